Source: an optimization exercise on an open RTL-to-GDS flow (aim: small area). Production flows keep margins and buffers that such runs may drop.
At most, simulation tests tie the RTL to the original design; equivalence was not proved.
The runs stand in the order in which they began. Some may have run side by side, so a run need not build on the results above it, and the first need not be the original design.
The series may have gaps, and a smaller design here may also do less where the tests do not look.
The RTL of run 1 was laid out without a check of its function.
Power figures rest on the tool's default switching activity, not on a simulated workload.

==> flow/run.sh <==
#!/bin/bash
# synth_recipe.tcl (not shown) runs the flow's synth.tcl, then flattens the netlist and writes it again
# the make line also repeats each setting of config.mk as NAME=value (left out here)
make -C /OpenROAD-flow-scripts/flow DESIGN_CONFIG=/design/flow/config.mk WORK_HOME=/design/flow/orfs CLKGATE_MAP_FILE= SYNTH_SCRIPT=/design/flow/synth_recipe.tcl finish
==> flow/config.mk <==
export PLATFORM = sky130hd
export DESIGN_NAME = mips_core
export DESIGN_NICKNAME = mips_core
export VERILOG_FILES = /design/flow/design.v
export SDC_FILE = /design/flow/constraint.sdc
export NUM_CORES = 4
export LEC_CHECK = 0
export CAP_MARGIN = 20
export CORE_MARGIN = 2
export CORE_UTILIZATION = 40
export SLEW_MARGIN = 20
==> flow/constraint.sdc <==
create_clock -name core_clock -period 12.0 [get_ports {clk}]
set_input_delay 2.4000 -clock core_clock [delete_from_list [all_inputs] [get_ports {clk}]]
set_output_delay 2.4000 -clock core_clock [all_outputs]
set_load 0.01 [all_outputs]
==> flow/design.v <==
module MUX2TO1
	(
		input[31:0] a, b, 
		input sel,
		output [31:0] res
	);
assign res = sel ? a : b ;
endmodule
module MUX3TO1
	(
		input[31:0] a, b,c , 
		input [1:0]sel,
		output [31:0] res
	);
	assign res = (sel== 2'b00) ? a : (sel == 2'b01) ? b : (sel == 2'b10) ? c  : 32'b0 ;
endmodule
module MUX5
(
	input[4:0] a, b, 
	input sel,
	output [4:0] res);
assign res = sel ? a : b ;
endmodule
module Sign_Extend
	(
		input [15:0] in,
		output [31:0] out
	);
	assign out = {in[7], in[7], in[7], in[7], in[7], in[7], in[7], in[7], in[7], in[7], in[7], in[7], in[7], in[7], in[7], in[7], in[15:0]};
endmodule
module ALU 
  (
    input [31:0] in1,
    input [31:0] in2,
    input [3:0] cmd,
    output [31:0] result
  );
  reg [31:0] Y;
  always @(in1 or in2 or cmd)begin
    case (cmd)
      4'b0000:  Y = in1 + in2;
      4'b0010:  Y = in1 - in2;
      4'b0110:  Y = ~ (in1 | in2);
      4'b0100:  Y = in1 & in2;
      4'b0101:  Y = in1 | in2;
      4'b0111:  Y = in1 ^ in2;
      4'b1000:  Y = in1 << in2;
      4'b1010:  Y = in1 >> in2;
      4'b1001:  Y = $signed(in1) >>> in2;
      default:  Y = 32'b0;
    endcase       
  end
  assign result = Y;
endmodule
module Condition_Check
	(
		input [1:0] Br_type,
		input [31:0] Val1,
		input [31:0] Src2_Val,
		output Branch_Taken
	);
	assign Branch_Taken = ((Br_type == 2'b01) && (Val1 == 32'b0))? 1 :
						((Br_type == 2'b10) && (Val1 != Src2_Val))? 1 :
						(Br_type == 2'b11)? 1 :
						(Br_type == 2'b00)? 0 : 0;
endmodule
module Control_Unit
	(
		input [5:0] opcode, 
		output reg [3:0] alu_command,
		output reg mem_read, 
		output reg mem_write, 
		output reg wb_enable, 
		output reg is_immediate,
		output reg [1:0] branch,
		output reg is_single_source
	);
	always@(*)
	begin
		mem_read = 1'b0;
		mem_write = 1'b0;
		wb_enable = 1'b0;
		is_immediate = 1'b0;
		branch = 2'b0;
		alu_command = 4'b0;
		is_single_source = 1'b0;
	case(opcode)
		6'd0 :
			begin
			mem_read = 1'b0;
			mem_write = 1'b0;
			wb_enable = 1'b0;
			is_immediate = 1'b0;
			branch = 2'b0;
			alu_command = 4'b0;
			is_single_source = 1'b0;
			end
		6'd1 :
			begin
			mem_read = 1'b0;
			mem_write = 1'b0;
			wb_enable = 1'b1;
			is_immediate = 1'b0;
			branch = 2'b0;
			alu_command = 4'b0;
			is_single_source = 1'b0;
			end
		6'd3 :
			begin
			mem_read = 1'b0;
			mem_write = 1'b0;
			wb_enable = 1'b1;
			is_immediate = 1'b0;
			branch = 2'b0;
			alu_command = 4'b0010;
			is_single_source = 1'b0;
			end
		6'd5 :
			begin
			mem_read = 1'b0;
			mem_write = 1'b0;
			wb_enable = 1'b1;
			is_immediate = 1'b0;
			branch = 2'b0;
			alu_command = 4'b0100;
			is_single_source = 1'b0;
			end
		6'd6 :
			begin
			mem_read = 1'b0;
			mem_write = 1'b0;
			wb_enable = 1'b1;
			is_immediate = 1'b0;
			branch = 2'b0;
			alu_command = 4'b0101;
			is_single_source = 1'b0;
			end
		6'd7 :
			begin
			mem_read = 1'b0;
			mem_write = 1'b0;
			wb_enable = 1'b1;
			is_immediate = 1'b0;
			branch = 2'b0;
			alu_command = 4'b0110;
			is_single_source = 1'b0;
			end
		6'd8 :
			begin
			mem_read = 1'b0;
			mem_write = 1'b0;
			wb_enable = 1'b1;
			is_immediate = 1'b0;
			branch = 2'b0;
			alu_command = 4'b0111;
			is_single_source = 1'b0;
			end
		6'd9 :
			begin
			mem_read = 1'b0;
			mem_write = 1'b0;
			wb_enable = 1'b1;
			is_immediate = 1'b0;
			branch = 2'b0;
			alu_command = 4'b1000;
			end
		6'd10 :
			begin
			mem_read = 1'b0;
			mem_write = 1'b0;
			wb_enable = 1'b1;
			is_immediate = 1'b0;
			branch = 2'b0;
			alu_command = 4'b1000;
			is_single_source = 1'b0;
			end
		6'd11 :
			begin
			mem_read = 1'b0;
			mem_write = 1'b0;
			wb_enable = 1'b1;
			is_immediate = 1'b0;
			branch = 2'b0;
			alu_command = 4'b1001;
			is_single_source = 1'b0;
			end
		6'd12 :
			begin
			mem_read = 1'b0;
			mem_write = 1'b0;
			wb_enable = 1'b1;
			is_immediate = 1'b0;
			branch = 2'b0;
			alu_command = 4'b1010;
			is_single_source = 1'b0;
			end
		6'd32 :
			begin
			mem_read = 1'b0;
			mem_write = 1'b0;
			wb_enable = 1'b1;
			is_immediate = 1'b1;
			branch = 2'b0;
			alu_command = 4'b0;
			is_single_source = 1'b1;
			end
		6'd33 :
			begin
			mem_read = 1'b0;
			mem_write = 1'b0;
			wb_enable = 1'b1;
			is_immediate = 1'b1;
			branch = 2'b0;
			alu_command = 4'b0010;
			is_single_source = 1'b1;
			end
		6'd36 :
			begin
			mem_read = 1'b1;
			mem_write = 1'b0;
			wb_enable = 1'b1;
			is_immediate = 1'b1;
			branch = 2'b0;
			alu_command = 4'b0000;
			is_single_source = 1'b1;
			end
		6'd37 :
			begin
			mem_read = 1'b0;
			mem_write = 1'b1;
			wb_enable = 1'b0;
			is_immediate = 1'b1;
			branch = 2'b0;
			alu_command = 4'b0000;
			is_single_source = 1'b0;
			end
		6'd40 :
			begin
			mem_read = 1'b0;
			mem_write = 1'b0;
			wb_enable = 1'b0;
			is_immediate = 1'b1;
			branch = 2'b01;
			alu_command = 4'b0;
			is_single_source = 1'b1;
			end
		6'd41 :
			begin
			mem_read = 1'b0;
			mem_write = 1'b0;
			wb_enable = 1'b0;
			is_immediate = 1'b1;
			branch = 2'b10;
			alu_command = 4'b0;
			is_single_source = 1'b0;
			end
		6'd42 :
			begin
			mem_read = 1'b0;
			mem_write = 1'b0;
			wb_enable = 1'b0;
			is_immediate = 1'b1;
			branch = 2'b11;
			alu_command = 4'b0;
			is_single_source = 1'b1;
			end
	endcase
end
endmodule
module Registers_File
    (
        input clk,
        input rst,
        input [4:0] src1,
        input [4:0] src2,
        input [4:0] dest,
        input [31:0] Write_Val,
        input Write_EN,
        output [31:0] reg1,
        output [31:0] reg2
    );
    reg [31:0] Reg [0:31];
    integer i;
    always @(negedge clk or posedge rst) begin
        if (rst) begin
            for (i = 0; i < 32; i = i + 1)
                Reg[i] <= 32'b0;
        end
        else if ((Write_EN) && (dest != 5'b0)) begin
            Reg[dest] <= Write_Val;
        end
    end
    assign reg1 = Reg[src1];
    assign reg2 = Reg[src2];
endmodule
module Hazard_Detection_Unit (
  	input is_forward ,
	input single_source,
	input [4:0] src1,
	input [4:0] src2,
	input [4:0] Exe_Dest,
	input Exe_WB_EN,
	input [4:0] Mem_Dest,
	input Mem_WB_EN,
	input Exe_RD_EN,
	output Hazard_Detected
);
 	wire Hazard_Detected_nf, Hazard_Detected_f;
	assign Hazard_Detected_nf = (single_source && Exe_Dest == src1 && Exe_WB_EN) ? 1 :
		 (single_source && src1 == Mem_Dest && Mem_WB_EN) ? 1 :
		 (!single_source && (Exe_Dest == src1 || Exe_Dest == src2) && Exe_WB_EN) ? 1 :
		 (!single_source && (src1 == Mem_Dest || src2 == Mem_Dest) && Mem_WB_EN) ? 1 : 0;
	assign Hazard_Detected_f = 
		((Exe_Dest == src1 || (Exe_Dest == src2 && !single_source)) && Exe_Dest != 5'b0 && Exe_RD_EN)? 1 : 0;
	assign  Hazard_Detected = is_forward ? Hazard_Detected_f : Hazard_Detected_nf;
endmodule
module Forwarding_Unit
  (
    input [4:0] ID_reg_out_dest,
    input [4:0] ID_reg_out_src1,
    input [4:0] ID_reg_out_src2,
    input EXE_reg_out_WBEN ,
    input [4:0] EXE_reg_out_DEST ,
    input [4:0] MEM_reg_out_DEST ,
    input MEM_reg_out_WBEN,
    input ID_reg_out_MEM_W, 
    output  [1:0]forward_a_select,
    output  [1:0]forward_b_select,
    output  [1:0]st_val_select
    );
  assign forward_a_select = ((ID_reg_out_src1 == EXE_reg_out_DEST) && EXE_reg_out_WBEN == 1'b1 && EXE_reg_out_DEST != 5'b0) ? 2'b01 :
      ((ID_reg_out_src1 == MEM_reg_out_DEST) && MEM_reg_out_WBEN == 1'b1 && MEM_reg_out_DEST != 5'b0) ? 2'b10 : 2'b00;
  assign forward_b_select = (!ID_reg_out_MEM_W && (ID_reg_out_src2 == EXE_reg_out_DEST) && EXE_reg_out_WBEN == 1'b1 && EXE_reg_out_DEST != 5'b0) ? 2'b01 :
      (!ID_reg_out_MEM_W && (ID_reg_out_src2 == MEM_reg_out_DEST) && MEM_reg_out_WBEN == 1'b1 && MEM_reg_out_DEST != 5'b0) ? 2'b10 : 2'b00;
  assign st_val_select = (MEM_reg_out_WBEN && (MEM_reg_out_DEST == ID_reg_out_dest) &&  MEM_reg_out_DEST != 5'b0)? 2'b10 : 
      (EXE_reg_out_WBEN && (EXE_reg_out_DEST == ID_reg_out_src2) &&  EXE_reg_out_DEST != 5'b0)? 2'b01 : 2'b00;
endmodule
module IF_Stage
	(
		input clk, 
		input rst,
		input Br_taken,
		input hazard_freeze,
		input [31:0] Br_Addr,
		input freeze,
		output reg[31:0] PC,
		output [31:0] Inst_Addr
	);
wire [31:0] PC_in;
	always @(posedge clk or posedge rst)
	begin
		if(rst)
			PC <= 32'b0;
		else if(freeze || hazard_freeze)
			PC <= PC_in;
		else
			PC <= PC_in + 32'd4;
	end
	MUX2TO1 pc_mux (
		.a				(Br_Addr),
		.b 				(PC),
		.sel 			(Br_taken),
		.res 			(PC_in)
	);
	assign Inst_Addr = PC_in;
endmodule
module IF_Stage_reg
	(
		input clk, 
		input rst,
		input flush,
		input hazard_freeze,
		input [31:0] PC_in, 
		input [31:0] Instruction_in,
		input freeze,
		output reg [31:0] PC, 
		output reg [31:0] Instruction
	);
	always@(posedge clk or posedge rst)
	begin
		if(rst)
		begin
			PC <= 32'b0;
			Instruction <= 32'b0;
		end
		else if (flush)
		  begin
		    Instruction <=32'b0 ;
		    end
		else if(!hazard_freeze && !freeze) 
		begin
			Instruction <= Instruction_in;
			PC <= PC_in;
		end
	end
endmodule
module ID_Stage
	(
		input clk, 
		input rst,
		input [31:0] Instruction,
		input [31:0] WB_Data,
		input [4:0] WB_Dest,
		input WB_Write_Enable,
		input [4:0] EXE_Dest,
		input Exe_WB_EN,
		input [4:0] MEM_Dest,
		input MEM_WB_EN,
		input is_forward,
		input MEM_R_EN_regout,
		output [31:0]Val1, Val2, Reg2, 
		output [4:0] Dest, 
		output [1:0] Branch_Type,
		output Br_Taken,  
		output  [3:0] EXE_CMD,
		output  MEM_R_EN,
		output  MEM_W_EN,
		output  WB_EN,
		output Hazard_Detected_Signal,
		output [4:0] src1,
		output [4:0] src2  
	);
	wire [31:0] signed_out;
	wire MEM_R_EN_ctrl, MEM_W_EN_ctrl, WB_EN_ctrl, is_Imm_ctrl;
	wire [3:0] EXE_CMD_ctrl;
	wire [1:0] Branch_Type_ctrl;
	wire is_Imm, single_src;
	Registers_File registers_file (
		.clk 				(clk),
		.rst 				(rst),
		.src1				(Instruction[25:21]),
		.src2 				(Instruction[20:16]),
		.dest 				(WB_Dest), 
		.Write_Val 			(WB_Data), 
		.Write_EN 			(WB_Write_Enable), 
		.reg1 				(Val1), 
		.reg2 				(Reg2)
	);
	Sign_Extend sign_extend (
		.in 				(Instruction[15:0]), 
		.out 				(signed_out)
	);
	MUX2TO1 mux_reg2 (
		.a 					(signed_out), 
		.b 					(Reg2), 
		.sel 				(is_Imm), 
		.res 				(Val2)
	);
	MUX5 mux_dest (
		.a 					(Instruction[20:16]), 
		.b 					(Instruction[15:11]), 
		.sel 				(is_Imm), 
		.res 				(Dest)
	);
	Hazard_Detection_Unit hazard_detection (
		.is_forward 		(is_forward),
		.single_source 		(single_src),
		.src1 				(Instruction[25:21]),
		.src2 				(Instruction[20:16]),
	 	.Exe_Dest			(EXE_Dest),
		.Exe_WB_EN 			(Exe_WB_EN),
		.Mem_Dest			(MEM_Dest),
		.Mem_WB_EN 			(MEM_WB_EN),
		.Exe_RD_EN 			(MEM_R_EN_regout),
		.Hazard_Detected 	(Hazard_Detected_Signal)
	);
	MUX5 hazard_mux1 (
		.a 					(5'b0),
		.b 					({MEM_R_EN_ctrl, MEM_W_EN_ctrl, WB_EN_ctrl, Branch_Type_ctrl}),
		.sel 				(Hazard_Detected_Signal),
		.res 				({MEM_R_EN, MEM_W_EN, WB_EN, Branch_Type})
	);
	MUX5 hazard_mux2 (
		.a 					(5'b0),
		.b 					({EXE_CMD_ctrl, is_Imm_ctrl}),
		.sel 				(Hazard_Detected_Signal),
		.res 				({EXE_CMD, is_Imm})
	);
	Control_Unit controller (
		.opcode 			(Instruction[31:26]), 
		.alu_command 		(EXE_CMD_ctrl), 
		.mem_read 			(MEM_R_EN_ctrl), 
		.mem_write 			(MEM_W_EN_ctrl), 
		.wb_enable 			(WB_EN_ctrl), 
		.is_immediate 		(is_Imm_ctrl), 
		.branch 			(Branch_Type_ctrl),
		.is_single_source	(single_src)
	);
	assign Br_Taken = (Instruction[31:29] == 3'b101)? 1'b1 : 1'b0;
	assign src1 = Instruction[25:21];
  	assign src2 = Instruction[20:16];
endmodule
module ID_Stage_reg
	(
		input clk,
		input rst,
		input flush,
		input [4:0] src1_in ,
		input [4:0] src2_in ,
		input [4:0] Dest_in,
		input [31:0] Reg2_in,
		input [31:0] Val2_in,
		input [31:0] Val1_in,
		input [31:0] PC_in,
		input [1:0] Br_type_in,
		input [3:0] EXE_CMD_in,
		input MEM_R_EN_in,
		input MEM_W_EN_in,
		input WB_EN_in,
		input freeze,
		output reg [4:0] Dest,
		output reg [31:0] Reg2,
		output reg [31:0] Val2,
		output reg [31:0] Val1,
		output reg [31:0] PC_out,
		output reg [1:0] Br_type,
		output reg [3:0] EXE_CMD,
		output reg MEM_R_EN,
		output reg MEM_W_EN,
		output reg WB_EN ,
		output reg [4:0] src1_out ,
		output reg [4:0] src2_out 
	);
	always@(posedge clk or posedge rst)
	begin
		if(rst )
		begin
			EXE_CMD <= 0;
			MEM_R_EN <= 0;
			MEM_W_EN <= 0;
			WB_EN <= 0; 
			PC_out <= 0;
			Br_type <= 0;
			Dest <= 0;
			Val1 <= 0;
			Val2 <= 0;
			Reg2 <= 0;
			src1_out <= 5'b0 ;
			src2_out <= 5'b0 ;
		end 
		else if (flush) begin
		  EXE_CMD <= 0;
			MEM_R_EN <= 0;
			MEM_W_EN <= 0;
			WB_EN <= 0; 
			PC_out <= 0;
			Br_type <= 0;
			Dest <= 0;
			Val1 <= 0;
			Val2 <= 0;
			Reg2 <= 0;
			src1_out <= 5'b0 ;
			src2_out <= 5'b0 ;
		  end
		else if(!freeze) begin
			EXE_CMD <= EXE_CMD_in;
			MEM_R_EN <= MEM_R_EN_in;
			MEM_W_EN <= MEM_W_EN_in;
			WB_EN <= WB_EN_in; 
			PC_out <= PC_in;
			Br_type <= Br_type_in;
			Dest <= Dest_in;
			Val1 <= Val1_in;
			Val2 <= Val2_in;
			Reg2 <= Reg2_in;
			src1_out <= src1_in ;
			src2_out <= src2_in ;
		end
	end
endmodule
module EXE_Stage
	(
		input clk,		
		input [3:0] EXE_CMD,
		input [31:0] val1,
		input [31:0] val2,
		input [31:0] PC,
		input [1:0] Br_type,
		input [1:0] sel_A, sel_B, sel_ST,
		input [31:0] reg_2,
		input [31:0] MEM_ALU_result, 
		input [31:0] WB_ALU_result,
		output [31:0] ALU_result,
		output reg [31:0] Br_Addr,
		output Br_taken,
		output [31:0] Src2_Val
	);
	wire [31:0] in_A , in_B ;
	always @(PC or val2) begin
		Br_Addr <= PC + {val2[29:0], 2'd0};
	end
	Condition_Check condition_check (
		.Br_type 			(Br_type), 
		.Val1 				(in_A), 
		.Src2_Val 			(Src2_Val), 
		.Branch_Taken 		(Br_taken)
	);
	MUX3TO1 MUXA (
		.a 					(val1),
		.b 					(MEM_ALU_result),
		.c 					(WB_ALU_result), 
		.sel 				(sel_A),
    	.res 				(in_A)
	);
	MUX3TO1 MUXB (
    	.a 					(val2),
    	.b 					(MEM_ALU_result),
    	.c 					(WB_ALU_result), 
		.sel 				(sel_B),
		.res 				(in_B)
	);
	MUX3TO1 MUXST (
		.a 					(reg_2),
		.b 					(MEM_ALU_result),
		.c 					(WB_ALU_result), 
		.sel 				(sel_ST),
		.res 				(Src2_Val)
	);
	ALU alu (
		.in1 				(in_A), 
		.in2 				(in_B), 
		.cmd 				(EXE_CMD), 
		.result 			(ALU_result)
	);
endmodule
module EXE_Stage_reg
	(
		input clk,
		input rst,
		input WB_en_in,
		input MEM_R_EN_in,
		input MEM_W_EN_in,
		input [31:0] ALU_result_in,
		input [31:0] ST_val_in,
		input [4:0] Dest_in,
		input freeze,
		output reg WB_en,
		output reg MEM_R_EN,
		output reg MEM_W_EN,
		output reg [31:0] ALU_result,
		output reg [31:0] ST_Val,
		output reg [4:0] Dest
	);
	always@(posedge clk or posedge rst)
	begin
		if(rst)
		begin
			WB_en <= 0;
			MEM_R_EN <= 0;
			MEM_W_EN <= 0;
			ALU_result <= 0;
			ST_Val <= 0;
			Dest <= 0;
		end
		else if(!freeze) begin
			WB_en <= WB_en_in;
			MEM_R_EN <= MEM_R_EN_in;
			MEM_W_EN <= MEM_W_EN_in;
			ALU_result <= ALU_result_in;
			ST_Val <= ST_val_in;
			Dest <= Dest_in;
		end
	end
endmodule
module SRAM_Controller
  (
    input clk,
    input rst,
    input wr_en,
    input rd_en,
    input [31:0] address,
    input [31:0] writeData,
    output [31:0] readData,
    output ready,
    input [15:0] SRAM_DQ_in,
    output [15:0] SRAM_DQ_out,
    output reg [17:0] SRAM_ADDR,
    output reg SRAM_WE_N
  );
  reg[2:0] count;
  wire[2:0] count_nx = count + 3'd1;
  reg[15:0] Data1, Data2;
  reg[15:0] wr_data;
  always@(posedge clk)
  begin
    if(rst)
    begin
      count <= 0;
      SRAM_WE_N <= 1; 
      SRAM_ADDR <= 18'd0;
    end
    else 
    begin
      if(wr_en)
      begin
        count <= count_nx;
        case(count_nx)
          3'd1:
            begin
               SRAM_ADDR <= {address[17:2], 2'd0};
               wr_data <= writeData[15:0];
               SRAM_WE_N <= 0;
            end
          3'd2:
            begin
              SRAM_ADDR <= {address[17:2], 2'd1};
              wr_data <= writeData[31:16];
              SRAM_WE_N <= 0;
            end
          3'd3:
            begin
              SRAM_WE_N <= 1;
            end
          3'd4:
            begin
            end
          3'd5:
            begin
            end
          3'd6: 
            begin 
              count <= 3'd0;
            end
        endcase
      end 
      else if(rd_en) 
      begin
      SRAM_WE_N <= 1;
        count <= count_nx;
        case(count_nx)
          3'd1:
            begin
              SRAM_ADDR <= {address[17:2], 2'd0};
            end
          3'd2:
            begin
              SRAM_ADDR <= {address[17:2], 2'd1};
              Data1 <= SRAM_DQ_in;
            end
          3'd3:
            begin
              Data2 <= SRAM_DQ_in;
            end
          3'd4:
            begin
            end
          3'd5:
            begin
            end
          3'd6: 
            begin
              count <= 0;
            end
       endcase
      end
    end
  end
  assign ready = (!(rd_en || wr_en) || (count == 5))? 1 : 0;
  assign SRAM_DQ_out = wr_data;
  assign readData = {Data2, Data1};
endmodule
module MEM_Stage
	(
		input clk,
		input rst ,
		input MEM_R_EN_in,
		input MEM_W_EN_in,
		input [31:0] ALU_result_in,
		input [31:0] ST_val,
    	input wb_en_mem_in ,
		output [31:0] MEM_read_value,
		output MEM_WB_EN_MUX,  
		input [15:0] SRAM_DQ_in,	 
		output [15:0] SRAM_DQ_out,	 
		output [17:0] SRAM_ADDR,	 
		output SRAM_WE_N,			 
		output freeze
	);
	wire [31:0] Address;
	wire ready;
	SRAM_Controller SRAM_Controller (
		.clk 					(clk),
		.rst  					(rst),
		.wr_en 					(MEM_W_EN_in),
		.rd_en 					(MEM_R_EN_in), 
		.address 				(ALU_result_in),
		.writeData 				(ST_val),
   		.readData 				(MEM_read_value),
		.ready 					(ready),
		.SRAM_DQ_in				(SRAM_DQ_in),
		.SRAM_DQ_out			(SRAM_DQ_out),
		.SRAM_ADDR 				(SRAM_ADDR),
		.SRAM_WE_N 				(SRAM_WE_N)
	);
	assign MEM_WB_EN_MUX = ready? wb_en_mem_in : 0;
	assign freeze = ~ready;
endmodule
module MEM_Stage_reg
	(
		input clk,
		input rst,
		input WB_en_in,
		input MEM_R_EN_in,
		input [31:0] ALU_result_in,
		input [31:0] Mem_read_value_in,
		input [4:0] Dest_in,
		input freeze,
		output reg WB_en,
		output reg MEM_R_EN,
		output reg [31:0] ALU_result,
		output reg [31:0] Mem_read_value,
		output reg [4:0] Dest
	);
	always@(posedge clk or posedge rst)
	begin
		if(rst)
		begin
			WB_en <= 0;
			MEM_R_EN <= 0;
			ALU_result <= 0;
			Mem_read_value <= 0;
			Dest <= 0;
		end
		else if (!freeze) begin
			WB_en <= WB_en_in;
			MEM_R_EN <= MEM_R_EN_in;
			ALU_result <= ALU_result_in;
			Mem_read_value <= Mem_read_value_in;
			Dest <= Dest_in;
		end
	end
endmodule
module WB_Stage
	(
		input clk,
		input WB_en_in,
		input MEM_R_EN,
		input [31:0] ALU_result,
		input [31:0] Mem_read_value,
		input [4:0] Dest_in,
		output WB_en,
		output [31:0] Write_value,
		output [4:0] Dest
	);
	assign WB_en = WB_en_in;
	assign Dest = Dest_in;
	MUX2TO1 wb_mux (
		.a 				(Mem_read_value),
		.b 				(ALU_result),
		.sel 			(MEM_R_EN),
		.res 			(Write_value)
	);
endmodule
module mips_core
	(
		input			clk,
		input			rst,			 
		input			is_forward,		 
		output	[31:0]	inst_addr,
		input	[31:0]	inst_data,
		output	[17:0]	sram_addr,
		output			sram_we_n,
		output	[15:0]	sram_dq_out,
		input	[15:0]	sram_dq_in,
		output			wb_en,
		output	[4:0]	wb_dest,
		output	[31:0]	wb_data
	);
wire [31:0] PC, BrAddress, instruction, PCf, instruction_out, Result_WB_Value, val1_ID, val2_ID, Reg2_ID, Reg2, val1, val2, PC_ID_OUT;
wire [31:0] ALU_res_MEM, ALU_result_toReg, BrAddress_EXE, ST_Val, Data, ALU_Result_WBin, memreadval;
wire MEM_W_EN_EXE, MEM_R_EN_EXE, WB_EN_EXE, WB_EN_MEM, MEM_R_EN_MEM, MEM_W_EN_MEM, MEM_R_EN_WB;
wire Br_taken_IF, WB_EN, WB_en_output, WB_EN_input, Br_taken, MEM_R_EN_ID, MEM_W_EN_ID, WB_EN_ID;
wire [4:0] Dest_WB, Dest_ID, Dest_MEM, Dest_out, WBdestAddress;
wire [1:0] Br_type_ID, Br_type;
wire [3:0 ] EXE_CMD_Sig, EXECMD;
wire hazard_freeze, freeze , wb_out;
wire [1:0] frwA , frwB , stSelect ;
wire [4:0] src1 , src2 ;
wire [31:0] st_val_out ,st_val_in ;
wire isFrw;
assign isFrw = is_forward;
IF_Stage if_stage (
	.clk 					(clk),
	.rst 					(rst),
	.PC 					(PC),
	.hazard_freeze			(hazard_freeze),
	.freeze 				(freeze),
	.Br_taken 				(Br_taken_IF),
	.Br_Addr 				(BrAddress_EXE),
	.Inst_Addr 				(inst_addr)
);
assign instruction = inst_data;
IF_Stage_reg if_stage_reg (
	.clk 					(clk),
	.rst 					(rst),
	.PC_in 					(PC),
	.hazard_freeze			(hazard_freeze),
	.freeze 				(freeze),
	.Instruction_in 		(instruction),
	.flush 					(Br_taken_IF),
	.PC 					(PCf),
	.Instruction 			(instruction_out)
);
wire [4:0] source1, source2;
ID_Stage id_stage (
	.is_forward 			(isFrw),
	.clk 					(clk),
	.rst 					(rst),
	.Instruction 			(instruction_out),
	.WB_Data 				(Result_WB_Value),
	.WB_Dest 				(Dest_WB),
	.WB_Write_Enable 		(WB_en_output),
  	.MEM_R_EN_regout 		(MEM_R_EN_EXE),
	.EXE_Dest				(Dest_MEM),
	.Exe_WB_EN				(WB_EN_EXE),
	.MEM_Dest				(Dest_out),
	.MEM_WB_EN				(WB_EN_MEM),
	.Val1 					(val1_ID), 
	.Val2 					(val2_ID),
	.Reg2 					(Reg2_ID), 
	.Dest 					(Dest_ID), 
	.Branch_Type 			(Br_type_ID),  
	.Br_Taken 				(Br_taken), 
	.EXE_CMD 				(EXE_CMD_Sig),
	.MEM_R_EN 				(MEM_R_EN_ID),
	.MEM_W_EN 				(MEM_W_EN_ID),
	.WB_EN 					(WB_EN_ID),
	.Hazard_Detected_Signal	(hazard_freeze),
	.src1 					(source1),
	.src2 					(source2)
);
ID_Stage_reg id_stage_reg	(
	.clk 					(clk),
	.rst 					(rst),
	.freeze 				(freeze),
	.flush 					(Br_taken_IF),
	.src1_in  				(source1),
	.src2_in  				(source2),
	.Dest_in 				(Dest_ID),
	.Reg2_in 				(Reg2_ID),
	.Val2_in 				(val2_ID),
	.Val1_in				(val1_ID),
	.PC_in 					(PCf),
	.Br_type_in				(Br_type_ID),
	.EXE_CMD_in 			(EXE_CMD_Sig),
	.MEM_R_EN_in 			(MEM_R_EN_ID),
	.MEM_W_EN_in 			(MEM_W_EN_ID),
    .WB_EN_in 				(WB_EN_ID),
    .Dest 					(Dest_MEM),
	.Reg2 					(Reg2),
	.Val2 					(val2),
	.Val1 					(val1),
	.PC_out 				(PC_ID_OUT),
	.Br_type 				(Br_type),
	.EXE_CMD 				(EXECMD),
	.MEM_R_EN 				(MEM_R_EN_EXE),
	.MEM_W_EN 				(MEM_W_EN_EXE),
	.WB_EN 					(WB_EN_EXE),
	.src1_out  				(src1),
	.src2_out  				(src2)
);
Forwarding_Unit forwardingUnit(
    .ID_reg_out_dest 		(Dest_MEM),
    .ID_reg_out_src1 		(src1),
    .ID_reg_out_src2 		(src2),
    .EXE_reg_out_WBEN 		(WB_EN_MEM),
    .EXE_reg_out_DEST 		(Dest_out),
    .MEM_reg_out_DEST 		(WBdestAddress),
    .MEM_reg_out_WBEN  		(WB_EN_input),
  	.ID_reg_out_MEM_W  		(MEM_W_EN_EXE),
    .forward_a_select 		(frwA),
    .forward_b_select  		(frwB),
    .st_val_select 			(stSelect)
);
EXE_Stage exe_stage (
    .clk 					(clk),
    .sel_A   				(frwA),
    .sel_B   				(frwB),
    .sel_ST 				(stSelect),
    .reg_2  				(Reg2),
	.EXE_CMD 				(EXECMD),
	.val1 					(val1),
	.val2 					(val2),
	.PC 					(PC_ID_OUT),
	.Br_type 				(Br_type),
	.MEM_ALU_result		 	(ALU_res_MEM),
	.WB_ALU_result 			(Result_WB_Value),
	.ALU_result 			(ALU_result_toReg),
	.Br_Addr 				(BrAddress_EXE),
	.Br_taken 				(Br_taken_IF),
	.Src2_Val 				(st_val_in)	
);
EXE_Stage_reg exe_stage_reg (
	.clk 					(clk),
	.rst 					(rst),
	.freeze 				(freeze),
	.WB_en_in 				(WB_EN_EXE),
	.MEM_R_EN_in 			(MEM_R_EN_EXE),
	.MEM_W_EN_in 			(MEM_W_EN_EXE),
	.ALU_result_in 			(ALU_result_toReg),
	.ST_val_in 				(st_val_in),
	.Dest_in 				(Dest_MEM),
	.WB_en 					(WB_EN_MEM),
	.MEM_R_EN 				(MEM_R_EN_MEM),
	.MEM_W_EN 				(MEM_W_EN_MEM),
	.ALU_result 			(ALU_res_MEM),
	.ST_Val 				(st_val_out),
	.Dest 					(Dest_out)
);	
MEM_Stage mem_stage (
	.clk 					(clk),
	.rst 					(rst),
	.MEM_R_EN_in 			(MEM_R_EN_MEM),
	.MEM_W_EN_in 			(MEM_W_EN_MEM),
	.ALU_result_in 			(ALU_res_MEM),
	.ST_val 				(st_val_out),
	.MEM_read_value 		(Data),
	.SRAM_DQ_in				(sram_dq_in),
	.SRAM_DQ_out			(sram_dq_out),
	.SRAM_ADDR				(sram_addr),
	.SRAM_WE_N 				(sram_we_n),
	.wb_en_mem_in			(WB_EN_MEM),
	.MEM_WB_EN_MUX  		(wb_out),
	.freeze 				(freeze)
);
MEM_Stage_reg mem_stage_reg (
	.clk 					(clk),
	.rst 					(rst),
	.freeze 				(freeze),
	.WB_en_in 				(wb_out),
	.MEM_R_EN_in 			(MEM_R_EN_MEM),
	.ALU_result_in 			(ALU_res_MEM),
	.Mem_read_value_in 		(Data),
	.Dest_in 				(Dest_out),
	.WB_en 					(WB_EN_input),
	.MEM_R_EN 				(MEM_R_EN_WB),
	.ALU_result 			(ALU_Result_WBin),
	.Mem_read_value 		(memreadval),
	.Dest 					(WBdestAddress)
);
WB_Stage wb_stage (
	.clk 					(clk),
	.WB_en_in 				(WB_EN_input),
	.MEM_R_EN 				(MEM_R_EN_WB),
	.ALU_result 			(ALU_Result_WBin),
	.Mem_read_value 		(memreadval),
	.Dest_in 				(WBdestAddress),
	.WB_en 					(WB_en_output),
    .Write_value			(Result_WB_Value),
    .Dest 					(Dest_WB)
);
assign wb_en   = WB_en_output;
assign wb_dest = Dest_WB;
assign wb_data = Result_WB_Value;
endmodule
==> summary.md, run 1 <==
Count of cell types in the netlist: 110. The worst slew margin relative to its limit is 8.81%. The mean number of vias per cell works out to 6.97.

After the last flow step, the layout net total stands at 9,104. The tools report the maximum frequency from static timing analysis as 99.7 MHz. Leakage power figure: 39.0 nW.

TritonCTS built the clock tree. The tools report the final count of hold timing violations as 0. The synthesized netlist occupies a cell area of 81,000 um2. Slew of the pin with the lowest slew margin: 1360 ps.

For the number of max-slew violations in the final report, the log shows 0. Initial antenna violation count: 26. Entering global routing, the biggest net connects 148 pins. The startpoint identified for the worst hold timing path is id_stage.registers_file.Reg[0][4]. The remaining antenna violation count is 0, and the detail-routed net length per standard cell is 36.3 um. In this run the worst setup path begins at mem_stage_reg.MEM_R_EN. For the half-perimeter wire length of the detailed placement result, the log shows 264,000 um.

The later pin in the worst-skew pair is clocked with a latency of 870 ps. For the area enclosed by the die boundary, the log shows 206,000 um2. The critical path class is register to output port.

After clock tree synthesis, the repair step resized 0 gates. For this design, the sink count on the clock tree is 1,484. The number of buffers inserted by port buffering was 154; the utilization after layout was 45.7%. The most used flip-flop cell after synthesis is sky130_fd_sc_hd__dfrtn_1.

After clock tree synthesis, the flow added hold-fix buffers numbering 0. The H-tree was split into 4 levels. The startpoint of the lowest-slack register-to-register path was mem_stage_reg.Dest[1]. The tools report the total routing resource utilization after global routing as 40.4%. Portion of the post-synthesis area used by sequential elements: 46.0%. The clock period minus final worst setup slack came out at 10,030 ps. The first global-routing pass estimated 591,000 um of wire. The routed design has 426,000 um of wire. Synthesis produced a netlist whose cell count is 9,169. The min-delay analysis places its worst path in the category register to register. Max-cap violations in this run came to 0. The launching element type of the critical path is a register.

In this run, synthesis inferred 48 flip-flops with an integrated enable. In this run the worst path has a maximum fanout of 39. Timing analysis after detailed placement gives a worst setup slack of 1810 ps. The run gives 125 ps as the clock skew after layout. Power per cell area: 306 nW/um2.

The arrival time of the worst setup path came out at 7630 ps. The die outline width is 454 um. The critical path data required time is 9600 ps. Setup repair after global routing left no endpoint under its margin.

The first-iteration detailed-routing DRC count was 13,400; the number of iterations in the first detailed-routing pass was 11. The effective utilization at floorplan is 40.2%. The core area is 202,000 um2. The floorplan has 165 rows. The number of global-route vias before repair was 76,100.

Power comes to 28.2 mW. The endpoint type of the worst setup path is an output port. The run gives 11 as the count of synthesis-stage warnings from yosys. A synthesized cell averages 8.84 um2. The share of synthesized flip-flops with an asynchronous set or reset is 95.4%, and the number of vias in the routed layout is 81,800.

The clock slew seen by the registers of the worst setup and hold paths is 60 ps. The tree is rooted in a sky130_fd_sc_hd__clkbuf_16. For the number of buffers on the longest clock path, the log shows 3.

The run finished with no timing, DRC or antenna violations. Setup total negative slack on the finished layout was measured at 0 ps. The cell area after placement was 86,100 um2; the finished layout cell area was 92,200 um2.

The die outline height is 454 um. Maximum ir drop on the vdd rail: 251 uV. The congestion estimate from routability-driven global placement came to 1.02. For this run the aggregate overflow at the end of global routing stands at 0. The number of top-level design ports was 156; the number of setup violations in the final report was 0. The worst-case register-to-register setup slack is 2420 ps, and the number of flip-flops and latches in the synthesized netlist is 1,484. The post-CTS setup buffer count is 0, and the final critical-path share of the clock period is 83.6%.

In the post-route analysis, the smallest setup slack over all paths is 1970 ps. The fraction of layout cells with a size suffix above 1 came out at 9.98%. After detailed routing, the number of remaining DRC violations is 0.

Clock tree synthesis inserted a total of 165 buffers. The synthesis-to-finish area growth was 13.8%.
==> flip-flops by register name, summed over array words and instances (netlist names), 5 cells and up <==
| name | cells |
|---|---|
| id_stage_reg.Val2 | 32 |
| id_stage_reg.Dest | 5 |
| mem_stage_reg.ALU_result | 32 |
| mem_stage.SRAM_Controller.SRAM_ADDR | 17 |
| id_stage.registers_file.Reg | 1024 |
| mem_stage.SRAM_Controller.wr_data | 16 |
| exe_stage_reg.ST_Val | 32 |
| if_stage.PC | 32 |
| id_stage_reg.Val1 | 32 |
| if_stage_reg.Instruction | 32 |
| mem_stage.SRAM_Controller.Data2 | 16 |
| id_stage_reg.src2_out | 5 |
| exe_stage_reg.ALU_result | 32 |
| mem_stage_reg.Dest | 5 |
| exe_stage_reg.Dest | 5 |
| id_stage_reg.src1_out | 5 |
| mem_stage.SRAM_Controller.Data1 | 16 |
| if_stage_reg.PC | 32 |
| mem_stage_reg.Mem_read_value | 32 |
| id_stage_reg.PC_out | 32 |
| id_stage_reg.Reg2 | 32 |
==> placed cells by master, fill, tap and decap left out, types with 130 or more instances in the layout <==
cell,count
sky130_fd_sc_hd__nor3_1,163
sky130_fd_sc_hd__nand2_1,1268
sky130_fd_sc_hd__o21ai_0,581
sky130_fd_sc_hd__clkdlybuf4s50_1,154
sky130_fd_sc_hd__a221oi_1,431
sky130_fd_sc_hd__dfrtn_1,1024
sky130_fd_sc_hd__a22o_1,386
sky130_fd_sc_hd__ha_1,136
sky130_fd_sc_hd__a21oi_1,1050
sky130_fd_sc_hd__buf_4,261
sky130_fd_sc_hd__nand3_1,155
sky130_fd_sc_hd__dfrtp_1,388
sky130_fd_sc_hd__a22oi_1,179
sky130_fd_sc_hd__xnor2_1,147
sky130_fd_sc_hd__mux2i_1,154
sky130_fd_sc_hd__nand4_1,167
sky130_fd_sc_hd__inv_1,130
sky130_fd_sc_hd__clkbuf_16,167
sky130_fd_sc_hd__nor2_1,876
==> through the flow <==
stage	std cells	hold WS (ps)
final	11700	352
after global placement	11400	348
after detailed placement	11400	352
after CTS	11700	353
after floorplan	9169	412
after global routing	11700	361
==> power by group <==
part / switching (mW) / internal (mW) / total, mW / leakage, nW
clock network: 2.29 / 3.21 / 5.50 / 2.87
registers: 2.12 / 6.96 / 9.08 / 19.4
logic: 9.47 / 4.17 / 13.6 / 16.8
total: 13.9 / 14.3 / 28.2 / 39.0
==> final cells by class <==
type | count | area [um2]
fill | 19300 | 110000
multi-input combinational | 6679 | 41000
sequential | 1484 | 37300
clock buffer | 229 | 4770
timing repair buffer | 446 | 4130
tap | 2672 | 3340
clock inverter | 73 | 1040
inverter | 139 | 531
antenna | 27 | 67.6
==> per-layer routing <==
metal / GRT usage (%) / wire length (um) / vias up
met5: 0.863 / 402 / -
met3: 16.8 / 61900 / 2300
met2: 56.3 / 171000 / 6908
met4: 31.3 / 42500 / 30
li1: - / - / 32900
met1: 48.9 / 151000 / 39700
==> worst max-delay path: stages (launching register included) <==
cell and delay (ps):
sky130_fd_sc_hd__dfrtp_4 980, sky130_fd_sc_hd__buf_4 580, sky130_fd_sc_hd__mux2i_4 980, sky130_fd_sc_hd__inv_1 580
sky130_fd_sc_hd__nor3_1 300, sky130_fd_sc_hd__o31a_1 360, sky130_fd_sc_hd__inv_1 330, sky130_fd_sc_hd__xnor2_1 240
sky130_fd_sc_hd__nand4_1 130, sky130_fd_sc_hd__nor4_2 80, sky130_fd_sc_hd__a31oi_4 530, sky130_fd_sc_hd__buf_4 660
sky130_fd_sc_hd__mux2_2 420, sky130_fd_sc_hd__clkdlybuf4s50_1 520
==> cells by family (layout without fill, tap and decap cells) <==
logic type               count (synthesis)  count (layout)  share of synthesized area (%)
adder cells (fa/ha/maj)                138             138                           2.15
buffers and inverters                 1006             887                           4.92
flip-flops                            1484            1484                           46.0
AO/OA/AOI/OAI                         3161            3161                           26.0
XOR/XNOR                               184             184                           1.99
AND/OR/NAND/NOR                       2911            2911                           15.3
multiplexers                           284             284                           3.69
other                                    1              28                        0.00463
==> Yosys cell counts, types with 28 or more instances <==
cell | number | area (um2)
sky130_fd_sc_hd__ha_1 | 136 | 1700
sky130_fd_sc_hd__buf_1 | 46 | 173
sky130_fd_sc_hd__dfrtp_1 | 391 | 9780
sky130_fd_sc_hd__a21oi_1 | 1053 | 5270
sky130_fd_sc_hd__nor2_1 | 954 | 3580
sky130_fd_sc_hd__nand3_1 | 156 | 781
sky130_fd_sc_hd__a211oi_1 | 88 | 661
sky130_fd_sc_hd__mux2_2 | 96 | 1080
sky130_fd_sc_hd__inv_1 | 132 | 495
sky130_fd_sc_hd__a31oi_1 | 56 | 350
sky130_fd_sc_hd__dfrtn_1 | 1024 | 25600
sky130_fd_sc_hd__clkbuf_1 | 713 | 2680
sky130_fd_sc_hd__a22oi_1 | 179 | 1340
sky130_fd_sc_hd__buf_2 | 88 | 440
sky130_fd_sc_hd__o32a_1 | 32 | 320
sky130_fd_sc_hd__o211ai_1 | 39 | 293
sky130_fd_sc_hd__nand4_1 | 167 | 1040
sky130_fd_sc_hd__a221oi_1 | 431 | 3770
sky130_fd_sc_hd__mux2i_1 | 186 | 1860
sky130_fd_sc_hd__o21ai_0 | 582 | 2910
sky130_fd_sc_hd__o22ai_1 | 29 | 181
sky130_fd_sc_hd__o221ai_1 | 42 | 368
sky130_fd_sc_hd__a22o_1 | 386 | 3380
sky130_fd_sc_hd__nor4_1 | 28 | 175
sky130_fd_sc_hd__nor3_1 | 168 | 841
sky130_fd_sc_hd__a21o_1 | 31 | 233
sky130_fd_sc_hd__xnor2_1 | 147 | 1290
sky130_fd_sc_hd__edfxtp_1 | 48 | 1440
sky130_fd_sc_hd__xor2_1 | 37 | 324
sky130_fd_sc_hd__nand2_1 | 1280 | 4800
==> final timing paths <==
path                                                        to  cells past startpoint
min in group asynchronous                id_stage_reg.Val1[30]                      4
max                                               inst_addr[1]                     13
min                          id_stage.registers_file.Reg[0][4]                      0
max reg2reg                id_stage.registers_file.Reg[13][28]                      5
min reg2reg                  id_stage.registers_file.Reg[0][4]                      0
max in group asynchronous  id_stage.registers_file.Reg[10][20]                      4
==> inputs of run 2 (changes only) <==
==> flow/design.v (replaced) <==
module mips_core
	(
		input			clk,
		input			rst,			 
		input			is_forward,		 
		output	[31:0]	inst_addr,
		input	[31:0]	inst_data,
		output	[17:0]	sram_addr,
		output			sram_we_n,
		output	[15:0]	sram_dq_out,
		input	[15:0]	sram_dq_in,
		output			wb_en,
		output	[4:0]	wb_dest,
		output	[31:0]	wb_data
	);
	integer kr, ks, kt, kw, kv;
	reg  [31:2] pc;                  
	reg  [5:0]  id_op;               
	reg  [4:0]  id_s1, id_s2;
	reg  [15:0] id_imm;
	reg  [3:0]  ex_cmd;              
	reg         ex_rd, ex_wr, ex_wb;
	reg  [1:0]  ex_br;
	reg         ex_isimm;
	reg  [4:0]  ex_s1, ex_s2;
	reg  [15:0] ex_imm;
	reg         mem_wb, mem_rd, mem_wr;    
	reg  [31:0] mem_alu;
	reg  [31:0] mem_st;              
	reg  [4:0]  mem_dest;
	reg  [2:0]  count;               
	reg         we_n_r;
	reg  [17:0] sram_addr_r;
	reg         wb_en_r;             
	reg  [4:0]  wb_dest_r;
	reg  [31:0] wb_val;
	reg  [32*32-1:32] rf;             
	reg  [31:1] rf_valid;
	reg  [3:0] c_cmd;
	reg        c_rd, c_wr, c_wb, c_imm, c_ss;
	reg  [1:0] c_br;
	always @(*) begin
		c_cmd = 4'b0000; c_rd = 1'b0; c_wr = 1'b0; c_wb = 1'b0;
		c_imm = 1'b0; c_br = 2'b00; c_ss = 1'b0;
		case (id_op)
			6'd1:  begin c_wb = 1'b1; end
			6'd3:  begin c_wb = 1'b1; c_cmd = 4'b0010; end
			6'd5:  begin c_wb = 1'b1; c_cmd = 4'b0100; end
			6'd6:  begin c_wb = 1'b1; c_cmd = 4'b0101; end
			6'd7:  begin c_wb = 1'b1; c_cmd = 4'b0110; end
			6'd8:  begin c_wb = 1'b1; c_cmd = 4'b0111; end
			6'd9:  begin c_wb = 1'b1; c_cmd = 4'b1000; end
			6'd10: begin c_wb = 1'b1; c_cmd = 4'b1000; end
			6'd11: begin c_wb = 1'b1; c_cmd = 4'b1001; end
			6'd12: begin c_wb = 1'b1; c_cmd = 4'b1010; end
			6'd32: begin c_wb = 1'b1; c_imm = 1'b1; c_ss = 1'b1; end
			6'd33: begin c_wb = 1'b1; c_imm = 1'b1; c_ss = 1'b1; c_cmd = 4'b0010; end
			6'd36: begin c_rd = 1'b1; c_wb = 1'b1; c_imm = 1'b1; c_ss = 1'b1; end
			6'd37: begin c_wr = 1'b1; c_imm = 1'b1; end
			6'd40: begin c_imm = 1'b1; c_br = 2'b01; c_ss = 1'b1; end
			6'd41: begin c_imm = 1'b1; c_br = 2'b10; end
			6'd42: begin c_imm = 1'b1; c_br = 2'b11; c_ss = 1'b1; end
			default: ;
		endcase
	end
	wire [4:0] ex_dest = ex_isimm ? ex_s2 : ex_imm[15:11];
	wire e1 = (ex_dest == id_s1);
	wire e2 = (ex_dest == id_s2);
	wire m1 = (mem_dest == id_s1);
	wire m2 = (mem_dest == id_s2);
	wire haz_nf = c_ss ? ((e1 && ex_wb) || (m1 && mem_wb))
	                   : (((e1 || e2) && ex_wb) || ((m1 || m2) && mem_wb));
	wire haz_f  = (e1 || (e2 && !c_ss)) && (ex_dest != 5'd0) && ex_rd;
	wire hazard = is_forward ? haz_f : haz_nf;
	reg  [31:0] rf_a, rf_b;
	always @(*) begin
		rf_a = 32'b0;
		rf_b = 32'b0;
		for (kr = 1; kr < 32; kr = kr + 1) begin
			rf_a = rf_a | (rf[kr*32 +: 32] & {32{(ex_s1 == kr) && rf_valid[kr]}});
			rf_b = rf_b | (rf[kr*32 +: 32] & {32{(ex_s2 == kr) && rf_valid[kr]}});
		end
	end
	wire mem_fw = mem_wb && (mem_dest != 5'd0);
	wire wb_fw  = wb_en_r && (wb_dest_r != 5'd0);
	wire mem_h1 = mem_fw && (mem_dest == ex_s1);
	wire mem_h2 = mem_fw && (mem_dest == ex_s2);
	wire wb_h1  = wb_fw && (wb_dest_r == ex_s1);
	wire wb_h2  = wb_fw && (wb_dest_r == ex_s2);
	wire [31:0] sext = {{16{ex_imm[7]}}, ex_imm};
	wire [31:0] in_a = mem_h1 ? mem_alu : wb_h1 ? wb_val : rf_a;
	wire [31:0] in_b = (!ex_wr && mem_h2) ? mem_alu :
	                   (!ex_wr && wb_h2)  ? wb_val  :
	                   ex_isimm ? sext : rf_b;
	wire [31:0] src2_val = wb_h2 ? wb_val : mem_h2 ? mem_alu : rf_b;
	wire        sub   = ex_cmd[1];
	wire [31:0] sum   = in_a + (in_b ^ {32{sub}}) + {31'b0, sub};
	reg  [31:0] logic_r;
	always @(*) begin
		case (ex_cmd[1:0])
			2'b00: logic_r = in_a & in_b;
			2'b01: logic_r = in_a | in_b;
			2'b10: logic_r = ~(in_a | in_b);
			default: logic_r = in_a ^ in_b;
		endcase
	end
	wire        sh_left = ~ex_cmd[1] & ~ex_cmd[0];
	wire        sh_fill = ex_cmd[0] & in_a[31];
	reg  [31:0] sh_in, sh_rev;
	always @(*) begin
		for (ks = 0; ks < 32; ks = ks + 1) sh_in[ks] = sh_left ? in_a[31-ks] : in_a[ks];
	end
	wire [63:0] sh_ext = {{32{sh_fill}}, sh_in} >> in_b[4:0];
	wire [31:0] sh_out = (|in_b[31:5]) ? {32{sh_fill}} : sh_ext[31:0];
	always @(*) begin
		for (kt = 0; kt < 32; kt = kt + 1) sh_rev[kt] = sh_left ? sh_out[31-kt] : sh_out[kt];
	end
	wire [31:0] alu_out = ex_cmd[3] ? sh_rev : ex_cmd[2] ? logic_r : sum;
	wire br_taken = ((ex_br == 2'b01) && (in_a == 32'b0)) ||
	                ((ex_br == 2'b10) && (in_a != src2_val)) ||
	                (ex_br == 2'b11);
	wire [31:2] br_addr = pc + {{14{ex_imm[7]}}, ex_imm} - 30'd2;
	wire ready  = !(mem_rd || mem_wr) || (count == 3'd5);
	wire freeze = !ready;
	wire [2:0] count_nx = count + 3'd1;
	always @(posedge clk) begin
		if (rst) begin
			count <= 3'd0;
			we_n_r <= 1'b1;
			sram_addr_r <= 18'd0;
		end else if (mem_wr) begin
			count <= (count_nx == 3'd6) ? 3'd0 : count_nx;
			case (count_nx)
				3'd1: begin sram_addr_r <= {mem_alu[17:2], 2'd0}; we_n_r <= 1'b0; end
				3'd2: begin sram_addr_r <= {mem_alu[17:2], 2'd1}; we_n_r <= 1'b0; end
				3'd3: we_n_r <= 1'b1;
				default: ;
			endcase
		end else if (mem_rd) begin
			we_n_r <= 1'b1;
			count <= (count_nx == 3'd6) ? 3'd0 : count_nx;
			case (count_nx)
				3'd1: sram_addr_r <= {mem_alu[17:2], 2'd0};
				3'd2: sram_addr_r <= {mem_alu[17:2], 2'd1};
				default: ;
			endcase
		end
	end
	assign sram_addr   = sram_addr_r;
	assign sram_we_n   = we_n_r;
	assign sram_dq_out = count[1] ? mem_st[31:16] : mem_st[15:0];
	wire [31:2] pc_in = br_taken ? br_addr : pc;
	assign inst_addr = {pc_in, 2'b00};
	always @(posedge clk or posedge rst) begin
		if (rst)
			pc <= 30'd0;
		else if (freeze || hazard)
			pc <= pc_in;
		else
			pc <= pc_in + 30'd1;
	end
	always @(posedge clk or posedge rst) begin
		if (rst) begin
			id_op <= 6'd0;
			id_s1 <= 5'd0;
			id_s2 <= 5'd0;
		end else if (br_taken) begin
			id_op <= 6'd0;
			id_s1 <= 5'd0;
			id_s2 <= 5'd0;
		end else if (!hazard && !freeze) begin
			id_op <= inst_data[31:26];
			id_s1 <= inst_data[25:21];
			id_s2 <= inst_data[20:16];
		end
	end
	always @(posedge clk) begin
		if (!hazard && !freeze)
			id_imm <= inst_data[15:0];
	end
	always @(posedge clk or posedge rst) begin
		if (rst) begin
			ex_cmd <= 4'd0; ex_rd <= 1'b0; ex_wr <= 1'b0; ex_wb <= 1'b0; ex_br <= 2'd0;
		end else if (br_taken || (!freeze && hazard)) begin
			ex_cmd <= 4'd0; ex_rd <= 1'b0; ex_wr <= 1'b0; ex_wb <= 1'b0; ex_br <= 2'd0;
		end else if (!freeze) begin
			ex_cmd <= c_cmd; ex_rd <= c_rd; ex_wr <= c_wr; ex_wb <= c_wb; ex_br <= c_br;
		end
	end
	always @(posedge clk) begin
		if (!freeze) begin
			ex_isimm <= c_imm;
			ex_s1 <= id_s1;
			ex_s2 <= id_s2;
			ex_imm <= id_imm;
		end
	end
	always @(posedge clk or posedge rst) begin
		if (rst) begin
			mem_wb <= 1'b0; mem_rd <= 1'b0; mem_wr <= 1'b0;
		end else if (!freeze) begin
			mem_wb <= ex_wb; mem_rd <= ex_rd; mem_wr <= ex_wr;
		end
	end
	always @(posedge clk) begin
		if (!freeze) begin
			mem_alu <= alu_out;
			mem_dest <= ex_dest;
			mem_st <= src2_val;
		end else if (mem_rd && !mem_wr) begin
			if (count == 3'd1) mem_st[15:0]  <= sram_dq_in;
			if (count == 3'd2) mem_st[31:16] <= sram_dq_in;
		end
	end
	always @(posedge clk or posedge rst) begin
		if (rst)
			wb_en_r <= 1'b0;
		else if (ready)
			wb_en_r <= mem_wb;
	end
	always @(posedge clk) begin
		if (ready) begin
			wb_dest_r <= mem_dest;
			wb_val <= mem_rd ? mem_st : mem_alu;
		end
	end
	assign wb_en   = wb_en_r;
	assign wb_dest = wb_dest_r;
	assign wb_data = wb_val;
	always @(posedge clk) begin
		for (kw = 1; kw < 32; kw = kw + 1)
			if (wb_fw && (wb_dest_r == kw))
				rf[kw*32 +: 32] <= wb_val;
	end
	always @(posedge clk or posedge rst) begin
		if (rst)
			rf_valid <= 31'd0;
		else
			for (kv = 1; kv < 32; kv = kv + 1)
				if (wb_fw && (wb_dest_r == kv))
					rf_valid[kv] <= 1'b1;
	end
endmodule
==> run 2 against run 1 <==
Still clean. Final area down 13%. Via count shrank 14%. Area after synthesis shrank 13%. Sequential power is 24% lower. Sequential cell count shrank 232. Final cell count down 22%. Clock power fell by 13%. Worst hold slack better by 59 ps. Synthesized cell count shrank 27%. Highest routed layer unchanged.
==> summary.md, run 2 <==
Counting I/O delays and the setup requirement, the final critical path takes 11,200 ps. The tools report the finished layout cell area as 80,500 um2. The area of combinational cells with multiple inputs was 30,700 um2; the highest net fanout along the worst path was 69. The area enclosed by the die boundary was 179,000 um2; the maximum ir drop on the vdd rail was 182 uV. The most common cell after layout, fill and taps aside is sky130_fd_sc_hd__edfxtp_1.

Yosys attributes the largest share of cell area to sky130_fd_sc_hd__edfxtp_1, sky130_fd_sc_hd__nand4_1, sky130_fd_sc_hd__nand3_1. For the wire length after detailed routing, the log shows 416,000 um. The run finished with no timing, DRC or antenna violations. In this run the cell area of the synthesized design comes to 70,300 um2. Sorting the synthesized cells by how often they occur yields sky130_fd_sc_hd__edfxtp_1, sky130_fd_sc_hd__nand3_1, sky130_fd_sc_hd__nand4_1, sky130_fd_sc_hd__nand2_1, sky130_fd_sc_hd__nor2_1. The number of placed instances with taps included is 8,907, and the average footprint of a synthesized cell is 10.5 um2. Setup total negative slack on the finished layout was measured at 0 ps.

The final count of hold timing violations came out at 0. Share of total power in combinational logic: 57.3%. The global-route wire length before repair is 552,000 um.

For this run, the post-layout net count is 6,891. The detailed router finished its first iteration with 17,000 violations. The min-delay analysis places its worst path in the category register to register. The cell area after placement was 75,300 um2; the initial antenna violation count was 41. Once the floorplan was initialized, standard cells occupied 40.3% of the core.

The adder-cell share of the synthesized area was 2.07%; the total routing resource utilization after global routing was 44.9%. Number of iterations in the first detailed-routing pass: 17. In this run the core area contains 153 standard-cell rows. Between clock sinks in the finished design, the worst skew comes to 56.6 ps. Leaving out fill and tap cells, the most frequent cells in the layout are sky130_fd_sc_hd__edfxtp_1, sky130_fd_sc_hd__nand3_1, sky130_fd_sc_hd__nand4_1.

In this run the remaining antenna-violating nets after routing total 0. After Yosys synthesis, and, or, nand and nor cells account for 20.4% of the synthesized area. The number of maximum-capacitance constraint violations is 0. The number of clock buffers added by TritonCTS is 145.

The count of cell types in the netlist is 122. The run gives 70,300 as the number of vias in the routed layout. Of the total power, the clock network draws 17.4%. The tools report the number of hold buffers added after CTS as 0. The power after layout was 27.4 mW.

STA puts the critical path data required time at 9600 ps. The region available for standard cell placement spans 174,000 um2. Headroom to the max-slew limit came out at 5.49%. At the end of the flow the core is filled with cells to 46.2%. For this design the static power due to leakage is 28.5 nW. The post-CTS setup buffer count was 0; the slew of the pin with the lowest slew margin was 1410 ps. Most prevalent standard cell on the critical path: sky130_fd_sc_hd__buf_4. The most used standard cell by instance count after synthesis is sky130_fd_sc_hd__edfxtp_1. The synthesis-to-finish area growth was 14.6%. Overflow left after global routing: 0.

Counting every instance in the synthesized netlist gives 6,661. Gates resized during post-CTS repair numbered 0. The number of global-route vias before repair came out at 63,300. Portion of the post-synthesis area used by sequential elements: 52.6%. The root buffer cell chosen for the clock tree is sky130_fd_sc_hd__clkbuf_16. The power per cell area is 340 nW/um2, and the number of flip-flops and latches in the synthesized netlist is 1,252. The net load switching power is 14.1 mW. The number of buffers inserted by port buffering was 152.

In this run the register-to-register setup slack is 3100 ps. The clock drives 1,252 sinks. The share of synthesized flip-flops with an asynchronous set or reset works out to 7.19%.

TritonCTS built the clock tree. The number of standard cells in the final layout excluding fillers was 9,204; the complex-gate fraction of the synthesized area was 14.0%. The logs give 36,900 um2 for the storage element area and 13.2 mW for the internal power component. The die is 423 um tall.

After synthesis, the largest family of logic cells by area is simple AND/OR/NAND/NOR gates. In this run the count of I/O pins placed on the die edge is 156. The final critical-path share of the clock period is 93.4%.

The number of buffers and inverters on the critical path is 6. The top-area cell type share of the netlist area works out to 48.8%. The portion of synthesized area spent on multiplexers is 3.64%. The tools report the number of setup violations in the final report as 0.

The weighted congestion at the end of routability-driven global placement came out at 1.09. Walking the worst path, the cells encountered are buf_4 -> and3b_1 -> and2_1 -> buf_4 -> a22oi_1 -> nand4_1 -> nor2_1 -> a31oi_2 -> nor3_1 -> nand4_1 -> nor4b_1 -> a31oi_1 -> a31oi_4 -> buf_4 -> buf_4 -> nor2_1 -> a21oi_1 -> inv_1 -> clkdlybuf4s50_1. The total of fill cells in the finished design came out at 16,100. Setup repair after global routing left no endpoint under its margin. In this design, the stage delay of the slowest critical-path cell is 820 ps. The number of remaining DRC errors was 0; the switching power share of the total was 51.6%.

Timing would allow up to 89.3 MHz. The number of buffers on the longest clock path was 3; the die outline width was 423 um. STA classifies the critical path endpoint as an output port. The fraction of layout cells with a size suffix above 1 was 12.4%. By startpoint and endpoint, the worst setup path is classified as register to output port.

The clock slew seen by the registers of the worst setup and hold paths is 60 ps, and the maximum number of pins on one net before global-route repair is 70. Data arrives at the worst endpoint at 8800 ps. Of the total synthesized cell area, the portion taken by XOR and XNOR cells is 2.64%. Grouping stages by cell kind, the critical path spends the most delay in simple AND/OR/NAND/NOR gates. The count of synthesis-stage warnings from yosys is 1. After detailed routing, the average wire length per cell comes to 45.2 um. Number of levels the H-tree was split into: 4. Counting flops with a built-in enable in the synthesized netlist gives 1,141. The most used flip-flop cell after synthesis is sky130_fd_sc_hd__edfxtp_1.

The register with the most flip-flops in the layout has 992 of them. On the critical path, the stage with the largest delay is an instance of sky130_fd_sc_hd__nor2_1. The clock latency of the later-clocked register in the worst-skew pair is 860 ps.

The most flop-heavy register is rf. STA classifies the critical path startpoint as a register. Using the TritonRoute via totals, the vias-per-cell ratio works out to 7.64.

The post-synthesis cell type with the largest combined area is sky130_fd_sc_hd__edfxtp_1. Once detailed placement completed, the half-perimeter wirelength came to 269,000 um. Number of max-slew violations in the final report: 0. The sequential cell fraction of total power was 25.2%.
-- run 2: changes by cell type after synthesis, moves of 352 or more --
cell	delta
sky130_fd_sc_hd__clkbuf_1	-389
sky130_fd_sc_hd__a21oi_1	-847
sky130_fd_sc_hd__nand3_1	+404
sky130_fd_sc_hd__a22o_1	-375
sky130_fd_sc_hd__dfrtn_1	-1024
sky130_fd_sc_hd__o21ai_0	-404
sky130_fd_sc_hd__nand4_1	+352
sky130_fd_sc_hd__nor2_1	-566
sky130_fd_sc_hd__edfxtp_1	+1093
sky130_fd_sc_hd__nand2_1	-774
sky130_fd_sc_hd__a221oi_1	-424
-- run 2: worst paths after layout --
path | from | to | cells past startpoint
setup / recovery | ex_s1[0] | inst_addr[7] | 19
hold / removal | id_imm[0] | ex_imm[0] | 0
setup reg to reg | ex_s2[2] | mem_alu[31] | 18
hold reg to reg | id_imm[0] | ex_imm[0] | 0
max in group asynchronous | rst | ex_cmd[0] | 3
min in group asynchronous | rst | rf_valid[18] | 2
-- run 2: power by group through the flow --
| stage | logic (mW) | clock network [mW] | registers [mW] |
|---|---|---|---|
| after floorplan | 8.24 | 0 | 6.78 |
| after global placement | 14.6 | 0 | 6.93 |
| after detailed placement | 14.6 | 0 | 6.93 |
| after CTS | 14.7 | 4.74 | 6.85 |
| after global routing | 16.0 | 4.90 | 6.91 |
| final | 15.7 | 4.77 | 6.91 |
-- run 2: layout make-up --
type / instances / area share [%]
antenna: 26 / 0.0808
multi-input combinational: 4635 / 38.1
sequential: 1252 / 45.9
timing repair buffer: 492 / 5.16
clock buffer: 168 / 4.73
clock inverter: 99 / 1.45
tap: 2325 / 3.61
inverter: 207 / 0.975
-- run 2: cell families after synthesis --
logic type / count (synthesis)
compound gates: 1345
xor+xnor: 209
fa+ha+maj: 118
buf+inv: 776
flops: 1252
mux: 245
other cells: 1
simple gates: 2715
-- run 2: metal layers --
layer / wire (um) / vias up / part of all wire [%] / GRT usage [%]
li1: - / 26100 / - / -
met1: 148000 / 34000 / 36 / 56.9
met2: 155000 / 7921 / 37 / 58.2
met3: 74800 / 2301 / 18 / 23.5
met4: 38500 / 24 / 9.2 / 30.4
met5: 267 / - / 0.064 / 0.538
-- run 2: metrics by stage --
step	hold slack (ps)	worst slack (ps)
after floorplan	400	5020
after global placement	402	2150
after detailed placement	405	2050
after CTS	415	1170
after global routing	425	720
final	412	796
==> inputs of run 3 (changes only) <==
--- a/flow/design.v
+++ b/flow/design.v
@@ -72,13 +72,25 @@
 	                   : (((e1 || e2) && ex_wb) || ((m1 || m2) && mem_wb));
 	wire haz_f  = (e1 || (e2 && !c_ss)) && (ex_dest != 5'd0) && ex_rd;
 	wire hazard = is_forward ? haz_f : haz_nf;
+	reg  [31:1] sel_a, sel_b;
+	reg  [32*11-1:0] grp_a, grp_b;
 	reg  [31:0] rf_a, rf_b;
 	always @(*) begin
+		for (kr = 1; kr < 32; kr = kr + 1) begin
+			sel_a[kr] = (ex_s1 == kr) && rf_valid[kr];
+			sel_b[kr] = (ex_s2 == kr) && rf_valid[kr];
+		end
+		grp_a = {32*11{1'b0}};
+		grp_b = {32*11{1'b0}};
+		for (kr = 1; kr < 32; kr = kr + 1) begin
+			grp_a[(kr/3)*32 +: 32] = grp_a[(kr/3)*32 +: 32] | (rf[kr*32 +: 32] & {32{sel_a[kr]}});
+			grp_b[(kr/3)*32 +: 32] = grp_b[(kr/3)*32 +: 32] | (rf[kr*32 +: 32] & {32{sel_b[kr]}});
+		end
 		rf_a = 32'b0;
 		rf_b = 32'b0;
-		for (kr = 1; kr < 32; kr = kr + 1) begin
-			rf_a = rf_a | (rf[kr*32 +: 32] & {32{(ex_s1 == kr) && rf_valid[kr]}});
-			rf_b = rf_b | (rf[kr*32 +: 32] & {32{(ex_s2 == kr) && rf_valid[kr]}});
+		for (kr = 0; kr < 11; kr = kr + 1) begin
+			rf_a = rf_a | grp_a[kr*32 +: 32];
+			rf_b = rf_b | grp_b[kr*32 +: 32];
 		end
 	end
 	wire mem_fw = mem_wb && (mem_dest != 5'd0);
==> flow/flow/run.sh (new file) <==
#!/bin/bash
# Own layout flow: the standard ORFS flow, with only ABC's combinational
# mapping script replaced by an area-oriented one (flow/abc_area_map.script).
# Registers are mapped by Yosys before ABC runs, so they are the standard
# synthesis's registers.
set -euo pipefail
here="$PWD"
rm -rf "$here/scripts_abc"
cp -r "$FLOW_HOME/scripts" "$here/scripts_abc"
cp "$here/flow/abc_area_map.script" "$here/scripts_abc/abc_speed.script"
bash standard.sh SCRIPTS_DIR="$here/scripts_abc" synth > "$here/synth.log" 2>&1
bash standard.sh SCRIPTS_DIR="$here/scripts_abc" finish > "$here/layout.log" 2>&1
==> flow/flow/abc_area_map.script (new file) <==
&get -n
&st
&dch
&nf -R 1000
&put
buffer -c
topo
stime -c
upsize -c
dnsize -c
==> flow/standard.sh (new file) <==
#!/bin/bash
# synth_recipe.tcl (not shown) runs the flow's synth.tcl, then flattens the netlist and writes it again
# the make line also repeats each setting of config.mk as NAME=value (left out here)
make -C /OpenROAD-flow-scripts/flow DESIGN_CONFIG=/design/flow/config.mk WORK_HOME=/design/flow/orfs CLKGATE_MAP_FILE= SYNTH_SCRIPT=/design/flow/synth_recipe.tcl "${@:-finish}"
removed: flow/run.sh
==> run 3 against run 2 <==
Power down 32%. Combinational power decreased by 48%. Fmax increased by 7.3%. Synthesized cell count shrank 25%. Still clean. Die area fell by 12%. Clock power down about 10%. Worst hold slack gained 2.2 ps. Critical path type unchanged. Critical path depth fell by 1. Final area shrank 12%. First-iteration DRC count shrank 35%. Area after synthesis down 12%. Sequential cell count is the same.
==> summary.md, run 3 <==
The run finished with no timing, DRC or antenna violations. For the pin with the worst max-slew slack, the measured transition is 1270 ps. The routed layout has 49,100 vias. The run gives 0 as the overflow left after global routing. The worst path needs 10,440 ps of the cycle, external delays included. Number of levels the H-tree was split into: 4. TritonCTS built the clock tree.

The global-route wire length before repair was 336,000 um. Global routing consumed, over all layers together, 29.3% of the routing resources. The leakage power figure is 24.2 nW, and the number of buffers on the longest clock path is 3. The root buffer cell was sky130_fd_sc_hd__clkbuf_16.

The synthesized instance count is 4,996. Internal power comes to 10.8 mW. The finished layout cell area was 71,100 um2; the number of standard cells in the final layout excluding fillers was 7,280. The die is 397 um tall. In the layout the commonest cells are sky130_fd_sc_hd__edfxtp_1, sky130_fd_sc_hd__a222oi_1, sky130_fd_sc_hd__nand2_1. Once routing completed, OpenROAD measured the worst setup slack at 1560 ps.

The clock network is responsible for 23.1% of the overall power. In the routed layout, each cell is associated on average with a via count of 6.74. The tools report the number of maximum-capacitance constraint violations as 0.

The cell area after placement was 66,500 um2; the switching power share of the total was 42.0%. The critical path is of the register to output port type. Leaving out fill and tap cells, the most frequent cell in the layout is sky130_fd_sc_hd__edfxtp_1. The number of global-route vias before repair was 46,600. The tightest min-delay check is of the register to register type. The count of cell types in the netlist is 87. The number of sinks driven by the clock tree was 1,252; the die outline width was 397 um. The share of synthesized flip-flops with an asynchronous set or reset works out to 7.19%. The number of flip-flops and latches in the synthesized netlist was 1,252.

Counting both buffers and inverters, the worst setup path holds a total of 4. For the clock skew after layout, the log shows 59.9 ps. The final critical-path share of the clock period is 87.0%, and the maximum frequency from static timing analysis is 95.8 MHz. The arrival time of the worst setup path was 8040 ps. The initial antenna violation count is 12. The highest net fanout along the worst path was 53. The tools report the post-synthesis instance area as 61,800 um2.

The count of synthesis-stage warnings from yosys is 1, and the portion of the post-synthesis area used by sequential elements is 59.8%. Clock-pin slew was measured on the worst setup and hold paths at 60 ps. Setup violations remaining at the end of the flow were counted as 0. Power spread over the standard cell area amounts to 262 nW/um2. Relative to the synthesized area, the layout overhead comes to 15.0%. Most used standard cell by instance count after synthesis: sky130_fd_sc_hd__edfxtp_1.

Longest individual stage delay on the worst path: 770 ps. Across the VDD grid, the largest voltage drop is 137 uV. The average footprint of a synthesized cell works out to 12.4 um2. Input and output buffers added on the ports amount to 152. Registers take 36,900 um2. At the worst endpoint, the required time is 9600 ps. The filler cells instantiated in the layout total 13,700. The top-area cell type share of the netlist area is 55.4%. Ranked by total cell area, the synthesized netlist is headed by sky130_fd_sc_hd__edfxtp_1, sky130_fd_sc_hd__a222oi_1, sky130_fd_sc_hd__dfrtp_1. The final hold slack was 414 ps.

By count the netlist is led by sky130_fd_sc_hd__edfxtp_1, sky130_fd_sc_hd__a222oi_1, sky130_fd_sc_hd__nand2_1, sky130_fd_sc_hd__nor2_1, sky130_fd_sc_hd__clkbuf_1. First-iteration detailed-routing DRC count: 11,000. Of the total power, combinational logic draws 43.9%. Including well taps, the total number of placed cells is 7,029. The tools report the wire length after detailed routing as 237,000 um. The largest individual stage delay along the critical path comes from the cell sky130_fd_sc_hd__a31oi_1. The worst slew margin relative to its limit was 14.3%; the number of top-level design ports was 156. The register with the most flip-flops in the layout has 992 of them. The initial utilization of the core area, before any placement, comes to 40.2%. For the count of standard-cell rows, the log shows 144. The signal on the critical path passes through nand2b_1 -> nor4b_2 -> buf_4 -> a222oi_1 -> and3_1 -> nand4_1 -> and4b_1 -> nand3_1 -> nand2_1 -> a31oi_1 -> xnor2_1 -> nor3_1 -> nand4_1 -> o21ai_4 -> buf_4 -> mux2i_1 -> inv_1 -> clkdlybuf4s50_1. Setup repair after global routing left no endpoint under its margin.

The worst setup path is launched from a register. Area enclosed by the die boundary: 158,000 um2. At the end of routability-driven placement, the weighted congestion stood at 1.01. The total area inside the core boundary comes to 154,000 um2. The tools report the final count of hold timing violations as 0.

sky130_fd_sc_hd__edfxtp_1 takes more of the synthesized area than any other cell. The most flop-heavy register is rf. Of the cells placed in the final design, the portion with a size suffix greater than 1 is 12.4%.

The tools report the number of hold buffers added after CTS as 0. In this run the power spent charging and discharging nets is 7.81 mW. In this run the remaining antenna-violating nets after routing total 0. Among cell families on the critical path, the largest total delay comes from simple AND/OR/NAND/NOR gates. The number of clock buffers added by TritonCTS is 137. Counting flops with a built-in enable in the synthesized netlist gives 1,141.

After clock tree synthesis, the setup repair step added 0 buffers. Area of combinational cells with multiple inputs: 23,100 um2. The tools report the endpoint type of the worst setup path as an output port.

After clock tree synthesis, the repair step resized 0 gates. The clock latency of the later-clocked register in the worst-skew pair is 800 ps, and the setup TNS after final layout is 0 ps. The net count of the finished layout is 5,341.

Timing analysis after detailed placement gives a worst setup slack of 2470 ps. Entering global routing, the biggest net connects 67 pins. Among all flip-flop cells after synthesis, the most frequent one is sky130_fd_sc_hd__edfxtp_1.

The number of max-slew violations in the final report is 0. In the final routed layout, each cell accounts on average for 32.6 um. The number of remaining DRC errors is 0, and the number of iterations in the first detailed-routing pass is 14. The HPWL after detailed placement is 158,000 um. For the sequential cell fraction of total power, the log shows 33.1%.
-- run 3: layer usage --
| metal | wire length [um] | vias up | share of wire (%) | global-route usage, % |
|---|---|---|---|---|
| met2 | 104000 | 3697 | 44 | 43.8 |
| li1 | - | 20500 | - | - |
| met3 | 30200 | 560 | 13 | 7.61 |
| met5 | 82 | - | 0.035 | 0 |
| met4 | 12800 | 12 | 5.4 | 14.2 |
| met1 | 90500 | 24300 | 38 | 39.5 |
-- run 3: layout make-up --
cell class              instances  share of cell area [%]
multi-input cells            3147                    32.4
flip-flops and latches       1252                    51.9
repair buffers                371                    4.48
well taps                    2044                    3.60
clock buffers                 171                    5.13
clock inverters                76                    1.27
diodes                          3                  0.0106
inverters                     216                    1.15
-- run 3: cell families after synthesis --
logic type / after synthesis / synth area share, %
simple gates: 1256 / 9.96
mux: 157 / 2.66
flops: 1252 / 59.8
fa+ha+maj: 165 / 3.36
other cells: 1 / 0.00607
compound gates: 1380 / 17.7
buf+inv: 599 / 3.90
xor+xnor: 186 / 2.64
-- run 3: worst register-to-register path: cells and delay by family (launching register included) --
| family | cells | cell delay (ps) |
|---|---|---|
| and+or+nand+nor | 10 | 1990 |
| xor gates and xnor gates | 2 | 400 |
| adders and majority gates | 1 | 460 |
| buffers and inverters | 3 | 760 |
| DFF | 1 | 620 |
| AOI/OAI and AO/OA | 18 | 4660 |
-- run 3: metrics by stage --
| stage | util (%) | total power, mW |
|---|---|---|
| 2_1_floorplan | - | 10.9 |
| 3_3_place_gp | 43.3 | 14.1 |
| 3_5_place_dp | 43.3 | 14.1 |
| 4_1_cts | 46.2 | 18.4 |
| 5_1_grt | 46.3 | 19.4 |
| 6_report | 46.3 | 18.6 |
-- run 3: path summary, 6_finish.rpt --
path | startpoint | endpoint | slack, ps | cells after the start
max reg2reg | ex_s2[2] | mem_alu[30] | 2790 | 34
min | id_imm[15] | ex_imm[15] | 410 | 0
min reg2reg | id_imm[15] | ex_imm[15] | 410 | 0
min in group asynchronous | rst | mem_rd | 2280 | 2
max | ex_s2[2] | inst_addr[12] | 1560 | 18
max in group asynchronous | rst | ex_cmd[1] | 8370 | 3
-- run 3: power groups by stage --
stage                     registers [mW]  clock network (mW)  logic (mW)
after floorplan                     6.10                   0        4.77
after global placement              6.22                   0        7.90
after detailed placement            6.22                   0        7.89
after CTS                           6.13                4.33        7.94
after global routing                6.18                4.51        8.69
final                               6.16                4.29        8.17
==> inputs of run 4 (changes only) <==
--- a/flow/design.v
+++ b/flow/design.v
@@ -13,7 +13,7 @@
 		output	[4:0]	wb_dest,
 		output	[31:0]	wb_data
 	);
-	integer kr, ks, kt, kw, kv;
+	integer kr, ks, kt, kw, kv, ka, la, kb, lb, kc;
 	reg  [31:2] pc;                  
 	reg  [5:0]  id_op;               
 	reg  [4:0]  id_s1, id_s2;
@@ -44,7 +44,7 @@
 		c_imm = 1'b0; c_br = 2'b00; c_ss = 1'b0;
 		case (id_op)
 			6'd1:  begin c_wb = 1'b1; end
-			6'd3:  begin c_wb = 1'b1; c_cmd = 4'b0010; end
+			6'd3:  begin c_wb = 1'b1; c_cmd = 4'b0001; end
 			6'd5:  begin c_wb = 1'b1; c_cmd = 4'b0100; end
 			6'd6:  begin c_wb = 1'b1; c_cmd = 4'b0101; end
 			6'd7:  begin c_wb = 1'b1; c_cmd = 4'b0110; end
@@ -54,7 +54,7 @@
 			6'd11: begin c_wb = 1'b1; c_cmd = 4'b1001; end
 			6'd12: begin c_wb = 1'b1; c_cmd = 4'b1010; end
 			6'd32: begin c_wb = 1'b1; c_imm = 1'b1; c_ss = 1'b1; end
-			6'd33: begin c_wb = 1'b1; c_imm = 1'b1; c_ss = 1'b1; c_cmd = 4'b0010; end
+			6'd33: begin c_wb = 1'b1; c_imm = 1'b1; c_ss = 1'b1; c_cmd = 4'b0001; end
 			6'd36: begin c_rd = 1'b1; c_wb = 1'b1; c_imm = 1'b1; c_ss = 1'b1; end
 			6'd37: begin c_wr = 1'b1; c_imm = 1'b1; end
 			6'd40: begin c_imm = 1'b1; c_br = 2'b01; c_ss = 1'b1; end
@@ -72,48 +72,73 @@
 	                   : (((e1 || e2) && ex_wb) || ((m1 || m2) && mem_wb));
 	wire haz_f  = (e1 || (e2 && !c_ss)) && (ex_dest != 5'd0) && ex_rd;
 	wire hazard = is_forward ? haz_f : haz_nf;
-	reg  [31:1] sel_a, sel_b;
-	reg  [32*11-1:0] grp_a, grp_b;
-	reg  [31:0] rf_a, rf_b;
-	always @(*) begin
-		for (kr = 1; kr < 32; kr = kr + 1) begin
-			sel_a[kr] = (ex_s1 == kr) && rf_valid[kr];
-			sel_b[kr] = (ex_s2 == kr) && rf_valid[kr];
-		end
-		grp_a = {32*11{1'b0}};
-		grp_b = {32*11{1'b0}};
-		for (kr = 1; kr < 32; kr = kr + 1) begin
-			grp_a[(kr/3)*32 +: 32] = grp_a[(kr/3)*32 +: 32] | (rf[kr*32 +: 32] & {32{sel_a[kr]}});
-			grp_b[(kr/3)*32 +: 32] = grp_b[(kr/3)*32 +: 32] | (rf[kr*32 +: 32] & {32{sel_b[kr]}});
-		end
-		rf_a = 32'b0;
-		rf_b = 32'b0;
-		for (kr = 0; kr < 11; kr = kr + 1) begin
-			rf_a = rf_a | grp_a[kr*32 +: 32];
-			rf_b = rf_b | grp_b[kr*32 +: 32];
-		end
-	end
 	wire mem_fw = mem_wb && (mem_dest != 5'd0);
 	wire wb_fw  = wb_en_r && (wb_dest_r != 5'd0);
 	wire mem_h1 = mem_fw && (mem_dest == ex_s1);
 	wire mem_h2 = mem_fw && (mem_dest == ex_s2);
 	wire wb_h1  = wb_fw && (wb_dest_r == ex_s1);
 	wire wb_h2  = wb_fw && (wb_dest_r == ex_s2);
+	wire older  = ex_wr || (ex_br == 2'b10);
+	reg  [32:0] sel_a, sel_b;
+	reg  [32*11-1:0] grp_a, grp_b;
+	reg  [31:0] in_a, fwd_b;
+	always @(*) begin
+		sel_a[0] = 1'b0;
+		sel_b[0] = 1'b0;
+		for (kr = 1; kr < 32; kr = kr + 1) begin
+			sel_a[kr] = (ex_s1 == kr) && rf_valid[kr] && !mem_h1 && !wb_h1;
+			sel_b[kr] = (ex_s2 == kr) && rf_valid[kr] && !mem_h2 && !wb_h2;
+		end
+		sel_a[32] = wb_h1 && !mem_h1;
+		sel_b[32] = wb_h2 && !(mem_h2 && !older);
+		grp_a = {32*11{1'b0}};
+		grp_b = {32*11{1'b0}};
+		for (kr = 1; kr < 32; kr = kr + 1) begin
+			grp_a[(kr/3)*32 +: 32] = grp_a[(kr/3)*32 +: 32] | (rf[kr*32 +: 32] & {32{sel_a[kr]}});
+			grp_b[(kr/3)*32 +: 32] = grp_b[(kr/3)*32 +: 32] | (rf[kr*32 +: 32] & {32{sel_b[kr]}});
+		end
+		grp_a[10*32 +: 32] = grp_a[10*32 +: 32] | (wb_val & {32{sel_a[32]}})
+		                                        | (mem_alu & {32{mem_h1}});
+		grp_b[10*32 +: 32] = grp_b[10*32 +: 32] | (wb_val & {32{sel_b[32]}})
+		                                        | (mem_alu & {32{mem_h2 && !(wb_h2 && older)}});
+		in_a  = 32'b0;
+		fwd_b = 32'b0;
+		for (kr = 0; kr < 11; kr = kr + 1) begin
+			in_a  = in_a  | grp_a[kr*32 +: 32];
+			fwd_b = fwd_b | grp_b[kr*32 +: 32];
+		end
+	end
 	wire [31:0] sext = {{16{ex_imm[7]}}, ex_imm};
-	wire [31:0] in_a = mem_h1 ? mem_alu : wb_h1 ? wb_val : rf_a;
-	wire [31:0] in_b = (!ex_wr && mem_h2) ? mem_alu :
-	                   (!ex_wr && wb_h2)  ? wb_val  :
-	                   ex_isimm ? sext : rf_b;
-	wire [31:0] src2_val = wb_h2 ? wb_val : mem_h2 ? mem_alu : rf_b;
-	wire        sub   = ex_cmd[1];
-	wire [31:0] sum   = in_a + (in_b ^ {32{sub}}) + {31'b0, sub};
+	wire [31:0] in_b = (ex_wr || (ex_isimm && !mem_h2 && !wb_h2)) ? sext : fwd_b;
+	wire [31:0] src2_val = fwd_b;
+	wire        sub   = ~ex_cmd[3] & ~ex_cmd[2] & ex_cmd[0];
+	wire [31:0] add_b = in_b ^ {32{sub}};
+	wire [31:0] bit_g = in_a & add_b;      
+	wire [31:0] bit_p = in_a ^ add_b;      
+	reg  [31:0] add_g, add_p, sum;
+	always @(*) begin
+		add_g = bit_g;
+		add_p = bit_p;
+		add_g[0] = add_g[0] | (add_p[0] & sub);
+		for (la = 1; la < 32; la = la * 2)
+			for (ka = 2*la - 1; ka < 32; ka = ka + 2*la) begin
+				add_g[ka] = add_g[ka] | (add_p[ka] & add_g[ka-la]);
+				add_p[ka] = add_p[ka] & add_p[ka-la];
+			end
+		for (la = 8; la >= 1; la = la / 2)
+			for (ka = 3*la - 1; ka < 32; ka = ka + 2*la) begin
+				add_g[ka] = add_g[ka] | (add_p[ka] & add_g[ka-la]);
+				add_p[ka] = add_p[ka] & add_p[ka-la];
+			end
+		sum = bit_p ^ {add_g[30:0], sub};
+	end
 	reg  [31:0] logic_r;
 	always @(*) begin
 		case (ex_cmd[1:0])
-			2'b00: logic_r = in_a & in_b;
-			2'b01: logic_r = in_a | in_b;
-			2'b10: logic_r = ~(in_a | in_b);
-			default: logic_r = in_a ^ in_b;
+			2'b00: logic_r = bit_g;
+			2'b01: logic_r = bit_g | bit_p;
+			2'b10: logic_r = ~(bit_g | bit_p);
+			default: logic_r = bit_p;
 		endcase
 	end
 	wire        sh_left = ~ex_cmd[1] & ~ex_cmd[0];
@@ -131,7 +156,34 @@
 	wire br_taken = ((ex_br == 2'b01) && (in_a == 32'b0)) ||
 	                ((ex_br == 2'b10) && (in_a != src2_val)) ||
 	                (ex_br == 2'b11);
-	wire [31:2] br_addr = pc + {{14{ex_imm[7]}}, ex_imm} - 30'd2;
+	reg  [15:0] imm_m2;
+	reg         imm_bw;
+	always @(*) begin
+		imm_bw = 1'b1;
+		imm_m2[0] = ex_imm[0];
+		for (kc = 1; kc < 16; kc = kc + 1) begin
+			imm_m2[kc] = ex_imm[kc] ^ imm_bw;
+			imm_bw = imm_bw & !ex_imm[kc];
+		end
+	end
+	wire [29:0] br_off = {{14{ex_imm[7] | imm_bw}}, imm_m2};
+	reg  [29:0] bra_g, bra_p, bra_s;
+	always @(*) begin
+		bra_g = pc & br_off;
+		bra_p = pc ^ br_off;
+		for (lb = 1; lb < 30; lb = lb * 2)
+			for (kb = 2*lb - 1; kb < 30; kb = kb + 2*lb) begin
+				bra_g[kb] = bra_g[kb] | (bra_p[kb] & bra_g[kb-lb]);
+				bra_p[kb] = bra_p[kb] & bra_p[kb-lb];
+			end
+		for (lb = 8; lb >= 1; lb = lb / 2)
+			for (kb = 3*lb - 1; kb < 30; kb = kb + 2*lb) begin
+				bra_g[kb] = bra_g[kb] | (bra_p[kb] & bra_g[kb-lb]);
+				bra_p[kb] = bra_p[kb] & bra_p[kb-lb];
+			end
+		bra_s = (pc ^ br_off) ^ {bra_g[28:0], 1'b0};
+	end
+	wire [31:2] br_addr = bra_s;
 	wire ready  = !(mem_rd || mem_wr) || (count == 3'd5);
 	wire freeze = !ready;
 	wire [2:0] count_nx = count + 3'd1;
@@ -192,15 +244,16 @@
 	end
 	always @(posedge clk or posedge rst) begin
 		if (rst) begin
-			ex_cmd <= 4'd0; ex_rd <= 1'b0; ex_wr <= 1'b0; ex_wb <= 1'b0; ex_br <= 2'd0;
+			ex_rd <= 1'b0; ex_wr <= 1'b0; ex_wb <= 1'b0; ex_br <= 2'd0;
 		end else if (br_taken || (!freeze && hazard)) begin
-			ex_cmd <= 4'd0; ex_rd <= 1'b0; ex_wr <= 1'b0; ex_wb <= 1'b0; ex_br <= 2'd0;
+			ex_rd <= 1'b0; ex_wr <= 1'b0; ex_wb <= 1'b0; ex_br <= 2'd0;
 		end else if (!freeze) begin
-			ex_cmd <= c_cmd; ex_rd <= c_rd; ex_wr <= c_wr; ex_wb <= c_wb; ex_br <= c_br;
+			ex_rd <= c_rd; ex_wr <= c_wr; ex_wb <= c_wb; ex_br <= c_br;
 		end
 	end
 	always @(posedge clk) begin
 		if (!freeze) begin
+			ex_cmd <= c_cmd;    
 			ex_isimm <= c_imm;
 			ex_s1 <= id_s1;
 			ex_s2 <= id_s2;
==> flow/flow/run.sh (replaced) <==
#!/bin/bash
# Own layout flow: the standard ORFS flow (standard.sh) with
#  * ABC's combinational mapping script replaced by an area-oriented one
#    (flow/abc_area_map.script); registers are mapped by Yosys before ABC
#    runs, so they are the standard synthesis's registers;
#  * clock tree: larger sink clusters and no dummy loads;
#  * port buffers: the smallest buffer (every port still gets one).
set -euo pipefail
here="$PWD"
rm -rf "$here/scripts_abc"
cp -r "$FLOW_HOME/scripts" "$here/scripts_abc"
cp "$here/flow/abc_area_map.script" "$here/scripts_abc/abc_speed.script"
export CTS_ARGS="-sink_clustering_enable -repair_clock_nets -dont_use_dummy_load -sink_clustering_size 25 -sink_clustering_max_diameter 80"
export BUFFER_PORTS_ARGS="-buffer_cell sky130_fd_sc_hd__buf_1"
bash standard.sh SCRIPTS_DIR="$here/scripts_abc" synth > "$here/synth.log" 2>&1
bash standard.sh SCRIPTS_DIR="$here/scripts_abc" finish > "$here/layout.log" 2>&1
==> flow/flow/abc_area_map.script (replaced) <==
&get -n
&st
&dch
&nf -R 1000nf -R 1000 -p
&put
buffer -c
topo
stime -c
upsize -c
dnsize -c
--- a/flow/config.mk
+++ b/flow/config.mk
@@ -7,5 +7,5 @@
 export LEC_CHECK = 0
 export CAP_MARGIN = 20
 export CORE_MARGIN = 2
-export CORE_UTILIZATION = 40
+export CORE_UTILIZATION = 50
 export SLEW_MARGIN = 20
==> run 4 against run 3 <==
Sequential power increased by 4.4%. Area after synthesis decreased by 3.8%. Worst hold slack got worse by 0.73 ps. Wire length decreased by 15%. Critical endpoint is now inst_addr[30]. Largest power group unchanged.
==> summary.md, run 4 <==
For hold timing, the worst endpoint is ex_imm[12]. The run gives 50.4% as the effective utilization at floorplan. The number of cells on the worst reg-to-reg path is 42. Number of maximum-capacitance constraint violations: 0. The number of flip-flops and latches in the synthesized netlist was 1,252; the net load switching power was 7.32 mW. Global routing used 32.4% of the available tracks across all layers. Entering global routing, the biggest net connects 68 pins. Power spread over the standard cell area amounts to 263 nW/um2. After synthesis the cells add up to 59,500 um2.

After detailed routing, the average wire length per cell comes to 33.3 um. Among all cell types in the netlist, the one instantiated most often is sky130_fd_sc_hd__edfxtp_1. The slew of the pin with the lowest slew margin was 1080 ps.

The maximum frequency from static timing analysis is 90.4 MHz, and the clock skew after layout is 81.6 ps. For the initial antenna violation count, the log shows 4. On the final layout, the worst hold slack is 413 ps.

By count the netlist is led by sky130_fd_sc_hd__edfxtp_1, sky130_fd_sc_hd__a222oi_1, sky130_fd_sc_hd__nand2_1, sky130_fd_sc_hd__clkbuf_1, sky130_fd_sc_hd__nor2_1. After clock tree synthesis, the clock-pin slew on the worst setup and hold paths is 100 ps. The run finished with no timing, DRC or antenna violations. The first global-routing pass estimated 290,000 um of wire. The design draws 16.9 mW.

The region available for standard cell placement spans 118,000 um2. Most flop-heavy register: rf. In the routed design, unresolved DRC markers number 0. The clock network accounts for 13.8% of the total power.

The floorplan has 126 rows. STA classifies the critical path startpoint as a register. The die covers 122,000 um2.

For the first-iteration detailed-routing DRC count, the log shows 10,500. For the count of cell types in the netlist, the log shows 76. Number of max-slew violations in the final report: 0. Final critical-path share of the clock period: 92.2%. The die outline width was 349 um. Sorting the synthesized cells by area gives the leading types as sky130_fd_sc_hd__edfxtp_1, sky130_fd_sc_hd__a222oi_1, sky130_fd_sc_hd__dfrtp_1. After global routing the overflow that remains totals 0. Number of iterations in the first detailed-routing pass: 15. Destination of the worst register-to-register timing path: mem_alu[31]. The clock period could shrink to 11,060 ps. CTS saw 1,252 sinks. By instance count, the cell type seen most on the critical path is sky130_fd_sc_hd__ha_1. The count of synthesis-stage warnings from yosys was 1; the share of synthesized flip-flops with an asynchronous set or reset was 6.87%.

The run gives 1750 ps as the worst-case register-to-register setup slack. The H-tree was split into 3 levels. The routed design has 202,000 um of wire.

The worst hold path was traced through 0 stages. The highest net fanout along the worst path was 12; the number of standard cells in the final layout excluding fillers was 6,074. The internal power component came out at 9.53 mW. After synthesis, flip-flops and latches occupy 62.1% of the total area. The number of buffers on the longest clock path came out at 3. Setup repair after global routing left no endpoint under its margin.

The worst register-to-register path begins at wb_dest_r[2]. For the worst setup path, the data required time is 9600 ps. The slowest cell on the critical path is sky130_fd_sc_hd__nor2_1. 156 I/O pins were placed. Clock latency on the worst-skew pair, taken at its later pin, is 670 ps.

Post-CTS timing repair inserted 0 buffers for setup. The share of total power in combinational logic is 48.1%, and the average footprint of a synthesized cell is 13.3 um2. Die outline height: 349 um. The switching power share of the total was 43.4%. The number of flops mapped to enable cells by yosys was 1,145; the number of buffers inserted by port buffering was 152.

After technology mapping, the gate count stands at 4,487. In the layout the commonest cells are sky130_fd_sc_hd__edfxtp_1, sky130_fd_sc_hd__a222oi_1, sky130_fd_sc_hd__nand2_1. In this design, the stage delay of the slowest critical-path cell is 740 ps. TritonCTS built the clock tree. The register with the most flip-flops in the layout has 992 of them. Hold repair after CTS inserted 0 buffers. The half-perimeter wire length of the detailed placement result was 134,000 um; the TritonCTS buffer count was 66.

The sequential cell fraction of total power came out at 38.1%. Summed over its instances, the top area cell type makes up 57.8% of the synthesized netlist area. In the synthesized netlist the dominant register cell turns out to be sky130_fd_sc_hd__edfxtp_1. Gates resized during post-CTS repair numbered 0. The largest total area in the synthesized netlist belongs to sky130_fd_sc_hd__edfxtp_1. Root buffer cell: sky130_fd_sc_hd__clkbuf_16. For the number of vias in the routed layout, the log shows 43,800. The class of the worst hold path is register to register. In the final layout, the share of cells above drive strength 1 is 10.2%. The setup TNS after final layout is 0 ps, and the maximum ir drop on the vdd rail is 177 uV. The filler cells instantiated in the layout total 9,748. STA classifies the critical path endpoint as an output port. Counting both buffers and inverters, the worst setup path holds a total of 3.

The worst pin sits at a relative slew slack of 27.1%. The tools report the worst hold path startpoint as id_imm[12]. Data arrives at the worst endpoint at 8660 ps. The mean number of vias per cell is 7.22. The tools report the number of setup violations in the final report as 0. The number of global-route vias before repair came out at 41,500. The number of placed instances with taps included is 6,005, and the remaining antenna violation count is 0. The tools report the final count of hold timing violations as 0. The leakage power figure was 21.3 nW. The library cell used most frequently in the layout, excluding fill and tap cells, is sky130_fd_sc_hd__edfxtp_1.

The synthesis-to-finish area growth is 7.81%, and the weighted congestion at the end of routability-driven global placement is 0.976. Among cell families on the critical path, the largest total delay comes from adder cells. The number of nets in the layout is 4,736. The critical path class was register to output port.
## run 4: cell types whose count changed in the layout (fill, tap and decap cells not counted), moves of 47 or more
| cell | delta |
|---|---|
| sky130_fd_sc_hd__a21oi_1 | -69 |
| sky130_fd_sc_hd__a222oi_1 | +69 |
| sky130_fd_sc_hd__buf_1 | +152 |
| sky130_fd_sc_hd__clkbuf_16 | -74 |
| sky130_fd_sc_hd__clkdlybuf4s50_1 | -152 |
| sky130_fd_sc_hd__ha_1 | -47 |
| sky130_fd_sc_hd__inv_1 | -63 |
| sky130_fd_sc_hd__nand2_1 | -91 |
| sky130_fd_sc_hd__nor2_1 | -95 |
## run 4: cells by family after synthesis
logic type / count (synthesis) / synth area share [%]
flip-flops: 1252 / 62.1
adder cells (fa/ha/maj): 147 / 3.48
AND/OR/NAND/NOR: 1121 / 9.93
multiplexers: 173 / 3.04
XOR/XNOR: 160 / 2.36
other: 1 / 0.00630
buffers and inverters: 495 / 3.33
AO/OA/AOI/OAI: 1138 / 15.7
## run 4: worst max-delay path by stage
stage,cells after the start,startpoint,slack (ps),to
3_5_place_dp,32,ex_imm[1],1530,inst_addr[30]
3_3_place_gp,32,ex_imm[1],1600,inst_addr[30]
6_report,32,ex_imm[1],940,inst_addr[30]
4_1_cts,32,ex_imm[1],800,inst_addr[30]
2_1_floorplan,31,ex_imm[1],2500,inst_addr[30]
5_1_grt,32,ex_imm[1],80,inst_addr[30]
## run 4: area by class of cell
type	instances	area, um2	area share [%]
Clock buffer	66	1650	2.58
Sequential cell	1252	37000	57.6
Inverter	149	564	0.880
Multi-Input combinational cell	2742	21100	33.0
Tap cell	1536	1920	3.00
Timing Repair Buffer	327	1900	2.96
Antenna cell	2	5.00	0.00780
## run 4: worst reg2reg max path: cells and delay by family, from the launching register on
kind / cells / cell delay, ps
fa+ha+maj: 2 / 960
simple gates: 23 / 4460
flops: 1 / 590
buf+inv: 2 / 510
compound gates: 14 / 3280
xor+xnor: 1 / 170
## run 4: power by group through the flow
| stage | Clock (mW) | Sequential [mW] | Combinational [mW] |
|---|---|---|---|
| 2_1_floorplan | 0 | 6.49 | 4.94 |
| 3_3_place_gp | 0 | 6.50 | 7.85 |
| 3_5_place_dp | 0 | 6.50 | 7.88 |
| 4_1_cts | 2.36 | 6.41 | 7.92 |
| 5_1_grt | 2.49 | 6.47 | 8.70 |
| 6_report | 2.32 | 6.43 | 8.10 |
## run 4: per-layer routing
layer | track usage, % | routed length (um) | vias up
li1 | - | - | 18500
met1 | 46.5 | 79200 | 21800
met2 | 50.0 | 91100 | 3108
met3 | 4.98 | 22900 | 375
met4 | 12.3 | 8800 | 6
met5 | 0 | 39 | -
## run 4: stage by stage
step	cell area [um2]	utilization (%)	setup WS [ps]
after floorplan	59500	-	2500
after global placement	62400	52.9	1600
after detailed placement	62400	52.9	1530
after CTS	64100	54.3	799
after global routing	64100	54.3	81.8
final	64100	54.3	936
==> inputs of run 5 (changes only) <==
==> flow/flow/abc_area_map.script (replaced) <==
&get -n
&st
&dch
&nf -R 1000 -p
&put
buffer -c
topo
stime -c
upsize -c
dnsize -c
--- a/flow/config.mk
+++ b/flow/config.mk
@@ -7,5 +7,5 @@
 export LEC_CHECK = 0
 export CAP_MARGIN = 20
 export CORE_MARGIN = 2
-export CORE_UTILIZATION = 50
+export CORE_UTILIZATION = 65
 export SLEW_MARGIN = 20
==> run 5 against run 4 <==
Still clean on timing, DRC and antenna. Clock skew fell by 19 ps. Global-route usage rose by 7.6 points. Core utilization rose by 16 points. Sequential cell count did not move. Largest cell class unchanged.
==> summary.md, run 5 <==
Synthesis-to-finish area growth: 6.68%. The global-route wire length before repair was 277,000 um. The number of flops mapped to enable cells by yosys came out at 1,145. For the worst-skew pair, the clock arrives at the later sink with an insertion delay of 720 ps. In this run the post-CTS setup repair buffer count came out at 0. Setup repair after global routing left no endpoint under its margin. The number of max-slew violations in the final report was 0. The run gives 0 as the count of instances resized after the clock tree is built. Ranked by total cell area, the synthesized netlist is headed by sky130_fd_sc_hd__edfxtp_1, sky130_fd_sc_hd__a222oi_1, sky130_fd_sc_hd__dfrtp_1.

The fraction of layout cells with a size suffix above 1 came out at 9.78%. Across the run, the number of max-cap violations was 0. Static timing analysis puts the maximum clock frequency at 94.6 MHz.

Once detail routing completed, the nets flagged for antenna violations numbered 0. By count the netlist is led by sky130_fd_sc_hd__edfxtp_1, sky130_fd_sc_hd__a222oi_1, sky130_fd_sc_hd__nand2_1, sky130_fd_sc_hd__clkbuf_1, sky130_fd_sc_hd__nor2_1. At the placement stage, the worst setup path has a slack of 2010 ps.

The number of different library cells used by synthesis comes to 76. The maximum ir drop on the vdd rail is 232 uV, and the number of top-level design ports is 156. For this run, the detailed router's first-pass iteration total came to 17. The leakage power figure was 21.2 nW; the share of synthesized flip-flops with an asynchronous set or reset was 6.87%. The number of flip-flops in the largest register was 992. The run finished with no timing, DRC or antenna violations.

Routability-driven placement finished with a final weighted congestion of 1.03. The number of cells on the worst reg-to-reg path is 42. The die covers 93,900 um2. The first-iteration detailed-routing DRC count was 12,100. The power per cell area is 262 nW/um2. STA puts the critical path data arrival time at 8170 ps. The number of vias in the routed layout is 44,600. Most prevalent standard cell on the critical path: sky130_fd_sc_hd__nand4_1. Of the post-synthesis cell area, the dominant cell type holds 57.8%. The clock period minus final worst setup slack was 10,570 ps; the cell area after placement was 61,900 um2.

The most common cell after layout, fill and taps aside was sky130_fd_sc_hd__edfxtp_1. The number of buffers on the longest clock path came out at 3. Clock-pin slew was measured on the worst setup and hold paths at 100 ps. The count of synthesis-stage warnings from yosys was 1; the number of buffers inserted by port buffering was 152. Global routing used 40.0% of the available tracks across all layers.

Among all flip-flop cells after synthesis, the most frequent one is sky130_fd_sc_hd__edfxtp_1. The number of hold buffers added after CTS was 0. The tools report the core area as 90,300 um2. The mean number of vias per cell came out at 7.82. TritonCTS built the clock tree. The root buffer cell was sky130_fd_sc_hd__clkbuf_16. The logs give 62.1% for the portion of the post-synthesis area used by sequential elements and 66 for the maximum number of pins on one net before global-route repair. The tools report the overflow left after global routing as 0. The most used standard cell by instance count after synthesis is sky130_fd_sc_hd__edfxtp_1.

Measured along the x axis, the die boundary spans 307 um. After routing the design area is 63,500 um2. STA classifies the critical path endpoint as an output port. The average footprint of a synthesized cell is 13.3 um2. In this run the worst path has a maximum fanout of 45.

The run gives 414 ps as the final hold slack. The number of clock buffers added by TritonCTS is 61. The tools report the initial antenna violation count as 2. The number of nets in the layout is 4,719, and the clock skew after layout is 63.0 ps.

For the final routed database, the setup TNS stands at 0 ps. For the effective utilization at floorplan, the log shows 65.9%. The logs give 20.5% for the worst slew margin relative to its limit and 126,000 um for the half-perimeter wire length of the detailed placement result.

The number of global-route vias before repair is 41,500, and the number of remaining DRC errors is 0. The storage element area came out at 37,000 um2. Post-synthesis cell type with the largest combined area: sky130_fd_sc_hd__edfxtp_1. At the pin with the least slew margin, the transition time is 1190 ps. The worst path uses 88.1% of the clock period. After filler insertion, the fill cell instance count of the layout stands at 6,326. The synthesized instance count is 4,487. The die outline height was 307 um; the final count of hold timing violations was 0. The slowest cell on the critical path was sky130_fd_sc_hd__and4bb_1. The detail-routed net length per standard cell is 33.6 um. The number of setup violations in the final report was 0. The worst hold path was traced through 0 stages. The longest individual stage delay on the worst path came out at 640 ps. The clock tree synthesis step divided the H-tree into 2 levels.

In the layout the commonest cells are sky130_fd_sc_hd__edfxtp_1, sky130_fd_sc_hd__a222oi_1, sky130_fd_sc_hd__nand2_1. Counting flops per register, the top entry is rf. The final layout contains routed wiring with a total length of 192,000 um.

The critical path is of the register to output port type. In this run the cell area of the synthesized design comes to 59,500 um2. The run gives 1,252 as the number of sinks driven by the clock tree. The launching element type of the critical path is a register.

Counting flops and latches in the post-synthesis netlist gives 1,252. The tools report the post-layout worst setup margin as 1430 ps. The signal on the critical path passes through nor2_1 -> nand2_1 -> o21ai_1 -> nor4_1 -> nand3_1 -> nand2b_4 -> and4bb_1 -> buf_4 -> a222oi_1 -> and3_1 -> nand4_1 -> and4b_1 -> nand4_1 -> xnor2_1 -> nor4_1 -> nand4_1 -> nor4_2 -> o2bb2ai_4 -> buf_4 -> mux2i_1 -> inv_1 -> buf_1. Data on the critical path is required at its endpoint by 9600 ps. For the count of standard-cell rows, the log shows 110. Summing all multi-input logic gate instances after layout gives 21,100 um2. The worst hold path belongs to the class register to register.
## run 5: per-stage QoR
step	instances	total power [mW]	util, %
final	5696	16.7	70.3
after global routing	5695	17.4	70.3
after CTS	5694	16.4	70.3
after detailed placement	5633	14.2	68.6
after global placement	5632	14.1	68.6
after floorplan	4489	11.4	-
## run 5: per-layer routing
| layer | GRT usage, % | vias up | wire length [um] |
|---|---|---|---|
| met5 | 0 | - | 13 |
| met4 | 19.3 | 2 | 10800 |
| met3 | 8.15 | 530 | 28500 |
| met2 | 58.6 | 3940 | 83900 |
| met1 | 57.7 | 21600 | 68400 |
| li1 | - | 18500 | - |
## run 5: final cells by class
class / count / area share (%)
Antenna cell: 1 / 0.00394
Multi-Input combinational cell: 2742 / 33.3
Tap cell: 1176 / 2.32
Sequential cell: 1252 / 58.2
Timing Repair Buffer: 315 / 2.85
Clock buffer: 61 / 2.41
Inverter: 149 / 0.889
## run 5: logic make-up (layout without fill, tap and decap cells)
kind of cell / count (synthesis) / after routing / share of synthesized area (%)
adder cells (fa/ha/maj): 147 / 147 / 3.48
AO/OA/AOI/OAI: 1138 / 1138 / 15.7
XOR/XNOR: 160 / 160 / 2.36
AND/OR/NAND/NOR: 1121 / 1121 / 9.93
buffers and inverters: 495 / 525 / 3.33
multiplexers: 173 / 173 / 3.04
other: 1 / 4 / 0.00630
flip-flops: 1252 / 1252 / 62.1
## run 5: final timing paths
path,startpoint,endpoint,slack [ps]
hold reg to reg,id_imm[12],ex_imm[12],410
setup / recovery,wb_dest_r[0],inst_addr[16],1430
hold / removal,id_imm[12],ex_imm[12],410
setup reg to reg,wb_dest_r[0],mem_alu[31],1780
max in group asynchronous,rst,rf_valid[25],8820
min in group asynchronous,rst,pc[10],1900
## run 5: where the power goes
group	internal [mW]	switching [mW]	total, mW
registers	5.90	0.498	6.40
logic	2.62	5.43	8.05
clock network	0.901	1.30	2.21
total	9.42	7.23	16.7
## run 5: worst max-delay path, delay by kind of cell (launching register included)
family | cells | cell delay [ps]
AND/OR/NAND/NOR | 13 | 3910
buffers and inverters | 4 | 1190
AO/OA/AOI/OAI | 3 | 880
multiplexers | 1 | 520
flip-flops | 1 | 580
XOR/XNOR | 1 | 300
==> inputs of run 6 (changes only) <==
--- a/flow/flow/run.sh
+++ b/flow/flow/run.sh
@@ -10,7 +10,7 @@
 rm -rf "$here/scripts_abc"
 cp -r "$FLOW_HOME/scripts" "$here/scripts_abc"
 cp "$here/flow/abc_area_map.script" "$here/scripts_abc/abc_speed.script"
-export CTS_ARGS="-sink_clustering_enable -repair_clock_nets -dont_use_dummy_load -sink_clustering_size 25 -sink_clustering_max_diameter 80"
+export CTS_ARGS="-sink_clustering_enable -repair_clock_nets -dont_use_dummy_load -sink_clustering_size 25 -sink_clustering_max_diameter 100"
 export BUFFER_PORTS_ARGS="-buffer_cell sky130_fd_sc_hd__buf_1"
 bash standard.sh SCRIPTS_DIR="$here/scripts_abc" synth > "$here/synth.log" 2>&1
 bash standard.sh SCRIPTS_DIR="$here/scripts_abc" finish > "$here/layout.log" 2>&1
--- a/flow/config.mk
+++ b/flow/config.mk
@@ -7,5 +7,5 @@
 export LEC_CHECK = 0
 export CAP_MARGIN = 20
 export CORE_MARGIN = 2
-export CORE_UTILIZATION = 65
+export CORE_UTILIZATION = 70
 export SLEW_MARGIN = 20
==> run 6 against run 5 <==
Sequential share of layout area grew 0.064 points. Sequential cell count is the same. Critical endpoint is now inst_addr[23]. Still clean. Critical path type unchanged. Fmax shrank 1.5%. Power shrank 0.14%.
==> summary.md, run 6 <==
In the synthesized netlist the async set-or-reset flop fraction comes to 6.87%. After clock tree synthesis, the clock-pin slew on the worst setup and hold paths is 100 ps. The register with the most flip-flops in the layout has 992 of them.

The number of maximum-capacitance constraint violations was 0; the synthesis-to-finish area growth was 6.56%. The most used flip-flop cell after synthesis is sky130_fd_sc_hd__edfxtp_1. The portion of the post-synthesis area used by sequential elements was 62.1%; the leakage power figure was 21.1 nW.

The clock share of power was 12.7%. The biggest area contributor in the post-synthesis netlist is sky130_fd_sc_hd__edfxtp_1. For flop-to-flop paths, the worst setup slack is 1650 ps. The share of synthesized area in the top cell type comes to 57.8%. Entering global routing, the biggest net connects 69 pins. The worst hold path belongs to the class register to register. Leaving out fill and tap cells, the most frequent cell in the layout is sky130_fd_sc_hd__edfxtp_1. The most flop-heavy register is rf.

The die outline width works out to 296 um. Along the worst path, the maximum fanout reaches 49. For the arrival time of the worst setup path, the log shows 8330 ps.

Setup slack on the critical path of the routed design comes to 1270 ps. The synthesized design contains 1,252 register bits. Yosys mapped the design onto 76 distinct sky130hd cell types. The mean number of vias per cell is 7.99. The tools report the overflow left after global routing as 0. The floorplan step defined a die boundary enclosing 87,300 um2. The tools report the number of setup violations in the final report as 0.

In this run the tool buffered the top-level ports with 152 buffer cells. The initial antenna violation count is 11. Sorting the synthesized cells by area gives the leading types as sky130_fd_sc_hd__edfxtp_1, sky130_fd_sc_hd__a222oi_1, sky130_fd_sc_hd__dfrtp_1. The count of synthesis-stage warnings from yosys came out at 1.

At the worst endpoint, the required time is 9600 ps. The hold path endpoint is ex_imm[10]. The net load switching power came out at 7.26 mW. On the worst path, the slowest cell contributes a delay of 620 ps. The TritonCTS buffer count was 57; the worst reg2reg path depth was 42. The root buffer cell was sky130_fd_sc_hd__clkbuf_16. The first global-routing pass estimated 273,000 um of wire. Clock skew on the completed layout was measured at 97.0 ps. Synthesis produced 4,487 cells. The run gives 38.5% as the sequential cell fraction of total power. The power after layout is 16.6 mW, and the slew of the pin with the lowest slew margin is 1180 ps. Buffers added to address setup during post-CTS repair amount to 0.

Before CTS, the worst setup slack after placement is 1830 ps. TritonCTS built the clock tree. The total routing resource utilization after global routing was 42.5%. In the final timing run, aggregate negative setup slack is 0 ps. Number of iterations in the first detailed-routing pass: 15.

For this run, the post-layout net count is 4,711. The tree built by TritonCTS fans out to 1,252 sinks. Along the worst hold path, the cell count comes to 0. Net switching is 43.6% of the power. Of the total power, combinational logic draws 48.8%.

For the core area, the log shows 84,000 um2. The number of max-slew violations in the final report is 0. The tools report the worst hold path startpoint as id_imm[10].

After detailed routing, the total wire length is 189,000 um. Clock period minus final worst setup slack: 10,730 ps. Routability-driven placement finished with a final weighted congestion of 1.03.

Dividing the detail-routed wire length by the instance count gives 33.5 um. The first-iteration detailed-routing DRC count is 13,200. The fraction of layout cells with a size suffix above 1 is 9.62%. The worst setup path is of the register to output port kind. The endpoint identified for the worst register-to-register timing path is mem_alu[31].

In this run the power density over the cells is 262 nW/um2. In this design, the largest share of critical-path delay is due to simple AND/OR/NAND/NOR gates. The internal power of the cells totals 9.38 mW. For the worst-skew pair, the clock arrives at the later sink with an insertion delay of 700 ps. The number of top-level design ports was 156. Leaving out fill and tap cells, the most frequent cells in the layout are sky130_fd_sc_hd__edfxtp_1, sky130_fd_sc_hd__a222oi_1, sky130_fd_sc_hd__nand2_1. Together, buffers and inverters on the worst path number 4.

By count the netlist is led by sky130_fd_sc_hd__edfxtp_1, sky130_fd_sc_hd__a222oi_1, sky130_fd_sc_hd__nand2_1, sky130_fd_sc_hd__clkbuf_1, sky130_fd_sc_hd__nor2_1. In the post-synthesis netlist, the cell with the most instances is sky130_fd_sc_hd__edfxtp_1. The worst register-to-register path begins at wb_dest_r[1]. For this run, design rule violations remaining after detail routing come to 0.

The die outline height came out at 296 um. After filler insertion, the fill cell instance count of the layout stands at 5,221. The number of global-route vias before repair was 41,500. Setup repair after global routing left no endpoint under its margin. For the effective utilization at floorplan, the log shows 70.9%. The number of flops mapped to enable cells by yosys is 1,145.

The signal on the critical path passes through nor2_1 -> nand2_1 -> o21ai_1 -> nor4_1 -> nand3_1 -> nand2b_4 -> and4bb_1 -> buf_4 -> a222oi_1 -> nand4_1 -> and4b_1 -> and3_1 -> nand4_1 -> xnor2_1 -> nor4_1 -> nand4_1 -> nor4_2 -> o2bb2ai_4 -> buf_4 -> nor2_1 -> a21oi_1 -> inv_1 -> buf_1. After layout, the worst path uses 89.4% of the clock period. The worst setup path is launched from a register. Average footprint of a synthesized cell: 13.3 um2.

Based on the critical path, the design can be clocked at up to 93.2 MHz. The count of standard-cell rows is 106, and the remaining antenna violation count is 0. The number of buffers on the longest clock path was 3. Summing over every cut layer, the via total after detailed routing is 45,200. For the number of levels the H-tree was split into, the log shows 2. Detailed placement finished with a half-perimeter wire length of 124,000 um.

The most numerous cell type found on the critical path is sky130_fd_sc_hd__nand4_1. IR analysis of the VDD net gives a maximum drop of 195 uV. The run finished with no timing, DRC or antenna violations. STA classifies the critical path endpoint as an output port. The tools report the final count of hold timing violations as 0. The number of hold buffers added after CTS was 0.

The post-synthesis instance area was 59,500 um2. The number of gates resized after CTS was 0. The worst slew margin relative to its limit came out at 21.0%.

The largest individual stage delay along the critical path comes from the cell sky130_fd_sc_hd__and4bb_1.
-- run 6: cell counts after synthesis --
No cell type changed its count.
-- run 6: cell type report --
class,instances,area [um2],area share (%)
antenna,3,7.51,0.0118
sequential,1252,37000,58.3
multi-input combinational,2742,21100,33.3
tap,1134,1420,2.24
timing repair buffer,311,1890,2.98
inverter,149,564,0.890
clock buffer,57,1430,2.25
-- run 6: per-layer routing --
| layer | wire length, um | vias up | track usage (%) |
|---|---|---|---|
| met5 | 295 | - | 1.66 |
| met4 | 11300 | 16 | 20.1 |
| met3 | 30000 | 661 | 9.25 |
| met2 | 82500 | 4537 | 62.5 |
| met1 | 65000 | 21500 | 61.0 |
| li1 | - | 18500 | - |
-- run 6: worst max path at each step --
stage | start | to | slack, ps | cells after the start
3_5_place_dp | wb_dest_r[1] | mem_alu[31] | 1830 | 42
5_1_grt | ex_imm[1] | inst_addr[30] | 750 | 33
3_3_place_gp | wb_dest_r[1] | mem_alu[31] | 2110 | 42
6_report | wb_dest_r[1] | inst_addr[23] | 1270 | 23
4_1_cts | ex_imm[1] | inst_addr[30] | 1340 | 33
2_1_floorplan | ex_imm[1] | inst_addr[30] | 2500 | 31
-- run 6: cell families (layout without fill, tap and decap cells) --
family | after synthesis | in the layout | synth area share [%]
flip-flops | 1252 | 1252 | 62.1
AO/OA/AOI/OAI | 1138 | 1138 | 15.7
AND/OR/NAND/NOR | 1121 | 1121 | 9.93
buffers and inverters | 495 | 517 | 3.33
multiplexers | 173 | 173 | 3.04
XOR/XNOR | 160 | 160 | 2.36
adder cells (fa/ha/maj) | 147 | 147 | 3.48
other | 1 | 6 | 0.00630
-- run 6: power groups by stage --
stage	registers (mW)	logic, mW	clock network, mW
after global placement	6.47	7.64	0
after CTS	6.39	7.76	2.10
after global routing	6.44	8.63	2.23
final	6.41	8.11	2.11
after floorplan	6.49	4.94	0
after detailed placement	6.49	7.71	0
-- run 6: worst register-to-register path: cells and delay by family (launching register included) --
family,cells,cell delay (ps)
AO/OA/AOI/OAI,15,3510
XOR/XNOR,1,170
adder cells (fa/ha/maj),2,1000
buffers and inverters,1,400
flip-flops,1,580
AND/OR/NAND/NOR,23,4350
-- run 6: stage by stage --
stage	hold slack (ps)	utilization (%)	instances	cell area, um2
after global placement	402	73.5	5578	61700
after floorplan	400	-	4489	59500
after global routing	440	75.5	5646	63400
final	427	75.5	5648	63400
after detailed placement	405	73.6	5579	61800
after CTS	428	75.3	5636	63200
==> inputs of run 7 (changes only) <==
--- a/flow/design.v
+++ b/flow/design.v
@@ -115,7 +115,7 @@
 	wire [31:0] add_b = in_b ^ {32{sub}};
 	wire [31:0] bit_g = in_a & add_b;      
 	wire [31:0] bit_p = in_a ^ add_b;      
-	reg  [31:0] add_g, add_p, sum;
+	reg  [31:0] add_g, add_p, add_x, sum;
 	always @(*) begin
 		add_g = bit_g;
 		add_p = bit_p;
@@ -130,16 +130,14 @@
 				add_g[ka] = add_g[ka] | (add_p[ka] & add_g[ka-la]);
 				add_p[ka] = add_p[ka] & add_p[ka-la];
 			end
-		sum = bit_p ^ {add_g[30:0], sub};
-	end
-	reg  [31:0] logic_r;
-	always @(*) begin
-		case (ex_cmd[1:0])
-			2'b00: logic_r = bit_g;
-			2'b01: logic_r = bit_g | bit_p;
-			2'b10: logic_r = ~(bit_g | bit_p);
-			default: logic_r = bit_p;
+		case (ex_cmd[2:0])
+			3'b100: add_x = bit_p | bit_g;
+			3'b101: add_x = bit_g;
+			3'b110: add_x = ~bit_g;
+			3'b111: add_x = 32'b0;
+			default: add_x = {add_g[30:0], sub};
 		endcase
+		sum = bit_p ^ add_x;
 	end
 	wire        sh_left = ~ex_cmd[1] & ~ex_cmd[0];
 	wire        sh_fill = ex_cmd[0] & in_a[31];
@@ -152,7 +150,7 @@
 	always @(*) begin
 		for (kt = 0; kt < 32; kt = kt + 1) sh_rev[kt] = sh_left ? sh_out[31-kt] : sh_out[kt];
 	end
-	wire [31:0] alu_out = ex_cmd[3] ? sh_rev : ex_cmd[2] ? logic_r : sum;
+	wire [31:0] alu_out = ex_cmd[3] ? sh_rev : sum;
 	wire br_taken = ((ex_br == 2'b01) && (in_a == 32'b0)) ||
 	                ((ex_br == 2'b10) && (in_a != src2_val)) ||
 	                (ex_br == 2'b11);
==> run 7 against run 6 <==
Still clean. Combinational power shrank 27%. Non-clock buffer count grew 5. Worst setup slack improved by 87 ps. Clock power hardly changed. Die area shrank 0.12%. Critical path depth is 5 lower. Power is 14% lower. Wire length is 2.5% higher. Core utilization shrank 0.49 points. Largest cell class unchanged. Largest power group is now sequential cells.
==> summary.md, run 7 <==
The clock slew seen by the registers of the worst setup and hold paths is 90 ps, and the share of total power in combinational logic is 41.3%. After the first detailed-routing iteration, the DRC count stood at 12,600. After routing, the total negative slack on setup checks comes to 0 ps. Share of synthesized flip-flops with an asynchronous set or reset: 6.87%. Ranked by instance count, the synthesized netlist is headed by sky130_fd_sc_hd__edfxtp_1, sky130_fd_sc_hd__a222oi_1, sky130_fd_sc_hd__nand2_1, sky130_fd_sc_hd__nor2_1, sky130_fd_sc_hd__o21ai_0.

The tools report the maximum ir drop on the vdd rail as 190 uV. The detail route stage leaves a number of antenna-violating nets equal to 0. Buffers inserted during clock tree synthesis total 57.

The die outline width was 295 um. Headroom to the max-slew limit came out at 23.8%. The post-synthesis instance area was 59,400 um2; the critical path data required time was 9600 ps. The logs give 6 for the initial antenna violation count and 21.2 nW for the leakage power figure. Traced cell by cell, the critical path runs through xor2_1 -> nor3_2 -> or2_1 -> and4bb_1 -> buf_4 -> a222oi_1 -> nand4_1 -> and4b_1 -> nand3_1 -> a2111oi_1 -> xnor2_1 -> nand4_1 -> nor4_1 -> a32oi_4 -> buf_4 -> o21ai_0 -> inv_1 -> buf_1. The critical path crosses 18 cells after its start point. The count of standard-cell rows was 106.

After the last flow step, the layout net total stands at 4,659. The register with the most flip-flops in the layout has 992 of them. rf holds more flip-flops than any other register. Routability-driven placement finished with a final weighted congestion of 1.01. The maximum number of pins on one net before global-route repair is 75, and the count of instances resized after the clock tree is built is 0.

The final critical-path share of the clock period was 88.7%; the number of remaining DRC errors was 0. The number of standard cells in the final layout excluding fillers was 5,613; the final count of hold timing violations was 0. The library cells used most frequently in the layout, excluding fill and tap cells, are sky130_fd_sc_hd__edfxtp_1, sky130_fd_sc_hd__a222oi_1, sky130_fd_sc_hd__nand2_1. The launching element type of the critical path is a register.

Setup repair after global routing left no endpoint under its margin. After clock tree synthesis, the flow added hold-fix buffers numbering 0. The switching power share of the total works out to 40.0%. A synthesized cell averages 13.3 um2. The post-route netlist has 9.88% of its cells at a drive strength greater than 1. The total routing resource utilization after global routing was 43.7%. The core area came out at 83,800 um2.

The number of global-route vias before repair was 42,600. The number of buffers inserted by port buffering is 152, and the number of max-slew violations in the final report is 0. For the internal power component, the log shows 8.58 mW.

For the overflow left after global routing, the log shows 0. Synthesis produced 4,470 cells. The worst hold path passes through 0 cells. The synthesis-to-finish area growth was 5.83%.

The clock latency of the later-clocked register in the worst-skew pair was 700 ps; the number of top-level design ports was 156. After legalization and detailed placement, the total HPWL measured 125,000 um. The worst hold path belongs to the class register to register.

Leaving out fill and tap cells, the most frequent cell in the layout is sky130_fd_sc_hd__edfxtp_1. Summed over all instances, the cell type with the most area after synthesis is sky130_fd_sc_hd__edfxtp_1. The die is 295 um tall. The tools report the arrival time of the worst setup path as 8240 ps.

The cell sitting at the root of the clock tree is a sky130_fd_sc_hd__clkbuf_16. The tools report the global-route wire length before repair as 279,000 um. For the effective utilization at floorplan, the log shows 70.9%. The tree built by TritonCTS fans out to 1,252 sinks. For this block, the via count after detailed routing is 45,200. Once placement completed, the tool counted placed cells totaling 5,548. The worst reg2reg path depth works out to 25.

The slowest cell on the critical path is sky130_fd_sc_hd__edfxtp_1. The most used flip-flop cell after synthesis was sky130_fd_sc_hd__edfxtp_1. The number of flops mapped to enable cells by yosys works out to 1,145. Dividing total power by cell area gives a power density of 228 nW/um2. Of the post-synthesis cell area, the dominant cell type holds 57.9%. The mean number of vias per cell came out at 8.05.

TritonCTS built the clock tree. The total of fill cells in the finished design came out at 5,485. The critical path is of the register to output port type.

The wire length after detailed routing was 194,000 um. Slew of the pin with the lowest slew margin: 1140 ps. The clock period minus final worst setup slack is 10,640 ps, and the net load switching power is 5.73 mW. The number of flip-flops and latches in the synthesized netlist works out to 1,252.

Across the run, the number of max-cap violations was 0. Together, buffers and inverters on the worst path number 4. The run gives 2 as the number of levels the H-tree was split into.

The number of setup buffers added after CTS is 0. The die covers 87,200 um2. Of the synthesized area, sequential elements account for 62.2%. The run finished with no timing, DRC or antenna violations. The highest net fanout along the worst path is 74, and the count of synthesis-stage warnings from yosys is 1.

In this design, the largest share of critical-path delay is due to simple AND/OR/NAND/NOR gates. In the post-synthesis netlist, the biggest area contributors are sky130_fd_sc_hd__edfxtp_1, sky130_fd_sc_hd__a222oi_1, sky130_fd_sc_hd__dfrtp_1. After synthesis, the netlist uses 90 different library cells. Most used standard cell by instance count after synthesis: sky130_fd_sc_hd__edfxtp_1. The first TritonRoute pass finished after 17 iterations.

The longest individual stage delay on the worst path was 970 ps; the clock share of power was 14.8%. The tools report the clock skew after layout as 134 ps. Detail-routed net length per standard cell: 34.5 um. STA classifies the critical path endpoint as an output port. Static timing analysis puts the maximum clock frequency at 94.0 MHz. Setup violations remaining at the end of the flow were counted as 0. For the number of buffers on the longest clock path, the log shows 3.

The tools report the sequential cell fraction of total power as 43.9%.
-- run 7: changes by cell type in the layout (fill, tap and decap cells not counted), moves of 21 or more --
| cell | before | now |
|---|---|---|
| sky130_fd_sc_hd__nor3_2 | 34 | 9 |
| sky130_fd_sc_hd__nand3_1 | 112 | 81 |
| sky130_fd_sc_hd__mux2i_1 | 113 | 82 |
| sky130_fd_sc_hd__nor3_1 | 20 | 41 |
| sky130_fd_sc_hd__nand2_1 | 332 | 273 |
| sky130_fd_sc_hd__xnor2_1 | 98 | 119 |
-- run 7: cell families (layout without fill, tap and decap cells) --
group	Yosys count	count (layout)	synth area share, %
flops	1252	1252	62.2
compound gates	1197	1197	16.3
simple gates	1049	1049	9.54
buf+inv	519	522	3.82
xor+xnor	177	177	2.61
mux	144	144	2.56
fa+ha+maj	131	131	2.95
other cells	1	7	0.00631
-- run 7: worst paths after layout --
kind                            from            end  slack [ps]
min                        id_imm[5]      ex_imm[5]         420
max reg2reg                 ex_s2[4]    mem_alu[30]        2370
max                         ex_s2[4]  inst_addr[18]        1360
min in group asynchronous        rst         mem_wr        2030
min reg2reg                id_imm[5]      ex_imm[5]         420
max in group asynchronous        rst   rf_valid[27]        8790
-- run 7: layout make-up --
cell class                      count  area (um2)  share of cell area, %
Antenna cell                        4        10.0                 0.0159
Clock buffer                       57        1430                   2.27
Inverter                          149         566                  0.899
Multi-Input combinational cell   2701       20600                   32.8
Sequential cell                  1252       37000                   58.8
Tap cell                         1134        1420                   2.26
Timing Repair Buffer              316        1870                   2.97
-- run 7: metrics by stage --
| stage | util, % | hold WS, ps | setup WS, ps | area (um2) | power, mW |
|---|---|---|---|---|---|
| after global placement | 73.2 | 402 | 2300 | 61300 | 11.9 |
| after CTS | 74.9 | 423 | 1470 | 62800 | 14.0 |
| after detailed placement | 73.2 | 405 | 2160 | 61400 | 12.0 |
| after floorplan | - | 400 | 3240 | 59400 | 9.97 |
| after global routing | 75.0 | 434 | 898 | 62900 | 14.8 |
| final | 75.0 | 423 | 1360 | 62900 | 14.3 |
-- run 7: power groups by stage --
stage / Combinational [mW] / Clock [mW] / Sequential (mW)
after floorplan: 3.61 / 0 / 6.36
after global placement: 5.57 / 0 / 6.34
after detailed placement: 5.66 / 0 / 6.34
after CTS: 5.69 / 2.10 / 6.25
after global routing: 6.29 / 2.24 / 6.31
final: 5.91 / 2.12 / 6.28
-- run 7: routing by layer --
layer / share of wire, % / up-vias / track usage [%]
li1: - / 18300 / -
met1: 34 / 21700 / 60.0
met2: 44 / 4486 / 64.9
met3: 17 / 696 / 12.7
met4: 5.9 / 12 / 21.1
met5: 0.054 / - / 0
-- run 7: worst reg2reg max path: stages (launching register included) --
cell and delay, ps:
sky130_fd_sc_hd__edfxtp_1 970, sky130_fd_sc_hd__xor2_1 170, sky130_fd_sc_hd__nor3_2 700, sky130_fd_sc_hd__or2_1 730, sky130_fd_sc_hd__and4bb_1 290, sky130_fd_sc_hd__buf_4 290, sky130_fd_sc_hd__a222oi_1 360, sky130_fd_sc_hd__nand3_1 140
sky130_fd_sc_hd__and4b_1 370, sky130_fd_sc_hd__nand4_1 240, sky130_fd_sc_hd__a211oi_1 280, sky130_fd_sc_hd__nand3_1 280, sky130_fd_sc_hd__mux2i_4 220, sky130_fd_sc_hd__buf_4 500, sky130_fd_sc_hd__mux2_2 460, sky130_fd_sc_hd__a21oi_1 320
sky130_fd_sc_hd__o21ai_1 220, sky130_fd_sc_hd__a21oi_1 640, sky130_fd_sc_hd__o31ai_1 320, sky130_fd_sc_hd__a21oi_1 620, sky130_fd_sc_hd__o31ai_1 310, sky130_fd_sc_hd__nand3_1 150, sky130_fd_sc_hd__nand2_1 90, sky130_fd_sc_hd__o22ai_1 180
sky130_fd_sc_hd__xor2_1 90, sky130_fd_sc_hd__o22ai_1 420

-- port drivers added, routing unchanged --
In the flow no input, the clock included, has a driving cell. The finished layouts below were timed again as built, in two steps. Step 1 sets driving cells, clkbuf_16 on the clock port and buf_2 on the other inputs (assumed; they add their load-dependent delay and slew). Step 2 also shifts input and output timing later by t, the mid clock arrival at the registers, as if the neighbouring blocks saw the same clock. a / b / c = ideal / step 1 / step 2; a / b = the first two.
run | t, ns | setup slack, ns | hold slack, ns | worst setup path after step 2 | pins driven straight from the clock port
run 2 | 0.918 | 0.796 / 0.711 / 1.629 | 0.412 / 0.412 / 0.412 | register to output | 1
run 3 | 0.857 | 1.558 / 1.472 / 2.329 | 0.414 / 0.414 / 0.414 | register to output | 1
run 4 | 0.712 | 0.936 / 0.856 / 1.568 | 0.413 / 0.413 / 0.413 | register to output | 1
run 5 | 0.769 | 1.434 / 1.358 / 1.784 | 0.414 / 0.414 / 0.414 | register to register | 1
run 6 | 0.720 | 1.271 / 1.199 / 1.650 | 0.427 / 0.427 / 0.427 | register to register | 1
run 7 | 0.710 | 1.358 / 1.286 / 1.996 | 0.423 / 0.423 / 0.423 | register to output | 1
After both steps every run listed still meets setup and hold.
